What follows belongs to an exercise in optimizing a design on an open flow for small area and a short achievable clock period; a production flow would make more cautious choices. RTL that was checked went through simulation tests only; none was proved equivalent to the original. Runs are listed by start time; runs that overlapped did not see each other's results, and the first one shown may already differ from the original design. Some runs may be left out. An edit can pass the tests and still lose a function that they never use. For runs 7 and 9, only the layout was checked, not whether the RTL still works. Power and IR drop assume default switching activity.

## flow/config.mk

```make
export PLATFORM = sky130hd
export DESIGN_NAME = cam
export DESIGN_NICKNAME = cam
export VERILOG_FILES = /design/flow/design.v
export SDC_FILE = /design/flow/constraint.sdc
export NUM_CORES = 4
export LEC_CHECK = 0
export CAP_MARGIN = 20
export CORE_MARGIN = 2
export CORE_UTILIZATION = 45
export SLEW_MARGIN = 20
```

## flow/design.v

```verilog
module cam(clk, enable, 
	       data_in, 
	       MatchEn, WriteEn,
	       WriteAddr,
	       MatchAddr, Match
	       );
input clk, enable;
input [15:0] data_in;
input MatchEn, WriteEn;
input [7:0] WriteAddr;
output [7:0] MatchAddr;
output Match;
reg [15:0] mem[255:0];
reg Equal, Hit, Match;
reg [7:0] HitAddr, MatchAddr;
integer i;
always @(posedge clk) begin
	if ((enable==1'b1) && (WriteEn==1'b1))
		mem[WriteAddr] <= data_in;
end
always @* begin
	Hit = 1'b0;
	HitAddr = 8'd0;
	if (MatchEn==1'b1) begin
		for(i=0;i<256;i=i+1) begin
			Equal = (mem[i]==data_in) ? 1'b1: 1'b0;
			if ((Equal==1'b1) && (Hit==1'b0)) begin
				Hit = 1'b1;
				HitAddr = i;
			end
			else begin
				Hit = Hit;
				HitAddr = HitAddr;
			end
		end
	end
	else begin
		Hit = Hit;
		HitAddr = HitAddr;
	end
end
always @(posedge clk) begin
	if(enable==1'b0) begin
		Match <= 1'b0;
		MatchAddr <= 8'd0;
	end
	else begin
		Match <= Hit;
		MatchAddr <= HitAddr;
	end
end
endmodule
```

## flow/constraint.sdc

```tcl
create_clock -name core_clock -period 10.0 [get_ports {clk}]
set_input_delay 2.0000 -clock core_clock [delete_from_list [all_inputs] [get_ports {clk}]]
set_output_delay 2.0000 -clock core_clock [all_outputs]
set_load 0.01 [all_outputs]
```

## flow/run.sh

```bash
#!/bin/bash
# synth_recipe.tcl (not shown) runs the flow's synth.tcl, then flattens the netlist and writes it again
# the make line also repeats each setting of config.mk as NAME=value (left out here)
make -C /OpenROAD-flow-scripts/flow DESIGN_CONFIG=/design/flow/config.mk WORK_HOME=/design/flow/orfs CLKGATE_MAP_FILE= SYNTH_SCRIPT=/design/flow/synth_recipe.tcl finish
```

==> flow_summary.yaml, run 1 <==
floorplan:
  rows: 232
  die_w_um: 637
  fp.coreArea_um2: 399000
  initial_core_util_pct: 45.2
  io_pins: 37
  chipHeight_um: 637
  die-area_um2: 406000
clock_tree:
  clockBufferDepth: 4
  insertion_delay_ns: 1.00
  h-tree-depth: 5
  holdBufCountCts: 0
  cts_buffers: 430
  clkSlewWorstSetupHoldPaths_ns: 0.07
  cts_root_buf: "clkbuf_16"
  ctsResizeCount: 0
  cts_tree: "built"
  clkSinkCount: 4105
  post_cts_buffers: 0
timing:
  hold_violations: 0
  worst_slew_pin_slew_ns: 1.18
  max_freq_mhz: 127
  setup_viol: 0
  fin_setup_tns_ns: 0
  rsz0062_at_grt: "false"
  slew_headroom_pct: 20.9
  holdWs_ns: 1.20
  finalCritPeriodShare_pct: 78.5
  layout_min_cycle_time_ns: 7.85
  drv_slew: 0
  finClkSkew_ns: 0.0650
critical_path:
  crit_fanout: 40
  critPathKind: "input port to flop"
  cp-endpoint: "MatchAddr[6]"
  critical_path.max_stage_delay_ns: 0.98
  reg2reg_depth: 13
  cp_top_family: "simple AND/OR/NAND/NOR gates"
  worstPathArrival_ns: 8.74
  crit_path_start: "data_in[12]"
  crit_required_ns: 10.89
  rrSetupSlack_ns: 3.91
  setup.worst_path.end_class: "flop"
  crit_buf_inv: 3
  crit_path_cell_trace: "buf_8 > buf_4 > xor2_1 > nor4_1 > and4_1 > nor4_2 > nand2_2 > nor2_1 > nand4_4 > buf_4 > nor4_2 > a31oi_1 > nand3_1 > nor3_1 > a41oi_1"
  cp-start-kind: "input port"
  cpMaxStageDelayCell: "nor4_2"
  cp.depth: 15
  r2r_start: "mem[94][12]"
  timing.rr.end: "MatchAddr[6]"
logic_synthesis:
  synth_cells: 11362
  synth_area_um2: 181000
  ys_ff_latch: 4105
  seq_area_frac_synth_pct: 68.2
  syn_avg_cell_area_um2: 15.9
  yosys_warnings: 1
  synthArstFlopShare_pct: 0
  synth_fp_nets: 11390
  synth_edf_count: 4096
  synth_cell_types: 94
  ys.flop_type: "edfxtp_1"
power:
  p_leak_nw: 63.8
  vdd_drop_max_uv: 188
  power_per_cell_area_nw_per_um2: 178
global_route:
  overflow: 0
  grt_pass1_wl_um: 730000
  antenna_found_initial: 26
  grt_pass1_vias: 97399
  grt_start_max_net_pins: 67
  grt_use_total_pct: 24.7
routing:
  routed_wl_um: 508000
  via_per_inst: 5.55
  ant_nets: 0
  drt_iter0_drc: 9448
  wl_per_cell_um: 28.8
  drc: 0
  dr_total_vias: 97948
  firstDrtPassIters: 6
layout:
  drive_gt1_share_pct: 12.8
  nets: 12057
  areaGrowthSynthToFinish_pct: 12.4
placed_design:
  gp_congestion: 0.960
  io_buffers: 36
  dp_hpwl_um: 324000
run_status:
  status: "no timing/DRC/antenna violations"
flow_run:
  max-cap-violations: 0
hold_path:
  hold_class: "flop to flop"
-- state kept, by name, summed over array words and instances, names as in the netlist --
register,count
Match,1
mem,4096
MatchAddr,8
-- logic make-up (layout without fill, tap and decap cells) --
kind of cell / count (synthesis) / after routing / synth area share (%)
flops: 4105 / 4105 / 68.2
simple gates: 2406 / 2406 / 7.97
compound gates: 184 / 184 / 0.746
xor+xnor: 4096 / 4096 / 19.9
buf+inv: 571 / 1592 / 3.20
other cells: 0 / 10 / 0
-- worst register-to-register path, delay by kind of cell (launching register included) --
kind	cells	cell delay [ns]
simple gates	9	4.36
compound gates	2	0.45
flops	1	0.43
xor+xnor	1	0.27
buf+inv	1	0.47
-- worst min path at each step --
stage,cells after the start,from,to,slack (ns)
after floorplan,5,mem[254][11],Match,0.74
after global placement,7,mem[114][10],MatchAddr[0],1.20
after detailed placement,7,mem[114][10],MatchAddr[0],1.20
after CTS,7,mem[114][10],MatchAddr[0],1.21
after global routing,7,mem[114][7],MatchAddr[0],1.31
final,7,mem[114][10],MatchAddr[0],1.20
-- Yosys cell counts (41+ instances only) --
cell / n / area share, %
edfxtp_1: 4096 / 68
xnor2_1: 2544 / 12
xor2_1: 1552 / 7.5
nand4_1: 800 / 2.8
nor4_1: 604 / 2.1
nor2_1: 401 / 0.83
buf_6: 285 / 1.8
nand2_1: 129 / 0.27
buf_4: 94 / 0.39
nor3_1: 83 / 0.23
nand3_1: 80 / 0.22
buf_8: 62 / 0.52
clkbuf_1: 44 / 0.091
inv_1: 41 / 0.085
-- power breakdown --
group	internal (mW)	switching (mW)
Combinational	0.687	1.31
Clock	8.56	6.71
Sequential	18.9	0.00775
Total	28.2	8.03
-- layer usage --
metal  vias up  GRT usage, %  share of wire [%]
li1      43331             -                  -
met1     51041          35.1                 45
met2      2878          39.4                 47
met3       688          3.80                5.6
met4        10          6.96                3.1
met5         -             0              0.013
-- area by class of cell --
| type | instances | area, um2 |
|---|---|---|
| diodes | 10 | 25.0 |
| clock buffers | 542 | 11200 |
| clock inverters | 244 | 2100 |
| fillers | 32972 | 196000 |
| inverters | 41 | 154 |
| multi-input cells | 6686 | 52400 |
| flip-flops and latches | 4105 | 123000 |
| well taps | 5265 | 6590 |
| repair buffers | 765 | 7350 |
-- stage by stage --
| step | util (%) | power, mW | cells | area [um2] | setup WS [ns] |
|---|---|---|---|---|---|
| after global routing | 50.8 | 37.3 | 17650 | 203000 | 2.37 |
| after CTS | 50.8 | 36.5 | 17648 | 203000 | 2.48 |
| after global placement | 47.4 | 21.3 | 16851 | 189000 | 0.807 |
| after detailed placement | 47.5 | 21.3 | 16862 | 190000 | 1.43 |
| final | 50.8 | 36.2 | 17658 | 203000 | 2.15 |
| after floorplan | - | 20.6 | 11362 | 181000 | 4.56 |
-- cell usage in the layout (no fill, tap or decap), types with 17 or more instances in the layout --
master / n
edfxtp_1: 4096
nor2_1: 312
xnor2_1: 2544
inv_1: 41
nor3b_1: 18
a31oi_1: 19
nand3_1: 76
a21oi_1: 20
nor4_1: 537
clkinv_1: 110
buf_4: 609
nor2_2: 94
buf_12: 112
and4_1: 31
nand4_1: 800
o21ai_0: 23
clkdlybuf4s50_1: 20
nor4_2: 79
clkbuf_1: 109
bufinv_16: 23
nor4_4: 21
clkinv_2: 72
nor3_1: 83
xor2_1: 1552
buf_8: 17
clkbuf_16: 433
nor2b_1: 30
nand2_1: 123
nand2b_1: 28
==> run 2, diff against run 1 <==
==> flow/design.v (replaced) <==
module cam(clk, enable,
	       data_in,
	       MatchEn, WriteEn,
	       WriteAddr,
	       MatchAddr, Match
	       );
input clk, enable;
input [15:0] data_in;
input MatchEn, WriteEn;
input [7:0] WriteAddr;
output [7:0] MatchAddr;
output Match;
reg Match;
reg [7:0] MatchAddr;
reg  [15:0] mem [0:255];
wire [255:0] m;    
genvar g;
generate
	for (g = 0; g < 256; g = g + 1) begin : row
		always @(posedge clk)
			if (enable && WriteEn && (WriteAddr == g))
				mem[g] <= data_in;
		assign m[g] = (mem[g] == data_in);
	end
endgenerate
wire [255:0] v0 = m;
wire [127:0] v1; wire [127:0]     a1;
wire [63:0]  v2; wire [64*2-1:0]  a2;
wire [31:0]  v3; wire [32*3-1:0]  a3;
wire [15:0]  v4; wire [16*4-1:0]  a4;
wire [7:0]   v5; wire [8*5-1:0]   a5;
wire [3:0]   v6; wire [4*6-1:0]   a6;
wire [1:0]   v7; wire [2*7-1:0]   a7;
wire         v8; wire [7:0]       a8;
generate
	for (g = 0; g < 128; g = g + 1) begin : l1
		assign v1[g] = v0[2*g] | v0[2*g+1];
		assign a1[g] = ~v0[2*g] & v0[2*g+1];
	end
	for (g = 0; g < 64; g = g + 1) begin : l2
		assign v2[g] = v1[2*g] | v1[2*g+1];
		assign a2[g*2 +: 2] = {~v1[2*g] & v1[2*g+1],
		                       a1[2*g] | (~v1[2*g] & a1[2*g+1])};
	end
	for (g = 0; g < 32; g = g + 1) begin : l3
		assign v3[g] = v2[2*g] | v2[2*g+1];
		assign a3[g*3 +: 3] = {~v2[2*g] & v2[2*g+1],
		                       a2[2*g*2 +: 2] | ({2{~v2[2*g]}} & a2[(2*g+1)*2 +: 2])};
	end
	for (g = 0; g < 16; g = g + 1) begin : l4
		assign v4[g] = v3[2*g] | v3[2*g+1];
		assign a4[g*4 +: 4] = {~v3[2*g] & v3[2*g+1],
		                       a3[2*g*3 +: 3] | ({3{~v3[2*g]}} & a3[(2*g+1)*3 +: 3])};
	end
	for (g = 0; g < 8; g = g + 1) begin : l5
		assign v5[g] = v4[2*g] | v4[2*g+1];
		assign a5[g*5 +: 5] = {~v4[2*g] & v4[2*g+1],
		                       a4[2*g*4 +: 4] | ({4{~v4[2*g]}} & a4[(2*g+1)*4 +: 4])};
	end
	for (g = 0; g < 4; g = g + 1) begin : l6
		assign v6[g] = v5[2*g] | v5[2*g+1];
		assign a6[g*6 +: 6] = {~v5[2*g] & v5[2*g+1],
		                       a5[2*g*5 +: 5] | ({5{~v5[2*g]}} & a5[(2*g+1)*5 +: 5])};
	end
	for (g = 0; g < 2; g = g + 1) begin : l7
		assign v7[g] = v6[2*g] | v6[2*g+1];
		assign a7[g*7 +: 7] = {~v6[2*g] & v6[2*g+1],
		                       a6[2*g*6 +: 6] | ({6{~v6[2*g]}} & a6[(2*g+1)*6 +: 6])};
	end
endgenerate
assign v8 = v7[0] | v7[1];
assign a8 = {~v7[0] & v7[1], a7[6:0] | ({7{~v7[0]}} & a7[13:7])};
wire search = enable & MatchEn;
always @(posedge clk) begin
	Match     <= search & v8;
	MatchAddr <= {8{search}} & a8;
end
endmodule
==> run 2 against run 1 <==
  * Final cell count fell by 4.6%
  * Worst hold slack lost 0.13 ns
  * Highest routed layer unchanged
  * Still clean on timing, DRC and antenna
  * Combinational power shrank 8%
==> flow_summary.yaml, run 2 <==
layout:
  final_common_cell: "edfxtp_1"
  nets: 11292
  drive_gt1_share_pct: 10.4
  mostFrequentLayoutCells: "4096 x edfxtp_1, 2576 x xor2_1, 1520 x xnor2_1, 737 x nor4_1, 549 x nand4_1"
  top_regs: "mem x4096, MatchAddr x8, Match x1"
  regMostFlops: "mem"
  largest_register_ff_count: 4096
  design_area_um2: 197000
  multi_input_area_um2: 48800
  regArea_um2: 123000
  fillCellCount: 32339
  areaGrowthSynthToFinish_pct: 11.6
placed_design:
  dp_hpwl_um: 244000
  dpl_cell_area_um2: 183000
  gp_congestion: 0.823
  io_buffers: 36
clock_tree:
  cts_buffers: 430
  ctsResizeCount: 0
  cts_tree: "built"
  clockBufferDepth: 4
  h-tree-depth: 5
  clkSlewWorstSetupHoldPaths_ns: 0.06
  insertion_delay_ns: 0.96
  holdBufCountCts: 0
  post_cts_buffers: 0
  cts_root_buf: "clkbuf_16"
  clkSinkCount: 4105
global_route:
  grt_use_total_pct: 21.0
  grt_pass1_vias: 93177
  overflow: 0
  grt_pass1_wl_um: 626000
  grt_start_max_net_pins: 104
  antenna_found_initial: 14
critical_path:
  crit_fanout: 42
  cpMaxStageDelayCell: "o31ai_1"
  rrSetupSlack_ns: 5.68
  critPathKind: "input port to flop"
  crit_path_cell_trace: "buf_8 > buf_4 > buf_4 > xnor2_1 > nand4_1 > nor4_1 > or2_2 > or4bb_1 > or2_2 > and2_1 > o31ai_1 > nand2_1 > a211oi_2 > o32ai_1"
  r2r_start: "mem[230][6]"
  critical_path.max_stage_delay_ns: 0.92
  cp-endpoint: "MatchAddr[4]"
  crit_buf_inv: 3
  setup.worst_path.end_class: "flop"
  cp_top_family: "simple AND/OR/NAND/NOR gates"
  worstPathArrival_ns: 7.29
  crit_path_start: "data_in[0]"
  reg2reg_depth: 11
  cp-start-kind: "input port"
  crit_required_ns: 10.80
  timing.rr.end: "MatchAddr[4]"
  cp.depth: 14
timing:
  max_freq_mhz: 154
  setup_viol: 0
  finalCritPeriodShare_pct: 64.9
  slew_headroom_pct: 22.2
  rsz0062_at_grt: "false"
  drv_slew: 0
  fin_setup_tns_ns: 0
  finClkSkew_ns: 0.0811
  worst_slew_pin_slew_ns: 1.16
  layout_min_cycle_time_ns: 6.49
  hold_violations: 0
hold_path:
  hold_class: "flop to flop"
  whs_path_depth: 6
floorplan:
  rows: 230
  io_pins: 37
  initial_core_util_pct: 45.1
  chipHeight_um: 630
  die-area_um2: 397000
  die_w_um: 630
  fp.coreArea_um2: 391000
logic_synthesis:
  synth_edf_count: 4096
  ys_top_cells_by_area: "edfxtp_1 70%, xor2_1 13%, xnor2_1 7.5%"
  synthArstFlopShare_pct: 0
  ys.flop_type: "edfxtp_1"
  yosysTopAreaCellShare_pct: 69.7
  synth.most_common_cell: "edfxtp_1"
  yosys_warnings: 2
  synth_fp_nets: 10890
  ys_ff_latch: 4105
  synth_area_um2: 177000
  synth_cell_types: 77
  yosys-top-cells-count: "4096 x edfxtp_1, 2576 x xor2_1, 1520 x xnor2_1, 737 x nor4_1, 549 x nand4_1"
  syn_avg_cell_area_um2: 16.3
  seq_area_frac_synth_pct: 69.8
  synth_cells: 10862
  synth_area_leader_cell: "edfxtp_1"
routing:
  firstDrtPassIters: 5
  routed_wl_um: 423000
  drt_iter0_drc: 7090
  ant_nets: 0
  via_per_inst: 5.36
  wl_per_cell_um: 25.1
  drc: 0
  dr_total_vias: 90250
power:
  power_per_cell_area_nw_per_um2: 185
  p_leak_nw: 63.2
  vdd_drop_max_uv: 158
run_status:
  status: "no timing/DRC/antenna violations"
flow_run:
  max-cap-violations: 0
run 2: cell types whose count changed after synthesis, sizes merged, moves of 66 or more:
cell,previous run,this run
nand3,88,22
nand4,812,549
nor2,408,330
nor3,94,18
nor4,637,742
xnor2,2544,1520
xor2,1552,2576
run 2: worst min-delay path by stage:
stage,endpoint,slack [ns],from
6_report,MatchAddr[0],1.07,mem[64][15]
5_1_grt,MatchAddr[0],1.16,mem[64][15]
4_1_cts,MatchAddr[0],1.10,mem[64][15]
3_5_place_dp,MatchAddr[0],1.08,mem[64][15]
3_3_place_gp,MatchAddr[0],1.11,mem[64][10]
2_1_floorplan,MatchAddr[0],0.78,mem[0][2]
run 2: metrics by stage:
stage	instances	total power [mW]	utilization, %	hold WS [ns]	setup slack [ns]
3_3_place_gp	16046	21.1	46.7	1.11	2.17
3_5_place_dp	16052	21.2	46.8	1.08	2.50
4_1_cts	16838	36.7	50.3	1.10	3.56
6_report	16841	36.4	50.3	1.07	3.51
2_1_floorplan	10862	20.5	-	0.782	5.14
5_1_grt	16839	37.5	50.3	1.16	3.39
run 2: cell families after synthesis:
kind of cell / Yosys count / synth area share (%)
AOI/OAI and AO/OA: 231 / 0.862
xor gates and xnor gates: 4096 / 20.3
buffers and inverters: 524 / 2.88
DFF: 4105 / 69.8
and+or+nand+nor: 1906 / 6.16
run 2: worst min-delay path, cell delays in order, from the launching register on:
cell	delay, ns
edfxtp_1	0.34
xnor2_1	0.06
nand4_1	0.07
nor4_1	0.09
o32a_1	0.20
o21ai_0	0.13
a221o_1	0.15
run 2: power by group:
part / total, mW / internal, mW / switching (mW)
Sequential: 18.9 / 18.9 / 0.00768
Clock: 15.6 / 9.00 / 6.62
Combinational: 1.84 / 0.582 / 1.26
Total: 36.4 / 28.5 / 7.89
run 2: area by class of cell:
type | count | share of cell area (%)
Sequential cell | 4105 | 62.5
Clock buffer | 533 | 5.71
Timing Repair Buffer | 468 | 2.38
Clock inverter | 253 | 1.27
Antenna cell | 3 | 0.00381
Inverter | 26 | 0.0495
Tap cell | 5220 | 3.32
Multi-Input combinational cell | 6233 | 24.7
run 2: layer usage:
layer / up-vias / routed length (um) / GRT usage [%] / share of wire, %
li1: 40624 / - / - / -
met1: 46882 / 189000 / 29.3 / 45
met2: 2172 / 202000 / 34.6 / 48
met3: 570 / 20900 / 2.81 / 4.9
met4: 2 / 11500 / 5.55 / 2.7
met5: - / 17 / 0 / 0.0040
==> run 3, diff against run 2 <==
--- a/flow/config.mk
+++ b/flow/config.mk
@@ -8,4 +8,5 @@
 export CAP_MARGIN = 20
 export CORE_MARGIN = 2
 export CORE_UTILIZATION = 45
+export SETUP_SLACK_MARGIN = 5
 export SLEW_MARGIN = 20
==> run 3 against run 2 <==
  * Still clean
  * Combinational power increased by about 20%
  * Via count increased by 5.0%
  * Register-to-register slack improved by 0.61 ns
  * Sequential share of layout area decreased by 1.5 points
  * Worst hold slack got worse by 0.017 ns
  * Worst setup slack improved by 1.4 ns
  * Area after synthesis unchanged
  * Clock power about the same
  * Design area increased by 2.5%
  * Critical path depth unchanged
  * Synthesized cell count unchanged
  * Flip-flop and latch count unchanged
==> flow_summary.yaml, run 3 <==
logic_synthesis:
  synth_cell_types: 77
  synth.most_common_cell: "edfxtp_1"
  yosys-top-cells-count: "4096 x edfxtp_1, 2576 x xor2_1, 1520 x xnor2_1, 737 x nor4_1, 549 x nand4_1"
  synth_fp_nets: 10890
  synth_cells: 10862
  ys.flop_type: "edfxtp_1"
  ys_top_cells_by_area: "edfxtp_1 70%, xor2_1 13%, xnor2_1 7.5%"
  seq_area_frac_synth_pct: 69.8
  yosys_warnings: 2
  yosysTopAreaCellShare_pct: 69.7
  synth_edf_count: 4096
  synth_area_leader_cell: "edfxtp_1"
  synth_area_um2: 177000
  ys_ff_latch: 4105
  synthArstFlopShare_pct: 0
  syn_avg_cell_area_um2: 16.3
power:
  power_per_cell_area_nw_per_um2: 183
  clkPwrFrac_pct: 42.6
  vdd_drop_max_uv: 158
  pwr-share-comb_pct: 6.0
  switching_share_pct: 22.2
  intPower_mw: 28.7
  p_leak_nw: 65.6
  power_switching_mw: 8.17
  finalPower_mw: 36.9
  p_seq_share_pct: 51.4
critical_path:
  cp_top_family: "simple AND/OR/NAND/NOR gates"
  rrSetupSlack_ns: 6.29
  setup.worst_path.end_class: "flop"
  timing.rr.end: "MatchAddr[1]"
  reg2reg_depth: 11
  crit_buf_inv: 3
  r2r_start: "mem[78][7]"
  cp-start-kind: "input port"
  crit_fanout: 20
  critPathKind: "input port to flop"
  worstPathArrival_ns: 5.88
  crit_required_ns: 10.81
  critical_path.max_stage_delay_ns: 0.55
  cpMaxStageDelayCell: "or4bb_1"
  crit_path_cell_trace: "buf_16 > buf_16 > buf_12 > xnor2_1 > nand4_1 > nor4_4 > or2_2 > or4bb_1 > or2_2 > and2_1 > o31ai_4 > nand2_2 > a211oi_4 > o32ai_1"
timing:
  finalCritPeriodShare_pct: 50.8
  setup_viol: 0
  rsz0062_at_grt: "true"
  max_freq_mhz: 197
  hold_violations: 0
  layout_min_cycle_time_ns: 5.08
  holdWs_ns: 1.06
  worst_slew_pin_slew_ns: 1.08
  drv_slew: 0
  slew_headroom_pct: 27.8
  fin_setup_tns_ns: 0
  finClkSkew_ns: 0.0915
clock_tree:
  clkSlewWorstSetupHoldPaths_ns: 0.06
  h-tree-depth: 5
  cts_root_buf: "clkbuf_16"
  clkSinkCount: 4105
  cts_buffers: 430
  clockBufferDepth: 4
  insertion_delay_ns: 0.98
  cts_tree: "built"
global_route:
  overflow: 0
  grt_pass1_wl_um: 646000
  grt_pass1_vias: 93758
  grt_use_total_pct: 21.9
  antenna_found_initial: 26
  grt_start_max_net_pins: 104
floorplan:
  die-area_um2: 397000
  die_w_um: 630
  io_pins: 37
  chipHeight_um: 630
  fp.coreArea_um2: 391000
  initial_core_util_pct: 45.1
  rows: 230
hold_path:
  whs_path_depth: 6
  min_from: "mem[64][10]"
  hold_class: "flop to flop"
  min_to: "MatchAddr[0]"
placed_design:
  io_buffers: 36
  gp_congestion: 0.823
  dp_hpwl_um: 244000
layout:
  final_common_cell: "edfxtp_1"
  areaGrowthSynthToFinish_pct: 14.4
  regMostFlops: "mem"
  largest_register_ff_count: 4096
  nets: 11497
  fillCellCount: 31895
  mostFrequentLayoutCells: "4096 x edfxtp_1, 2576 x xor2_1, 1520 x xnor2_1, 700 x nor4_1, 549 x nand4_1"
  drive_gt1_share_pct: 12.6
  top_regs: "mem x4096, MatchAddr x8, Match x1"
routing:
  dr_total_vias: 94771
  ant_nets: 0
  firstDrtPassIters: 5
  via_per_inst: 5.56
  wl_per_cell_um: 28.8
  drc: 0
  routed_wl_um: 491000
  drt_iter0_drc: 9821
flow_run:
  max-cap-violations: 0
run_status:
  status: "no timing/DRC/antenna violations"
[run 3: worst max path at each step]
| stage | from | to | cells after the start |
|---|---|---|---|
| 6_report | data_in[0] | MatchAddr[4] | 14 |
| 3_5_place_dp | data_in[11] | MatchAddr[4] | 14 |
| 2_1_floorplan | data_in[8] | MatchAddr[0] | 16 |
| 5_1_grt | data_in[0] | MatchAddr[4] | 14 |
| 4_1_cts | data_in[2] | MatchAddr[4] | 14 |
| 3_3_place_gp | data_in[9] | MatchAddr[4] | 14 |
[run 3: cell type report]
type | instances | area, um2 | share of cell area, %
inverters | 26 | 97.6 | 0.0483
clock buffers | 533 | 11300 | 5.57
diodes | 7 | 17.5 | 0.00868
well taps | 5220 | 6530 | 3.24
clock inverters | 253 | 2490 | 1.23
flip-flops and latches | 4105 | 123000 | 61.0
repair buffers | 673 | 8950 | 4.43
multi-input cells | 6233 | 49400 | 24.5
[run 3: kinds of logic after synthesis]
family                 Yosys count  share of synthesized area (%)
AO/OA/AOI/OAI                  231                          0.862
AND/OR/NAND/NOR               1906                           6.16
XOR/XNOR                      4096                           20.3
buffers and inverters          524                           2.88
flip-flops                    4105                           69.8
[run 3: metrics by stage]
stage | setup slack (ns) | utilization (%) | instance area, um2 | instances
floorplan | 5.14 | - | 177000 | 10862
global placement | 2.17 | 46.7 | 183000 | 16046
detailed placement | 2.50 | 46.8 | 183000 | 16052
CTS | 4.72 | 50.8 | 199000 | 16877
global route | 4.92 | 51.6 | 202000 | 17044
finish | 4.92 | 51.6 | 202000 | 17050
[run 3: per-layer routing]
| metal | GRT usage [%] | share of wire, % | up-vias |
|---|---|---|---|
| li1 | - | - | 41112 |
| met1 | 30.7 | 43 | 49579 |
| met2 | 36.0 | 47 | 3435 |
| met3 | 2.85 | 7.0 | 643 |
| met4 | 5.74 | 2.8 | 2 |
| met5 | 0 | 0.0026 | - |
[run 3: power groups by stage]
stage,Clock [mW],Sequential (mW),Combinational [mW]
CTS,15.9,18.9,1.99
detailed placement,0,19.3,1.87
global placement,0,19.3,1.82
global route,16.6,18.9,2.33
floorplan,0,19.3,1.18
finish,15.7,18.9,2.21
[run 3: worst min-delay path, cell delays in order (launching register included)]
cell and delay [ns]:
edfxtp_1 0.34, xnor2_1 0.06, nand4_1 0.09, nor4_2 0.07
o32a_1 0.19, o21ai_0 0.12, a221o_1 0.15
[run 3: repair_timing]
action / CTS / global route
resized for setup: 191 / 129
setup buffers: 17 / 107
cloned: 22 / 59
hold buffers: 0 / 0
pin swaps: 13 / 7
endpoints found under the setup margin: 525 / 197
==> run 4, diff against run 3 <==
==> flow/design.v (replaced) <==
module cam(clk, enable,
	       data_in,
	       MatchEn, WriteEn,
	       WriteAddr,
	       MatchAddr, Match
	       );
input clk, enable;
input [15:0] data_in;
input MatchEn, WriteEn;
input [7:0] WriteAddr;
output [7:0] MatchAddr;
output Match;
reg Match;
reg [7:0] MatchAddr;
wire        wr = enable & WriteEn;
wire [15:0] grp_any;
wire [63:0] grp_idx;
genvar g;
generate
	for (g = 0; g < 16; g = g + 1) begin : grp
		wire gsel = wr & (WriteAddr[7:4] == g);
		cam_group u (
			.clk(clk), .wsel(gsel), .waddr(WriteAddr[3:0]), .d(data_in),
			.any(grp_any[g]), .idx(grp_idx[4*g +: 4])
		);
	end
endgenerate
wire [7:0] addr;
cam_sel16 top_sel (.any(grp_any), .idx(grp_idx), .hit(), .addr(addr));
wire search = enable & MatchEn;
always @(posedge clk) begin
	Match     <= search & (|grp_any);
	MatchAddr <= {8{search}} & addr;
end
endmodule
module cam_sel16(any, idx, hit, addr);
input  [15:0] any;
input  [63:0] idx;
output        hit;
output [7:0]  addr;
reg [3:0] grp;
reg [3:0] low;
integer i;
always @* begin
	grp = 4'd0;
	low = 4'd0;
	for (i = 15; i >= 0; i = i - 1)
		if (any[i]) grp = i;
	for (i = 0; i < 16; i = i + 1)
		if ((any & ((16'd1 << i) - 16'd1)) == 16'd0)
			low = low | idx[4*i +: 4];
end
assign hit  = |any;
assign addr = {grp, low};
endmodule
module cam_group(clk, wsel, waddr, d, any, idx);
input        clk, wsel;
input  [3:0] waddr;
input  [15:0] d;
output       any;
output [3:0] idx;
wire [15:0] m;
genvar e;
generate
	for (e = 0; e < 16; e = e + 1) begin : ent
		wire we = wsel & (waddr == e);
		cam_row u (.clk(clk), .we(we), .we_n(~we), .d(d), .match(m[e]));
	end
endgenerate
reg [3:0] i4;
integer i;
always @* begin
	i4 = 4'd0;
	for (i = 15; i >= 0; i = i - 1)
		if (m[i]) i4 = i;
end
assign any = |m;
assign idx = i4;
endmodule
module cam_row(clk, we, we_n, d, match);
input clk, we, we_n;
input [15:0] d;
output match;
reg [15:0] q;
always @(posedge clk)
	q <= (q & {16{we_n}}) | (d & {16{we}});
assign match = (q == d);
endmodule
--- a/flow/config.mk
+++ b/flow/config.mk
@@ -10,3 +10,4 @@
 export CORE_UTILIZATION = 45
 export SETUP_SLACK_MARGIN = 5
 export SLEW_MARGIN = 20
+export SYNTH_HIERARCHICAL = 1
==> run 4 against run 3 <==
  * First-iteration DRC count down 17%
  * Worst setup slack lost 0.064 ns
  * Highest routed layer is now met4
  * Largest power group unchanged
  * Critical path type unchanged
  * Still clean
  * Worst hold slack got worse by 0.57 ns
  * Flip-flop and latch count did not move
  * Design area down 2.1%
==> flow_summary.yaml, run 4 <==
floorplan:
  rows: 229
  fp.coreArea_um2: 389000
  chipHeight_um: 629
  die-area_um2: 396000
  io_pins: 37
  initial_core_util_pct: 45.2
  die_w_um: 629
timing:
  fin_setup_tns_ns: 0
  drv_slew: 0
  hold_violations: 0
  setup_viol: 0
  slew_headroom_pct: 30.4
  worst_slew_pin_slew_ns: 1.04
  fin_ws_ns: 4.86
  rsz0062_at_grt: "true"
  layout_min_cycle_time_ns: 5.14
  finalCritPeriodShare_pct: 51.4
  max_freq_mhz: 195
  finClkSkew_ns: 0.0661
  holdWs_ns: 0.489
routing:
  dr_total_vias: 121355
  ant_nets: 0
  drc: 0
  via_per_inst: 5.72
  drt_iter0_drc: 8110
  routed_wl_um: 481000
  wl_per_cell_um: 22.7
  firstDrtPassIters: 5
critical_path:
  r2r_start: "grp[14].u.ent[11].u.q[0]"
  timing.rr.end: "MatchAddr[3]"
  cp-start-kind: "input port"
  crit_required_ns: 10.86
  crit_fanout: 17
  critPathKind: "input port to flop"
  rrSetupSlack_ns: 6.64
  cp-endpoint: "grp[14].u.ent[9].u.q[8]"
  worstPathArrival_ns: 6.00
  setup.worst_path.end_class: "flop"
  crit_path_start: "WriteAddr[7]"
  reg2reg_depth: 12
run_status:
  status: "no timing/DRC/antenna violations"
flow_run:
  max-cap-violations: 0
logic_synthesis:
  synth_cells: 15906
  yosys_warnings: 10
  synth_fp_nets: 15934
  synth_area_um2: 176000
  syn_avg_cell_area_um2: 11.0
global_route:
  grt_use_total_pct: 22.7
  grt_pass1_vias: 115929
  grt_start_max_net_pins: 91
  grt_pass1_wl_um: 721000
  antenna_found_initial: 5
  overflow: 0
layout:
  top_regs: "grp.u.ent.u.q x4096, MatchAddr x8, Match x1"
  largest_register_ff_count: 4096
  drive_gt1_share_pct: 10.3
  areaGrowthSynthToFinish_pct: 12.5
  stdcell_count: 21220
  nets: 15693
  mostFrequentLayoutCells: "4105 x dfxtp_1, 4096 x xnor2_1, 3840 x a22o_1, 1040 x nand4_1, 462 x clkbuf_16"
  design_area_um2: 198000
  final_common_cell: "dfxtp_1"
  regMostFlops: "grp.u.ent.u.q"
power:
  power_per_cell_area_nw_per_um2: 187
  vdd_drop_max_uv: 157
  p_leak_nw: 69.1
  p_seq_share_pct: 46.4
  power_switching_mw: 8.78
  pwr-share-comb_pct: 8.0
  clkPwrFrac_pct: 45.6
  intPower_mw: 28.2
  switching_share_pct: 23.8
clock_tree:
  clkSlewWorstSetupHoldPaths_ns: 0.06
  cts_tree: "built"
  cts_root_buf: "clkbuf_16"
  cts_buffers: 436
  clockBufferDepth: 4
  clkSinkCount: 4105
  insertion_delay_ns: 0.98
  h-tree-depth: 5
  holdBufCountCts: 0
placed_design:
  pre_cts_slack_ns: 3.27
  place_inst: 20374
  gp_congestion: 0.811
  dpl_cell_area_um2: 180000
  io_buffers: 36
  dp_hpwl_um: 271000
hold_path:
  hold_class: "flop to flop"
run 4: changes by cell type in the layout (fill, tap and decap cells not counted), moves of 279 or more:
| cell | previous run | this run |
|---|---|---|
| a22o_1 | 0 | 3840 |
| dfxtp_1 | 9 | 4105 |
| edfxtp_1 | 4096 | 0 |
| inv_1 | 26 | 305 |
| nand4_1 | 549 | 1040 |
| nor4_1 | 700 | 4 |
| xnor2_1 | 1520 | 4096 |
| xor2_1 | 2576 | 0 |
run 4: worst min path at each step:
stage	from	end	cells after the start
global placement	grp[1].u.ent[13].u.q[15]	grp[1].u.ent[13].u.q[15]	1
global route	grp[9].u.ent[8].u.q[14]	grp[9].u.ent[8].u.q[14]	1
detailed placement	grp[11].u.ent[3].u.q[14]	grp[11].u.ent[3].u.q[14]	1
floorplan	grp[0].u.ent[0].u.q[14]	grp[0].u.ent[0].u.q[14]	1
CTS	grp[2].u.ent[1].u.q[14]	grp[2].u.ent[1].u.q[14]	1
finish	grp[13].u.ent[7].u.q[14]	grp[13].u.ent[7].u.q[14]	1
run 4: area by class of cell:
type	count	area, um2
inverter	319	1250
tap	5197	6500
antenna	8	20.0
clock inverter	146	2030
sequential	4105	82200
clock buffer	642	13000
multi-input combinational	10454	87800
fill	34899	191000
timing repair buffer	349	4880
run 4: metrics by stage:
step	utilization [%]	power, mW
final	50.8	36.9
after global routing	50.8	38.2
after CTS	50.6	37.2
after detailed placement	46.4	20.3
after global placement	46.4	20.3
after floorplan	-	19.1
run 4: worst max-delay path: stages:
cell             delay [ns]
clkdlybuf4s50_1        0.88
nand2_1                0.66
nor2_2                 0.61
nand2_1                0.10
nor2_1                 0.41
nand2_1                0.50
inv_1                  0.58
a22o_1                 0.21
run 4: layer usage:
metal	share of wire, %	GRT usage (%)	wire length [um]	up-vias
li1	-	-	-	58062
met1	49	32.7	235000	60675
met2	45	36.1	215000	2014
met3	3.8	2.16	18300	604
met4	2.5	5.86	12200	0
met5	0	0	0	-
run 4: power groups by stage:
stage | registers, mW | clock network (mW) | logic [mW]
after floorplan | 17.4 | 0 | 1.64
after global placement | 17.5 | 0 | 2.81
after detailed placement | 17.5 | 0 | 2.82
after CTS | 17.1 | 17.2 | 2.89
after global routing | 17.2 | 17.8 | 3.17
final | 17.1 | 16.8 | 2.94
run 4: what timing repair did:
item	in CTS	in global routing
gates cloned	8	16
pin swaps	2	4
endpoints found under the setup margin	880	368
setup buffers	19	7
resized for setup	105	103
==> run 5, diff against run 4 <==
==> flow/flow/run.sh (new file) <==
#!/bin/bash
set -euo pipefail
bash standard.sh SETUP_SLACK_MARGIN=6.5 finish > standard_flow.log 2>&1
==> flow/standard.sh (new file) <==
#!/bin/bash
# synth_recipe.tcl (not shown) runs the flow's synth.tcl, then flattens the netlist and writes it again
# the make line also repeats each setting of config.mk as NAME=value (left out here)
make -C /OpenROAD-flow-scripts/flow DESIGN_CONFIG=/design/flow/config.mk WORK_HOME=/design/flow/orfs CLKGATE_MAP_FILE= SYNTH_SCRIPT=/design/flow/synth_recipe.tcl "${@:-finish}"
--- a/flow/config.mk
+++ b/flow/config.mk
@@ -7,7 +7,8 @@
 export LEC_CHECK = 0
 export CAP_MARGIN = 20
 export CORE_MARGIN = 2
-export CORE_UTILIZATION = 45
+export CORE_UTILIZATION = 55
 export SETUP_SLACK_MARGIN = 5
 export SLEW_MARGIN = 20
 export SYNTH_HIERARCHICAL = 1
+export TNS_END_PERCENT = 5
removed: flow/run.sh
==> run 5 against run 4 <==
  * Still clean on timing, DRC and antenna
  * Clock skew is 0.034 ns lower
  * Via count grew 12%
  * Worst hold slack about the same
  * Power grew 2.8%
  * Sequential share of layout area decreased by 2.8 points
  * First-iteration DRC count rose by 64%
  * Count of clock-buffer cells in the layout increased by 18
  * Global-route usage rose by 15 points
  * Critical path depth increased by 8
  * Final cell count fell by 1.4%
  * Non-clock buffer count is 681 higher
  * Combinational power is 35% higher
==> flow_summary.yaml, run 5 <==
timing:
  finalCritPeriodShare_pct: 44.6
  setup_viol: 0
  worst_slew_pin_slew_ns: 1.01
  fin_ws_ns: 5.54
  finClkSkew_ns: 0.0325
  fin_setup_tns_ns: 0
  drv_slew: 0
  layout_min_cycle_time_ns: 4.46
  max_freq_mhz: 224
  rsz0062_at_grt: "true"
  holdWs_ns: 0.490
  slew_headroom_pct: 32.7
  hold_violations: 0
global_route:
  antenna_found_initial: 24
  overflow: 0
  grt_use_total_pct: 37.2
  grt_start_max_net_pins: 65
  grt_pass1_wl_um: 909000
  grt_pass1_vias: 131428
routing:
  dr_total_vias: 136385
  via_per_inst: 6.52
  wl_per_cell_um: 30.4
  drc: 0
  ant_nets: 0
  drt_iter0_drc: 13276
  routed_wl_um: 636000
  firstDrtPassIters: 13
placed_design:
  pre_cts_slack_ns: 2.83
  dpl_cell_area_um2: 180000
  io_buffers: 36
  dp_hpwl_um: 290000
  place_inst: 19372
  gp_congestion: 0.851
power:
  clkPwrFrac_pct: 44.4
  vdd_drop_max_uv: 219
  pwr-share-comb_pct: 10.4
  intPower_mw: 28.7
  finalPower_mw: 38.0
  switching_share_pct: 24.5
  power_per_cell_area_nw_per_um2: 179
  p_leak_nw: 77.0
  p_seq_share_pct: 45.2
  power_switching_mw: 9.30
clock_tree:
  h-tree-depth: 5
  insertion_delay_ns: 1.00
  clkSlewWorstSetupHoldPaths_ns: 0.06
  cts_tree: "built"
  cts_root_buf: "clkbuf_16"
  clockBufferDepth: 4
  clkSinkCount: 4105
  holdBufCountCts: 0
  cts_buffers: 431
layout:
  design_area_um2: 212000
  top_regs: "grp.u.ent.u.q x4096, MatchAddr x8, Match x1"
  mostFrequentLayoutCells: "4103 x dfxtp_1, 4089 x xnor2_1, 3840 x a22o_1, 1040 x nand4_1, 464 x clkbuf_16"
  areaGrowthSynthToFinish_pct: 20.5
  regMostFlops: "grp.u.ent.u.q"
  drive_gt1_share_pct: 15.8
  stdcell_count: 20914
  fin_util_pct: 66.6
  nets: 16380
  largest_register_ff_count: 4096
  final_common_cell: "dfxtp_1"
floorplan:
  die_w_um: 569
  chipHeight_um: 569
  rows: 207
  io_pins: 37
  fp.coreArea_um2: 318000
  die-area_um2: 324000
  initial_core_util_pct: 55.3
logic_synthesis:
  synth_cells: 15906
  synth_area_um2: 176000
  synth_fp_nets: 15934
  syn_avg_cell_area_um2: 11.0
  yosys_warnings: 10
critical_path:
  critPathKind: "input port to flop"
  crit_required_ns: 10.86
  critical_path.max_stage_delay_ns: 0.43
  cpMaxStageDelayCell: "nor4_4"
  reg2reg_depth: 13
  setup.worst_path.end_class: "flop"
  crit_path_cell_trace: "buf_16 > buf_16 > buf_6 > xnor2_1 > nand4_1 > nor4_4 > nor4_2 > and3_1 > nand4_1 > buf_4 > inv_1 > a21oi_1 > o21ai_1 > a21o_1 > a221o_1 > and3_1"
  cp-start-kind: "input port"
  crit_fanout: 17
  worstPathArrival_ns: 5.32
flow_run:
  max-cap-violations: 0
hold_path:
  whs_path_depth: 1
  hold_class: "flop to flop"
run_status:
  status: "no timing/DRC/antenna violations"
run 5: cell types whose count changed in the layout (fill, tap and decap cells not counted), sizes merged, moves of 3 or more:
cell           delta
diode            +10
dlymetal6s2s      +3
inv             -110
clkbuf           +24
clkdlybuf4s50     -4
bufbuf          +146
clkinvlp        +114
buf             +529
run 5: cell type report:
type | count | area [um2]
clock inverter | 137 | 1710
fill | 23857 | 106000
antenna | 18 | 45.0
timing repair buffer | 1030 | 17600
clock buffer | 660 | 13200
timing repair inverter | 11 | 62.6
multi-input combinational | 10454 | 90100
tap | 4180 | 5230
sequential | 4105 | 82200
inverter | 319 | 1680
run 5: critical path: cells and delay by family:
kind                      cells  cell delay [ns]
and+or+nand+nor               6             1.20
buffers and inverters         5             0.97
AOI/OAI and AO/OA             4             0.87
xor gates and xnor gates      1             0.14
run 5: worst paths after layout:
check | end | from | slack [ns]
min | grp[3].u.ent[3].u.q[14] | grp[3].u.ent[3].u.q[14] | 0.49
max reg2reg | MatchAddr[2] | grp[2].u.ent[8].u.q[9] | 6.91
min reg2reg | grp[3].u.ent[3].u.q[14] | grp[3].u.ent[3].u.q[14] | 0.49
max | MatchAddr[2] | data_in[15] | 5.54
run 5: power by group through the flow:
stage          Sequential [mW]  Clock, mW  Combinational [mW]
2_1_floorplan             17.4          0                1.64
3_3_place_gp              17.5          0                2.81
3_5_place_dp              17.5          0                2.87
4_1_cts                   17.1       17.0                3.80
5_1_grt                   17.2       17.6                4.09
6_report                  17.2       16.9                3.96
run 5: per-layer routing:
layer | GRT usage (%) | part of all wire (%) | up-vias
met2 | 58.5 | 45 | 5809
met5 | 0 | 0.0077 | -
met3 | 5.28 | 8.2 | 1248
li1 | - | - | 59704
met4 | 15.9 | 4.6 | 6
met1 | 51.1 | 43 | 69618
run 5: timing repair:
| item | 4_1_cts | 5_1_grt |
|---|---|---|
| gates cloned | 193 | 32 |
| pin swaps | 149 | 72 |
| buffers inserted | 364 | 138 |
| setup endpoints to repair | 4114 | 4093 |
| resized for setup | 842 | 193 |
==> run 6, diff against run 5 <==
--- a/flow/config.mk
+++ b/flow/config.mk
@@ -7,7 +7,8 @@
 export LEC_CHECK = 0
 export CAP_MARGIN = 20
 export CORE_MARGIN = 2
-export CORE_UTILIZATION = 55
+export CORE_UTILIZATION = 60
+export CTS_BUF_LIST = sky130_fd_sc_hd__clkbuf_8
 export SETUP_SLACK_MARGIN = 5
 export SLEW_MARGIN = 20
 export SYNTH_HIERARCHICAL = 1
==> run 6 against run 5 <==
  * Still clean on timing, DRC and antenna
  * Flip-flop and latch count stayed put
  * Fmax grew 5.0%
  * Critical path type unchanged
  * Synthesized cell count unchanged
  * Clock skew rose by 0.013 ns
  * Utilization increased by 4.4 points
  * Clock power down 13%
==> flow_summary.yaml, run 6 <==
run_status:
  status: "no timing/DRC/antenna violations"
critical_path:
  cpMaxStageDelayCell: "nor4_4"
  rrSetupSlack_ns: 6.86
  crit_required_ns: 11.17
  setup.worst_path.end_class: "flop"
  critical_path.max_stage_delay_ns: 0.47
  crit_path_cell_trace: "bufbuf_16 > buf_16 > xnor2_1 > nand4_1 > nor4_4 > nor4_2 > and3_1 > nand4_1 > buf_12 > buf_4 > nor4_4 > nand3_2 > nor2_4 > a211oi_1 > nand3_1 > and3_1"
  cp-start-kind: "input port"
  r2r_start: "grp[3].u.ent[11].u.q[10]"
  timing.rr.end: "MatchAddr[1]"
  crit_fanout: 20
  critPathKind: "input port to flop"
  reg2reg_depth: 14
  worstPathArrival_ns: 5.41
global_route:
  grt_util_met3_pct: 8.43
  grt_pass1_wl_um: 899000
  top_usage_layer: "met2"
  grtUsageMet2_pct: 60.9
  overflow: 0
  antenna_found_initial: 24
  grt_start_max_net_pins: 87
  met1_usage_pct: 51.8
  grt_use_total_pct: 39.6
  grt_pass1_vias: 135071
hold_path:
  min_from: "grp[3].u.ent[1].u.q[14]"
  hold_class: "flop to flop"
  min_to: "grp[3].u.ent[1].u.q[14]"
  whs_path_depth: 1
routing:
  dr_total_vias: 137630
  drc: 0
  firstDrtPassIters: 7
  via_per_inst: 6.63
  wl_per_cell_um: 29.8
  drt_iter0_drc: 13879
  routed_wl_um: 618000
  ant_nets: 0
clock_tree:
  clkSlewWorstSetupHoldPaths_ns: 0.06
  cts_buffers: 667
  cts_root_buf: "clkbuf_8"
  insertion_delay_ns: 1.24
  h-tree-depth: 6
  clkSinkCount: 4105
  clockBufferDepth: 4
  cts_tree: "built"
power:
  power_per_cell_area_nw_per_um2: 173
  p_leak_nw: 74.7
  vdd_drop_max_uv: 144
layout:
  final_common_cell: "dfxtp_1"
  regMostFlops: "grp.u.ent.u.q"
  fillCellCount: 20819
  largest_register_ff_count: 4096
  drive_gt1_share_pct: 15.9
  nets: 16359
  top_regs: "grp.u.ent.u.q x4096, MatchAddr x8, Match x1"
  mostFrequentLayoutCells: "4098 x dfxtp_1, 4095 x xnor2_1, 3840 x a22o_1, 1040 x nand4_1, 844 x clkbuf_8"
  areaGrowthSynthToFinish_pct: 17.5
  fin_util_pct: 71.0
timing:
  drv_slew: 0
  hold_violations: 0
  fin_setup_tns_ns: 0
  setup_viol: 0
  slew_headroom_pct: 28.3
  max_freq_mhz: 235
  layout_min_cycle_time_ns: 4.25
  finalCritPeriodShare_pct: 42.5
  worst_slew_pin_slew_ns: 1.08
  finClkSkew_ns: 0.0456
  rsz0062_at_grt: "true"
logic_synthesis:
  synth_cells: 15906
  synth_fp_nets: 15934
  synth_area_um2: 176000
  syn_avg_cell_area_um2: 11.0
  yosys_warnings: 10
floorplan:
  die-area_um2: 297000
  rows: 198
  initial_core_util_pct: 60.4
  fp.coreArea_um2: 291000
  die_w_um: 545
  io_pins: 37
  chipHeight_um: 545
placed_design:
  dp_hpwl_um: 278000
  gp_congestion: 0.879
  io_buffers: 36
flow_run:
  max-cap-violations: 0
## run 6: worst max path at each step
| stage | from | end | slack (ns) |
|---|---|---|---|
| after global placement | data_in[1] | MatchAddr[1] | 3.12 |
| after floorplan | data_in[4] | MatchAddr[2] | 5.77 |
| after detailed placement | data_in[1] | MatchAddr[1] | 3.13 |
| after CTS | data_in[11] | MatchAddr[2] | 6.07 |
| after global routing | data_in[3] | MatchAddr[1] | 5.78 |
| final | data_in[5] | MatchAddr[1] | 5.75 |
## run 6: metrics by stage
| stage | power, mW | cells | worst slack (ns) | cell area [um2] | hold slack [ns] |
|---|---|---|---|---|---|
| finish | 35.7 | 20751 | 5.75 | 207000 | 0.489 |
| global route | 36.6 | 20744 | 5.78 | 207000 | 0.502 |
| CTS | 35.6 | 20696 | 6.07 | 206000 | 0.493 |
| detailed placement | 20.3 | 19039 | 3.13 | 179000 | 0.474 |
| global placement | 20.2 | 19038 | 3.12 | 179000 | 0.473 |
| floorplan | 19.1 | 15906 | 5.77 | 176000 | 0.461 |
## run 6: final cells by class
| cell class | instances | area [um2] | area share [%] |
|---|---|---|---|
| Antenna cell | 16 | 40.0 | 0.0194 |
| Timing Repair inverter | 9 | 50.0 | 0.0242 |
| Clock buffer | 844 | 11600 | 5.62 |
| Tap cell | 3900 | 4880 | 2.36 |
| Sequential cell | 4105 | 82200 | 39.8 |
| Timing Repair Buffer | 775 | 14300 | 6.91 |
| Clock inverter | 329 | 1750 | 0.846 |
| Inverter | 319 | 1860 | 0.901 |
| Multi-Input combinational cell | 10454 | 89900 | 43.5 |
## run 6: worst max-delay path, delay by kind of cell
kind	cells	cell delay [ns]
AND/OR/NAND/NOR	10	2.12
buffers and inverters	4	1.01
XOR/XNOR	1	0.11
AO/OA/AOI/OAI	1	0.09
## run 6: per-layer routing
layer	share of wire (%)	wire length, um
met5	0.015	92
met3	9.7	60100
met4	6.3	39200
met2	44	270000
met1	40	249000
## run 6: timing repair
action                      CTS  global route
hold buffers                  0             0
pin swaps                   115            19
buffers inserted            303            25
cloned                      181            14
setup endpoints to repair  4114          4062
gates resized for setup     966            79
## run 6: power by group
group	switching [mW]	leakage (nW)	total [mW]	internal (mW)
clock	6.93	7.73	14.7	7.76
combinational	2.05	33.8	3.80	1.76
sequential	0.335	33.2	17.2	16.8
==> run 7, diff against run 6 <==
==> flow/design.v (replaced) <==
module cam(clk, enable,
	       data_in,
	       MatchEn, WriteEn,
	       WriteAddr,
	       MatchAddr, Match
	       );
input clk, enable;
input [15:0] data_in;
input MatchEn, WriteEn;
input [7:0] WriteAddr;
output [7:0] MatchAddr;
output Match;
reg Match;
reg [7:0] MatchAddr;
wire        wr = enable & WriteEn;
wire [15:0] grp_none;    
wire [63:0] grp_idx;     
genvar g;
generate
	for (g = 0; g < 16; g = g + 1) begin : grp
		wire gsel = wr & (WriteAddr[7:4] == g);
		cam_group u (
			.clk(clk), .wsel(gsel), .waddr(WriteAddr[3:0]), .d(data_in),
			.none(grp_none[g]), .idx(grp_idx[4*g +: 4])
		);
	end
endgenerate
wire search = enable & MatchEn;
reg [3:0] hi;
reg [3:0] low;
integer i;
always @* begin
	hi = 4'd0;
	low = 4'd0;
	for (i = 15; i >= 0; i = i - 1)
		if (!grp_none[i]) hi = i;
	for (i = 0; i < 16; i = i + 1)
		if ((~grp_none & ((16'd1 << i) - 16'd1)) == 16'd0)
			low = low | grp_idx[4*i +: 4];
end
always @(posedge clk) begin
	Match     <= search & ~(&grp_none);
	MatchAddr <= {8{search}} & {hi, low};
end
endmodule
module cam_group(clk, wsel, waddr, d, none, idx);
input        clk, wsel;
input  [3:0] waddr;
input  [15:0] d;
output       none;
output [3:0] idx;
wire [15:0] mm;    
genvar e;
generate
	for (e = 0; e < 16; e = e + 1) begin : ent
		wire we = wsel & (waddr == e);
		cam_row u (.clk(clk), .we(we), .we_n(~we), .d(d), .mismatch(mm[e]));
	end
endgenerate
reg [3:0] i4;
integer i;
always @* begin
	i4 = 4'd0;
	for (i = 15; i >= 0; i = i - 1)
		if (!mm[i]) i4 = i;
end
assign none = &mm;
assign idx  = i4;
endmodule
module cam_row(clk, we, we_n, d, mismatch);
input clk, we, we_n;
input [15:0] d;
output mismatch;
reg [15:0] q;
always @(posedge clk)
	q <= (q & {16{we_n}}) | (d & {16{we}});
assign mismatch = |(q ^ d);
endmodule
==> run 7 against run 6 <==
  * Critical path type unchanged
  * Critical path depth fell by 2
  * Register-to-register slack hardly changed
  * Critical endpoint unchanged
  * Worst hold slack better by 0.0014 ns
  * Area after synthesis is 1.1% lower
  * Fmax rose by 1.0%
  * First-iteration DRC count decreased by 4.5%
  * Highest routed layer unchanged
  * Via count down 1.4%
  * Still clean on timing, DRC and antenna
  * Final cell count is 0.50% lower
  * Wire length is 2.6% lower
==> flow_summary.yaml, run 7 <==
run_status:
  status: "no timing/DRC/antenna violations"
routing:
  ant_nets: 0
  drt_iter0_drc: 13253
  dr_total_vias: 135723
  wl_per_cell_um: 29.2
  firstDrtPassIters: 6
  via_per_inst: 6.57
  drc: 0
  routed_wl_um: 602000
logic_synthesis:
  seq_area_frac_synth_pct: 47.3
  synthArstFlopShare_pct: 0
  synthSimpleGateAreaFrac_pct: 6.71
  synth.most_common_cell: "dfxtp_1"
  synth_compound_area_share_pct: 21.7
  synth_cells: 15891
  yosys-top-cells-count: "4105 x dfxtp_1, 4096 x xor2_1, 3840 x a22o_1, 1024 x nor4_1"
  ys_ff_latch: 4105
  synth_fp_nets: 15919
  synth_cell_types: 44
  ys_top_cells_by_area: "dfxtp_1 47%, xor2_1 21%, a22o_1 19%"
  synth_mux_area_share_pct: 0
  synth_xor_xnor_area_share_pct: 20.6
  ys.flop_type: "dfxtp_1"
  syn_avg_cell_area_um2: 10.9
  synth_area_leader_cell: "dfxtp_1"
  synth_top_family_by_area: "compound AO/OA/AOI/OAI gates"
  synth_area_um2: 174000
  synth_fa_ha_area_share_pct: 0
  yosysTopAreaCellShare_pct: 47.3
  yosys_warnings: 9
  synth_edf_count: 0
timing:
  slew_headroom_pct: 37.7
  max_freq_mhz: 238
  drv_slew: 0
  hold_violations: 0
  rsz0062_at_grt: "true"
  worst_slew_pin_slew_ns: 0.934
  fin_setup_tns_ns: 0
  setup_viol: 0
  finClkSkew_ns: 0.0565
  finalCritPeriodShare_pct: 42.0
  layout_min_cycle_time_ns: 4.20
critical_path:
  cp-start-kind: "input port"
  crit_fanout: 27
  critPathKind: "input port to flop"
  crit_required_ns: 11.13
  worstPathArrival_ns: 5.33
  setup.worst_path.end_class: "flop"
clock_tree:
  cts_tree: "built"
  cts_buffers: 666
  cts_root_buf: "clkbuf_8"
  holdBufCountCts: 0
  h-tree-depth: 6
  insertion_delay_ns: 1.25
  clkSlewWorstSetupHoldPaths_ns: 0.06
  clkSinkCount: 4105
  clockBufferDepth: 4
layout:
  final_common_cell: "dfxtp_1"
  design_area_um2: 203000
  largest_register_ff_count: 4096
  drive_gt1_share_pct: 15.3
  regMostFlops: "grp.u.ent.u.q"
  mostFrequentLayoutCells: "4099 x dfxtp_1, 4094 x xor2_1, 3840 x a22o_1, 963 x nor4_1, 835 x clkbuf_8"
  areaGrowthSynthToFinish_pct: 16.9
  fin_util_pct: 70.5
  top_regs: "grp.u.ent.u.q x4096, MatchAddr x8, Match x1"
  nets: 16352
placed_design:
  io_buffers: 36
  dp_hpwl_um: 275000
  gp_congestion: 0.838
  dpl_cell_area_um2: 177000
global_route:
  grt_use_total_pct: 39.0
  antenna_found_initial: 26
  grt_pass1_wl_um: 873000
  grt_pass1_vias: 131965
  grt_start_max_net_pins: 64
  overflow: 0
floorplan:
  chipHeight_um: 542
  initial_core_util_pct: 60.3
  io_pins: 37
  fp.coreArea_um2: 288000
  die-area_um2: 294000
  die_w_um: 542
  rows: 197
flow_run:
  max-cap-violations: 0
hold_path:
  hold_class: "flop to flop"
power:
  finalPower_mw: 35.3
  p_leak_nw: 93.2
  power_per_cell_area_nw_per_um2: 174
  vdd_drop_max_uv: 129
-- run 7: kinds of logic after synthesis --
| logic type | after synthesis |
|---|---|
| flops | 4105 |
| xor+xnor | 4096 |
| buf+inv | 1370 |
| compound gates | 4326 |
| simple gates | 1994 |
-- run 7: where the power goes --
group          switching, mW  internal, mW
Clock                   6.94          7.82
Sequential             0.327          16.8
Combinational           1.98          1.43
Total                   9.24          26.1
-- run 7: area by class of cell --
type	instances	area, um2
multi-input cells	10416	86900
fillers	20948	84900
flip-flops and latches	4105	82200
repair buffers	783	13700
clock buffers	834	11500
well taps	3781	4730
inverters	340	2030
clock inverters	360	1970
repair inverters	12	67.6
diodes	17	42.5
-- run 7: metrics by stage --
step	setup slack (ns)	std cells	hold WS (ns)
after CTS	6.06	20560	0.491
after detailed placement	3.40	18923	0.473
after global routing	5.79	20637	0.502
final	5.80	20648	0.490
after floorplan	5.99	15891	0.459
after global placement	3.38	18922	0.471
-- run 7: path summary, 6_finish.rpt --
check | cells past startpoint | start | end | slack, ns
min | 1 | grp[8].u.ent[10].u.q[14] | grp[8].u.ent[10].u.q[14] | 0.49
max | 14 | data_in[3] | MatchAddr[1] | 5.80
max reg2reg | 11 | grp[2].u.ent[13].u.q[1] | MatchAddr[1] | 6.86
min reg2reg | 1 | grp[8].u.ent[10].u.q[14] | grp[8].u.ent[10].u.q[14] | 0.49
-- run 7: critical path, stage by stage --
cell	delay, ns
buf_16	0.13
buf_12	0.16
buf_16	0.23
xor2_1	0.18
nor4_1	0.35
nand4_1	0.25
a31o_1	0.26
a311oi_2	0.28
nor3_1	0.10
buf_4	0.19
a21o_1	0.23
a211oi_4	0.32
o22ai_2	0.12
or3_1	0.38
-- run 7: per-module statistics from Yosys, one instance, submodules excluded --
module,copies in the design,area (um2),flip-flops and latches
cam,1,957,9
cam_row,256,653,16
cam_group,16,354,0
-- run 7: repair_timing --
action / CTS / global route
pin swaps: 138 / 76
setup buffers: 275 / 48
setup endpoints to repair: 4114 / 3976
resized for setup: 845 / 140
gates cloned: 168 / 23
-- run 7: metal layers --
metal / routed length [um] / GRT usage, % / vias up / share of wire [%]
met4: 28200 / 17.4 / 20 / 4.7
li1: - / - / 59692 / -
met5: 142 / 0 / - / 0.024
met1: 255000 / 53.3 / 68748 / 42
met3: 54000 / 7.41 / 1314 / 9.0
met2: 265000 / 60.0 / 5949 / 44
==> run 8, diff against run 7 <==
==> flow/design.v (replaced) <==
module cam(clk, enable,
	       data_in,
	       MatchEn, WriteEn,
	       WriteAddr,
	       MatchAddr, Match
	       );
input clk, enable;
input [15:0] data_in;
input MatchEn, WriteEn;
input [7:0] WriteAddr;
output [7:0] MatchAddr;
output Match;
reg Match;
reg [7:0] MatchAddr;
wire        wr = enable & WriteEn;
wire [15:0] grp_any;
wire [63:0] grp_idx;
genvar g;
generate
	for (g = 0; g < 16; g = g + 1) begin : grp
		wire gsel = wr & (WriteAddr[7:4] == g);
		cam_group u (
			.clk(clk), .wsel(gsel), .waddr(WriteAddr[3:0]), .d(data_in),
			.any(grp_any[g]), .idx(grp_idx[4*g +: 4])
		);
	end
endgenerate
wire [7:0] addr;
cam_sel16 top_sel (.any(grp_any), .idx(grp_idx), .hit(), .addr(addr));
wire search = enable & MatchEn;
always @(posedge clk) begin
	Match     <= search & (|grp_any);
	MatchAddr <= {8{search}} & addr;
end
endmodule
module cam_sel16(any, idx, hit, addr);
input  [15:0] any;
input  [63:0] idx;
output        hit;
output [7:0]  addr;
reg [3:0] grp;
reg [3:0] low;
integer i;
always @* begin
	grp = 4'd0;
	low = 4'd0;
	for (i = 15; i >= 0; i = i - 1)
		if (any[i]) grp = i;
	for (i = 0; i < 16; i = i + 1)
		if ((any & ((16'd1 << i) - 16'd1)) == 16'd0)
			low = low | idx[4*i +: 4];
end
assign hit  = |any;
assign addr = {grp, low};
endmodule
module cam_group(clk, wsel, waddr, d, any, idx);
input        clk, wsel;
input  [3:0] waddr;
input  [15:0] d;
output       any;
output [3:0] idx;
wire [15:0] m;
genvar e;
generate
	for (e = 0; e < 16; e = e + 1) begin : ent
		wire we = wsel & (waddr == e);
		cam_row u (.clk(clk), .we(we), .we_n(~we), .d(d), .match(m[e]));
	end
endgenerate
reg [3:0] i4;
integer i;
always @* begin
	i4 = 4'd0;
	for (i = 15; i >= 0; i = i - 1)
		if (m[i]) i4 = i;
end
assign any = |m;
assign idx = i4;
endmodule
module cam_row(clk, we, we_n, d, match);
input clk, we, we_n;
input [15:0] d;
output match;
reg [15:0] q;
always @(posedge clk)
	q <= (q & {16{we_n}}) | (d & {16{we}});
assign match = (q == d);
endmodule
--- a/flow/config.mk
+++ b/flow/config.mk
@@ -8,7 +8,8 @@
 export CAP_MARGIN = 20
 export CORE_MARGIN = 2
 export CORE_UTILIZATION = 60
-export CTS_BUF_LIST = sky130_fd_sc_hd__clkbuf_8
+export CTS_CLUSTER_DIAMETER = 80
+export CTS_CLUSTER_SIZE = 30
 export SETUP_SLACK_MARGIN = 5
 export SLEW_MARGIN = 20
 export SYNTH_HIERARCHICAL = 1
==> run 8 against run 7 <==
  * Still clean on timing, DRC and antenna
  * Critical path depth rose by 2
  * Sequential share of layout area grew 0.93 points
  * Worst setup slack worse by 0.21 ns
  * Flip-flop and latch count unchanged
  * Synthesized cell count hardly changed
  * Clock power down 35%
  * Utilization fell by 2.3 points
  * Global-route usage decreased by 1.5 points
  * Critical path type unchanged
  * Critical endpoint is now MatchAddr[0]
  * Largest power group unchanged
==> flow_summary.yaml, run 8 <==
floorplan:
  io_pins: 37
  die-area_um2: 297000
  die_w_um: 545
  rows: 198
  initial_core_util_pct: 60.4
  fp.coreArea_um2: 291000
  chipHeight_um: 545
critical_path:
  cp-start-kind: "input port"
  crit_required_ns: 10.91
  timing.rr.end: "MatchAddr[0]"
  setup.worst_path.end_class: "flop"
  crit_fanout: 13
  reg2reg_depth: 13
  critPathKind: "input port to flop"
  rrSetupSlack_ns: 6.93
  r2r_start: "grp[14].u.ent[14].u.q[10]"
  worstPathArrival_ns: 5.32
routing:
  ant_nets: 0
  wl_per_cell_um: 29.9
  dr_total_vias: 133049
  via_per_inst: 6.69
  firstDrtPassIters: 6
  routed_wl_um: 594000
  drt_iter0_drc: 13398
  drc: 0
clock_tree:
  clkSlewWorstSetupHoldPaths_ns: 0.11
  cts_root_buf: "clkbuf_16"
  holdBufCountCts: 0
  h-tree-depth: 4
  clkSinkCount: 4105
  insertion_delay_ns: 0.99
  cts_tree: "built"
  clockBufferDepth: 4
  cts_buffers: 183
timing:
  holdWs_ns: 0.502
  max_freq_mhz: 227
  slew_headroom_pct: 31.0
  finalCritPeriodShare_pct: 44.1
  hold_violations: 0
  fin_setup_tns_ns: 0
  worst_slew_pin_slew_ns: 1.03
  drv_slew: 0
  fin_ws_ns: 5.59
  rsz0062_at_grt: "true"
  finClkSkew_ns: 0.0507
  setup_viol: 0
  layout_min_cycle_time_ns: 4.41
global_route:
  grt_use_total_pct: 37.6
  grt_pass1_wl_um: 856000
  antenna_found_initial: 21
  grt_start_max_net_pins: 83
  overflow: 0
  grt_pass1_vias: 128077
logic_synthesis:
  synth_area_um2: 176000
  yosys_warnings: 10
  synth_fp_nets: 15934
  syn_avg_cell_area_um2: 11.0
  synth_cells: 15906
run_status:
  status: "no timing/DRC/antenna violations"
layout:
  areaGrowthSynthToFinish_pct: 13.0
  regMostFlops: "grp.u.ent.u.q"
  nets: 15879
  mostFrequentLayoutCells: "4101 x dfxtp_1, 4095 x xnor2_1, 3840 x a22o_1, 1040 x nand4_1, 298 x buf_4"
  drive_gt1_share_pct: 12.6
  final_common_cell: "dfxtp_1"
  top_regs: "grp.u.ent.u.q x4096, MatchAddr x8, Match x1"
  stdcell_count: 19886
  largest_register_ff_count: 4096
placed_design:
  gp_congestion: 0.879
  dp_hpwl_um: 278000
  place_inst: 19039
  io_buffers: 36
  pre_cts_slack_ns: 3.13
power:
  p_leak_nw: 69.8
  finalPower_mw: 30.4
  vdd_drop_max_uv: 173
  power_per_cell_area_nw_per_um2: 153
flow_run:
  max-cap-violations: 0
hold_path:
  hold_class: "flop to flop"
  min_from: "grp[3].u.ent[1].u.q[14]"
  whs_path_depth: 1
  min_to: "grp[3].u.ent[1].u.q[14]"
## run 8: changes by cell type in the layout (fill, tap and decap cells not counted), moves of 61 or more
cell | previous run | this run
xnor2_1 | 0 | 4095
nor4_1 | 963 | 2
xor2_1 | 4094 | 0
nand2_2 | 118 | 57
clkbuf_16 | 11 | 213
nand4_1 | 309 | 1040
inv_1 | 384 | 158
clkbuf_8 | 835 | 6
nor4_4 | 0 | 195
## run 8: per-stage QoR
step | instance area (um2) | util, %
after floorplan | 176000 | -
after global placement | 179000 | 61.3
after detailed placement | 179000 | 61.4
after CTS | 196000 | 67.3
after global routing | 199000 | 68.2
final | 199000 | 68.2
## run 8: critical path, cell delays in order
cell and delay [ns]:
buf_16 0.21, buf_12 0.14, buf_12 0.16, buf_16 0.18, xnor2_1 0.13, nand4_1 0.18, nor4_4 0.43, buf_4 0.19
or2b_1 0.22, o311a_1 0.14, o22ai_1 0.32, nor2_1 0.14, a221oi_4 0.41, o31ai_2 0.15, nand3_1 0.12, and3_1 0.14
## run 8: repair_timing
action / in CTS / in global routing
gates resized for setup: 811 / 183
gates cloned: 144 / 33
setup endpoints to repair: 4114 / 4029
setup buffers: 243 / 107
endpoints found under the hold margin: 0 / 0
pin swaps: 83 / 79
## run 8: how the worst max path moves through the flow
| stage | startpoint | end | slack, ns | cells past startpoint |
|---|---|---|---|---|
| final | data_in[0] | MatchAddr[0] | 5.59 | 16 |
| after global routing | data_in[15] | MatchAddr[2] | 5.58 | 17 |
| after CTS | data_in[7] | MatchAddr[2] | 5.73 | 15 |
| after detailed placement | data_in[1] | MatchAddr[1] | 3.13 | 15 |
| after global placement | data_in[1] | MatchAddr[1] | 3.12 | 15 |
| after floorplan | data_in[4] | MatchAddr[2] | 5.77 | 13 |
## run 8: layout make-up
cell class	instances	area (um2)
antenna	20	50.0
clock buffer	199	4770
clock inverter	101	1170
fill	21493	92500
inverter	319	1800
multi-input combinational	10454	89900
sequential	4105	82200
tap	3900	4880
timing repair buffer	781	13800
timing repair inverter	7	47.5
## run 8: metal layers
metal / vias to the layer above / routed length [um] / track usage, %
li1: 58434 / - / -
met1: 67629 / 245000 / 50.5
met2: 5727 / 265000 / 59.0
met3: 1247 / 52700 / 6.31
met4: 12 / 31100 / 17.2
met5: - / 86 / 0
## run 8: where the power goes
| group | total (mW) | switching, mW | internal, mW |
|---|---|---|---|
| Combinational | 3.72 | 2.00 | 1.72 |
| Clock | 9.58 | 5.71 | 3.87 |
| Sequential | 17.1 | 0.333 | 16.8 |
==> run 9, diff against run 8 <==
==> flow/design.v (replaced) <==
module cam(clk, enable,
	       data_in,
	       MatchEn, WriteEn,
	       WriteAddr,
	       MatchAddr, Match
	       );
input clk, enable;
input [15:0] data_in;
input MatchEn, WriteEn;
input [7:0] WriteAddr;
output [7:0] MatchAddr;
output Match;
reg Match;
reg [7:0] MatchAddr;
wire        wr  = enable & WriteEn;
wire [15:0] wlo = 16'd1 << WriteAddr[3:0];
wire [15:0] whi = {15'd0, wr} << WriteAddr[7:4];
wire [255:0] mm;       
wire [63:0]  a_any;    
wire [127:0] a_idx;
wire [15:0]  b_none;   
wire [63:0]  b_idx;
wire [3:0]   c_any;    
wire [23:0]  c_idx;
wire         d_none;   
wire [7:0]   d_idx;
genvar g;
generate
	for (g = 0; g < 256; g = g + 1) begin : ent
		wire we = whi[g / 16] & wlo[g % 16];
		cam_row u (.clk(clk), .we(we), .we_n(~we), .d(data_in), .mismatch(mm[g]));
	end
	for (g = 0; g < 64; g = g + 1) begin : la
		cam_pe4_leaf u (.none(mm[4*g +: 4]), .any(a_any[g]), .idx(a_idx[2*g +: 2]));
	end
	for (g = 0; g < 16; g = g + 1) begin : lb
		cam_pe4_any #(.W(2)) u (.any(a_any[4*g +: 4]), .idx(a_idx[8*g +: 8]),
		                        .none(b_none[g]), .oidx(b_idx[4*g +: 4]));
	end
	for (g = 0; g < 4; g = g + 1) begin : lc
		cam_pe4_none #(.W(4)) u (.none(b_none[4*g +: 4]), .idx(b_idx[16*g +: 16]),
		                         .any(c_any[g]), .oidx(c_idx[6*g +: 6]));
	end
endgenerate
cam_pe4_any #(.W(6)) ld (.any(c_any), .idx(c_idx), .none(d_none), .oidx(d_idx));
wire search = enable & MatchEn;
always @(posedge clk) begin
	Match     <= search & ~d_none;
	MatchAddr <= {8{search}} & d_idx;
end
endmodule
module cam_pe4_leaf(none, any, idx);
input  [3:0] none;
output       any;
output [1:0] idx;
assign any    = ~&none;
assign idx[1] = none[0] & none[1] & ~(none[2] & none[3]);
assign idx[0] = none[0] & (~none[1] | (none[2] & ~none[3]));
endmodule
module cam_pe4_any(any, idx, none, oidx);
parameter W = 2;
input  [3:0]     any;
input  [4*W-1:0] idx;
output           none;
output [W+1:0]   oidx;
assign none = ~|any;
assign oidx[W+1] = ~any[0] & ~any[1] & (any[2] | any[3]);
assign oidx[W]   = ~any[0] & (any[1] | (~any[2] & any[3]));
assign oidx[W-1:0] = idx[0 +: W]
                   | ({W{~any[0]}} & idx[W +: W])
                   | ({W{~any[0] & ~any[1]}} & idx[2*W +: W])
                   | ({W{~any[0] & ~any[1] & ~any[2]}} & idx[3*W +: W]);
endmodule
module cam_pe4_none(none, idx, any, oidx);
parameter W = 2;
input  [3:0]     none;
input  [4*W-1:0] idx;
output           any;
output [W+1:0]   oidx;
assign any = ~&none;
assign oidx[W+1] = none[0] & none[1] & ~(none[2] & none[3]);
assign oidx[W]   = none[0] & (~none[1] | (none[2] & ~none[3]));
assign oidx[W-1:0] = idx[0 +: W]
                   | ({W{none[0]}} & idx[W +: W])
                   | ({W{none[0] & none[1]}} & idx[2*W +: W])
                   | ({W{none[0] & none[1] & none[2]}} & idx[3*W +: W]);
endmodule
module cam_row(clk, we, we_n, d, mismatch);
input clk, we, we_n;
input [15:0] d;
output mismatch;
reg [15:0] q;
always @(posedge clk)
	q <= (q & {16{we_n}}) | (d & {16{we}});
assign mismatch = |(q ^ d);
endmodule
--- a/flow/config.mk
+++ b/flow/config.mk
@@ -8,8 +8,7 @@
 export CAP_MARGIN = 20
 export CORE_MARGIN = 2
 export CORE_UTILIZATION = 60
-export CTS_CLUSTER_DIAMETER = 80
-export CTS_CLUSTER_SIZE = 30
+export CTS_BUF_LIST = sky130_fd_sc_hd__clkbuf_8
 export SETUP_SLACK_MARGIN = 5
 export SLEW_MARGIN = 20
 export SYNTH_HIERARCHICAL = 1
==> run 9 against run 8 <==
  * Still clean on timing, DRC and antenna
  * Sequential power about the same
  * Utilization increased by 3.4 points
  * Clock skew increased by 0.0057 ns
  * Fmax increased by 8.5%
  * Flip-flop and latch count unchanged
==> flow_summary.yaml, run 9 <==
logic_synthesis:
  syn_avg_cell_area_um2: 11.0
  yosys-top-cells-count: "4105 x dfxtp_1, 4096 x xor2_1, 3840 x a22o_1, 1040 x nor4_1, 542 x buf_2"
  synth_fp_nets: 16000
  yosysTopAreaCellShare_pct: 46.9
  synth_edf_count: 0
  ys.flop_type: "dfxtp_1"
  synthArstFlopShare_pct: 0
  ys_top_cells_by_area: "dfxtp_1 47%, xor2_1 20%, a22o_1 19%"
  synth.most_common_cell: "dfxtp_1"
  synth_cell_types: 45
  ys_ff_latch: 4105
  seq_area_frac_synth_pct: 46.9
  synth_area_leader_cell: "dfxtp_1"
  synth_cells: 15972
  synth_area_um2: 175000
  yosys_warnings: 8
layout:
  fillCellCount: 20871
  fin_util_pct: 71.6
  regMostFlops: "ent.u.q"
  multi_input_area_um2: 90500
  design_area_um2: 208000
  mostFrequentLayoutCells: "4098 x dfxtp_1, 4092 x xor2_1, 3840 x a22o_1, 918 x nor4_1, 881 x clkbuf_8"
  drive_gt1_share_pct: 17.2
  largest_register_ff_count: 4096
  areaGrowthSynthToFinish_pct: 18.8
  stdcell_count: 20969
  nets: 16533
  top_regs: "ent.u.q x4096, MatchAddr x8, Match x1"
  final_common_cell: "dfxtp_1"
  regArea_um2: 82200
critical_path:
  setup.worst_path.end_class: "flop"
  crit_fanout: 15
  rrSetupSlack_ns: 7.09
  critPathKind: "input port to flop"
  crit_required_ns: 11.18
  timing.rr.end: "MatchAddr[1]"
  worstPathArrival_ns: 5.25
  cp-endpoint: "MatchAddr[1]"
  crit_path_start: "data_in[7]"
  reg2reg_depth: 13
  r2r_start: "ent[91].u.q[4]"
  cp-start-kind: "input port"
run_status:
  status: "no timing/DRC/antenna violations"
clock_tree:
  cts_buffers: 668
  clockBufferDepth: 4
  insertion_delay_ns: 1.24
  clkSlewWorstSetupHoldPaths_ns: 0.06
  holdBufCountCts: 0
  cts_tree: "built"
  cts_root_buf: "clkbuf_8"
  clkSinkCount: 4105
  h-tree-depth: 6
routing:
  drt_iter0_drc: 16432
  routed_wl_um: 689000
  firstDrtPassIters: 8
  wl_per_cell_um: 32.8
  ant_nets: 0
  drc: 0
  dr_total_vias: 143178
  via_per_inst: 6.83
global_route:
  grt_use_total_pct: 44.1
  grt_start_max_net_pins: 69
  grt_pass1_wl_um: 965000
  antenna_found_initial: 36
  grt_pass1_vias: 137301
  overflow: 0
timing:
  drv_slew: 0
  finalCritPeriodShare_pct: 40.7
  fin_setup_tns_ns: 0
  worst_slew_pin_slew_ns: 1.13
  layout_min_cycle_time_ns: 4.07
  rsz0062_at_grt: "true"
  max_freq_mhz: 246
  finClkSkew_ns: 0.0564
  hold_violations: 0
  setup_viol: 0
  slew_headroom_pct: 24.4
floorplan:
  rows: 198
  io_pins: 37
  die_w_um: 544
  die-area_um2: 296000
  chipHeight_um: 544
  fp.coreArea_um2: 291000
  initial_core_util_pct: 60.2
power:
  intPower_mw: 26.3
  p_leak_nw: 94.1
  clkPwrFrac_pct: 41.9
  vdd_drop_max_uv: 137
  switching_share_pct: 26.7
  power_switching_mw: 9.59
  power_per_cell_area_nw_per_um2: 173
  p_seq_share_pct: 47.8
  pwr-share-comb_pct: 10.3
placed_design:
  gp_congestion: 0.887
  io_buffers: 36
  dpl_cell_area_um2: 180000
  place_inst: 19112
  dp_hpwl_um: 321000
flow_run:
  max-cap-violations: 0
hold_path:
  hold_class: "flop to flop"
  min_from: "ent[171].u.q[14]"
-- run 9: changes by cell type in the layout (fill, tap and decap cells not counted), moves of 178 or more --
cell,previous run,this run
nor4_4,195,17
nand4_1,1040,326
xnor2_1,4095,0
xor2_1,0,4092
buf_4,298,543
clkbuf_16,213,22
nor4_1,2,918
clkbuf_8,6,881
-- run 9: worst max-delay path, cell delays in order --
cell	delay, ns
buf_16	0.13
buf_12	0.18
buf_12	0.16
bufbuf_16	0.31
xor2_1	0.17
nor4_1	0.31
nand4_1	0.33
a21oi_1	0.31
a21oi_2	0.12
o31ai_2	0.48
a21oi_1	0.14
o21ai_1	0.18
a21oi_2	0.09
o21ai_2	0.12
and3_1	0.15
-- run 9: worst min-delay path by stage --
stage / cells after the start / to
floorplan: 1 / ent[0].u.q[14]
global placement: 1 / ent[208].u.q[14]
detailed placement: 1 / ent[144].u.q[14]
CTS: 1 / ent[30].u.q[14]
global route: 1 / ent[87].u.q[14]
finish: 1 / ent[171].u.q[14]
-- run 9: Yosys stat by module, one instance, submodules excluded, a selection --
module / flip-flops and latches / cells inside / times used / area [um2]
cam_row: 16 / 57 / 256 / 653
cam_pe4_leaf: 0 / 5 / 64 / 28.8
cam: 9 / 757 / 1 / 4440
-- run 9: final cells by class --
type	count	area share [%]
Timing Repair Buffer	1061	7.93
Tap cell	3900	2.35
Clock inverter	323	0.788
Sequential cell	4105	39.5
Inverter	34	0.0656
Clock buffer	880	5.82
Antenna cell	31	0.0373
Multi-Input combinational cell	10635	43.5
-- run 9: layer usage --
| layer | wire length, um | track usage, % | up-vias |
|---|---|---|---|
| met5 | 158 | 0 | - |
| li1 | - | - | 60792 |
| met2 | 292000 | 65.2 | 8380 |
| met4 | 53900 | 30.8 | 18 |
| met1 | 264000 | 56.6 | 71922 |
| met3 | 77900 | 10.5 | 2066 |
-- run 9: cells by family after synthesis --
| group | after synthesis | synth area share, % |
|---|---|---|
| simple gates | 2123 | 7.35 |
| xor+xnor | 4096 | 20.5 |
| flops | 4105 | 46.9 |
| buf+inv | 1237 | 3.49 |
| compound gates | 4411 | 21.7 |
-- run 9: power by group through the flow --
stage / logic [mW] / clock network (mW) / registers (mW)
after floorplan: 1.37 / 0 / 17.4
after CTS: 3.49 / 15.0 / 17.1
final: 3.71 / 15.0 / 17.2
after detailed placement: 2.70 / 0 / 17.5
after global routing: 3.79 / 15.8 / 17.2
after global placement: 2.64 / 0 / 17.5
-- run 9: through the flow --
step	setup WS [ns]	power (mW)	hold WS, ns
after floorplan	6.18	18.8	0.459
after global placement	2.93	20.1	0.472
after detailed placement	2.91	20.2	0.473
after CTS	6.14	35.7	0.492
after global routing	5.89	36.8	0.505
final	5.93	35.9	0.491
-- run 9: timing repair --
| item | CTS | global route |
|---|---|---|
| buffers inserted | 306 | 124 |
| resized for setup | 773 | 229 |
| gates cloned | 170 | 22 |
| pin swaps | 163 | 135 |
| endpoints found under the setup margin | 4114 | 3471 |
==> run 10, diff against run 9 <==
--- a/flow/design.v
+++ b/flow/design.v
@@ -15,6 +15,7 @@
 wire        wr  = enable & WriteEn;
 wire [15:0] wlo = 16'd1 << WriteAddr[3:0];
 wire [15:0] whi = {15'd0, wr} << WriteAddr[7:4];
+wire [15:0] wdata_n = ~data_in;
 wire [255:0] mm;       
 wire [63:0]  a_any;    
 wire [127:0] a_idx;
@@ -28,7 +29,8 @@
 generate
 	for (g = 0; g < 256; g = g + 1) begin : ent
 		wire we = whi[g / 16] & wlo[g % 16];
-		cam_row u (.clk(clk), .we(we), .we_n(~we), .d(data_in), .mismatch(mm[g]));
+		cam_row u (.clk(clk), .we(we), .we_n(~we), .key(data_in), .wdata_n(wdata_n),
+		           .mismatch(mm[g]));
 	end
 	for (g = 0; g < 64; g = g + 1) begin : la
 		cam_pe4_leaf u (.none(mm[4*g +: 4]), .any(a_any[g]), .idx(a_idx[2*g +: 2]));
@@ -85,12 +87,13 @@
                    | ({W{none[0] & none[1]}} & idx[2*W +: W])
                    | ({W{none[0] & none[1] & none[2]}} & idx[3*W +: W]);
 endmodule
-module cam_row(clk, we, we_n, d, mismatch);
+module cam_row(clk, we, we_n, key, wdata_n, mismatch);
 input clk, we, we_n;
-input [15:0] d;
+input [15:0] key;
+input [15:0] wdata_n;
 output mismatch;
-reg [15:0] q;
+reg [15:0] q_n;
 always @(posedge clk)
-	q <= (q & {16{we_n}}) | (d & {16{we}});
-assign mismatch = |(q ^ d);
+	q_n <= (q_n & {16{we_n}}) | (wdata_n & {16{we}});
+assign mismatch = |(q_n ~^ key);
 endmodule
--- a/flow/config.mk
+++ b/flow/config.mk
@@ -8,7 +8,8 @@
 export CAP_MARGIN = 20
 export CORE_MARGIN = 2
 export CORE_UTILIZATION = 60
-export CTS_BUF_LIST = sky130_fd_sc_hd__clkbuf_8
+export CTS_CLUSTER_DIAMETER = 60
+export CTS_CLUSTER_SIZE = 24
 export SETUP_SLACK_MARGIN = 5
 export SLEW_MARGIN = 20
 export SYNTH_HIERARCHICAL = 1
==> run 10 against run 9 <==
  * Synthesized cell count is 0.10% higher
  * Now fails the layout checks on max-slew violations
  * Register-to-register slack hardly changed
  * Sequential share of layout area is 0.62 points higher
  * Fmax is 4.0% lower
  * Design area is 1.6% lower
  * Via count is 1.7% higher
  * Global-route usage is 3.0 points higher
  * First-iteration DRC count is 23% higher
  * Count of clock-buffer cells in the layout is 555 lower
  * Worst setup slack worse by 0.17 ns
  * Power is 4.6% lower
  * Combinational power is 15% higher
==> flow_summary.yaml, run 10 <==
critical_path:
  crit_required_ns: 10.85
  crit_buf_inv: 5
  critPathKind: "input port to flop"
  setup.worst_path.end_class: "flop"
  cp_top_family: "compound AO/OA/AOI/OAI gates"
  critical_path.max_stage_delay_ns: 0.42
  rrSetupSlack_ns: 7.09
  crit_fanout: 10
  cp-start-kind: "input port"
  timing.rr.end: "MatchAddr[0]"
  crit_path_frequent_cell: "buf_16"
  r2r_start: "ent[163].u.q_n[10]"
  cpMaxStageDelayCell: "a21oi_4"
  reg2reg_depth: 13
  crit_path_cell_trace: "buf_16 > buf_16 > buf_16 > xnor2_1 > nor4_1 > nand4_1 > nand4_1 > buf_4 > inv_2 > a21oi_4 > o31ai_4 > a21oi_2 > o21ai_2 > a21oi_2 > o21ai_1 > and3_1"
  worstPathArrival_ns: 5.09
layout:
  drive_gt1_share_pct: 15.6
  largest_register_ff_count: 4096
  regMostFlops: "ent.u.q_n"
  mostFrequentLayoutCells: "4096 x dfxtp_1, 4091 x xnor2_1, 3840 x a22o_1, 880 x nor4_1, 591 x buf_4"
  areaGrowthSynthToFinish_pct: 16.9
  top_regs: "ent.u.q_n x4096, MatchAddr x8, Match x1"
  final_common_cell: "dfxtp_1"
  nets: 16240
  stdcell_count: 20360
  fillCellCount: 20951
global_route:
  grt_use_total_pct: 47.1
  grt_pass1_vias: 136067
  antenna_found_initial: 21
  grt_start_max_net_pins: 120
  overflow: 0
  grt_pass1_wl_um: 1010000
hold_path:
  min_from: "ent[230].u.q_n[13]"
  whs_path_depth: 1
  min_to: "ent[230].u.q_n[13]"
  hold_class: "flop to flop"
placed_design:
  io_buffers: 36
  gp_congestion: 0.907
  place_inst: 19056
  dp_hpwl_um: 331000
logic_synthesis:
  yosys_warnings: 8
  synth_top_family_by_area: "compound AO/OA/AOI/OAI gates"
  synth.most_common_cell: "dfxtp_1"
  synthSimpleGateAreaFrac_pct: 7.34
  synth_area_um2: 175000
  synth_fp_nets: 16016
  synth_edf_count: 0
  ys.flop_type: "dfxtp_1"
  synth_fa_ha_area_share_pct: 0
  ys_top_cells_by_area: "dfxtp_1 47%, xnor2_1 20%, a22o_1 19%"
  syn_avg_cell_area_um2: 11.0
  synth_cells: 15988
  synth_compound_area_share_pct: 21.7
  seq_area_frac_synth_pct: 46.9
  synth_area_leader_cell: "dfxtp_1"
  synth_mux_area_share_pct: 0
  yosys-top-cells-count: "4105 x dfxtp_1, 4096 x xnor2_1, 3840 x a22o_1, 1040 x nor4_1, 542 x buf_2"
  synthArstFlopShare_pct: 0
  synth_xor_xnor_area_share_pct: 20.5
  ys_ff_latch: 4105
  synth_cell_types: 45
  yosysTopAreaCellShare_pct: 46.9
timing:
  finalCritPeriodShare_pct: 42.4
  finClkSkew_ns: 0.0307
  drv_slew: 57
  fin_setup_tns_ns: 0
  worst_slew_pin_slew_ns: 1.62
  hold_violations: 0
  slew_headroom_pct: -7.97
  max_freq_mhz: 236
  setup_viol: 0
  rsz0062_at_grt: "true"
  holdWs_ns: 0.508
  layout_min_cycle_time_ns: 4.24
clock_tree:
  clockBufferDepth: 4
  insertion_delay_ns: 0.95
  clkSlewWorstSetupHoldPaths_ns: 0.09
  clkSinkCount: 4105
  cts_buffers: 283
  cts_tree: "built"
  cts_root_buf: "clkbuf_16"
  h-tree-depth: 5
floorplan:
  io_pins: 37
  rows: 198
  initial_core_util_pct: 60.3
  fp.coreArea_um2: 291000
  die_w_um: 544
  chipHeight_um: 544
  die-area_um2: 296000
run_status:
  status: "finished with violations"
  violations: "max-slew violations"
power:
  p_leak_nw: 71.3
  vdd_drop_max_uv: 189
  power_per_cell_area_nw_per_um2: 167
  finalPower_mw: 34.3
routing:
  drt_iter0_drc: 20173
  routed_wl_um: 745000
  drc: 0
  wl_per_cell_um: 36.6
  ant_nets: 0
  firstDrtPassIters: 8
  dr_total_vias: 145584
  via_per_inst: 7.15
flow_run:
  max-cap-violations: 0
## run 10: cell types whose count changed after synthesis, sizes merged
cell / before / now
xnor2: 0 / 4096
xor2: 4096 / 0
inv: 34 / 50
buf: 598 / 593
clkbuf: 605 / 610
## run 10: cells by family after synthesis
kind of cell,count (synthesis)
flip-flops,4105
buffers and inverters,1253
XOR/XNOR,4096
AO/OA/AOI/OAI,4411
AND/OR/NAND/NOR,2123
## run 10: stage by stage
stage | worst slack, ns | cell area [um2] | util [%]
floorplan | 5.06 | 175000 | -
global placement | 2.66 | 179000 | 61.5
detailed placement | 3.13 | 179000 | 61.5
CTS | 5.84 | 199000 | 68.6
global route | 5.80 | 205000 | 70.4
finish | 5.76 | 205000 | 70.5
## run 10: per-layer routing
layer  track usage [%]  share of wire [%]  up-vias  wire (um)
li1                  -                  -    59985          -
met1              60.1                 36    73011     271000
met2              68.6                 41     9919     307000
met3              11.1                 13     2661      97900
met4              36.6                9.2        8      68700
met5                 0             0.0077        -         57
## run 10: area by class of cell
class | count | area [um2] | share of cell area [%]
inverter | 50 | 255 | 0.125
clock buffer | 325 | 7660 | 3.74
timing repair inverter | 9 | 50.0 | 0.0244
tap | 3900 | 4880 | 2.38
sequential | 4105 | 82200 | 40.1
timing repair buffer | 1130 | 16600 | 8.10
clock inverter | 187 | 2160 | 1.05
multi-input combinational | 10633 | 90900 | 44.4
antenna | 21 | 52.6 | 0.0257
## run 10: Yosys stat by module, one instance, submodules excluded, a selection
module        cells  copies in the design  cell area [um2]  flip-flops and latches
cam             773                     1             4500                       9
cam_pe4_leaf      5                    64             28.8                       0
cam_row          57                   256              653                      16
## run 10: what timing repair did
action / in CTS / in global routing
pin swaps: 142 / 237
gates cloned: 150 / 47
setup buffers: 306 / 266
resized for setup: 672 / 379
setup endpoints to repair: 4114 / 3994
hold buffers: 0 / 0
## run 10: power breakdown
part           internal, mW  switching, mW  total [mW]
sequential             16.8          0.337        17.1
combinational          1.77           2.48        4.25
clock                  6.20           6.68        12.9
## run 10: worst reg2reg max path: stages (launching register included)
cell and delay [ns]:
dfxtp_1 0.33, xnor2_1 0.14, nor4_2 0.37, nand4_1 0.24
nand4_1 0.21, buf_4 0.13, inv_2 0.05, a21oi_4 0.42
o31ai_4 0.19, a21oi_2 0.20, o21ai_2 0.09, a21oi_2 0.22
o21ai_1 0.08, and3_1 0.14
## run 10: how the worst max path moves through the flow
stage                 start                end  cells past startpoint
2_1_floorplan    data_in[3]    ent[0].u.q_n[3]                      2
3_3_place_gp     data_in[6]       MatchAddr[1]                     13
3_5_place_dp     data_in[1]       MatchAddr[0]                     14
4_1_cts        WriteAddr[6]  ent[250].u.q_n[3]                      5
5_1_grt          data_in[3]       MatchAddr[0]                     16
6_report         data_in[1]       MatchAddr[0]                     16
==> run 11, diff against run 10 <==
--- a/flow/config.mk
+++ b/flow/config.mk
@@ -8,8 +8,7 @@
 export CAP_MARGIN = 20
 export CORE_MARGIN = 2
 export CORE_UTILIZATION = 60
-export CTS_CLUSTER_DIAMETER = 60
-export CTS_CLUSTER_SIZE = 24
+export CTS_BUF_LIST = sky130_fd_sc_hd__clkbuf_8
 export SETUP_SLACK_MARGIN = 5
 export SLEW_MARGIN = 20
 export SYNTH_HIERARCHICAL = 1
==> run 11 against run 10 <==
  * Now clean on timing, DRC and antenna
  * Design area is 0.68% higher
  * Worst setup slack improved by 0.24 ns
  * Non-clock buffer count shrank 178
  * Critical endpoint is now ent[30].u.q_n[10]
  * Largest cell class unchanged
  * Largest power group unchanged
==> flow_summary.yaml, run 11 <==
logic_synthesis:
  synth_area_um2: 175000
  ys_top_cells_by_area: "dfxtp_1 47%, xnor2_1 20%, a22o_1 19%"
  yosys_warnings: 8
  synthArstFlopShare_pct: 0
  yosysTopAreaCellShare_pct: 46.9
  ys_ff_latch: 4105
  syn_avg_cell_area_um2: 11.0
  seq_area_frac_synth_pct: 46.9
  synth_cells: 15988
  synth_area_leader_cell: "dfxtp_1"
  synth.most_common_cell: "dfxtp_1"
  synth_edf_count: 0
  synth_fp_nets: 16016
  ys.flop_type: "dfxtp_1"
  yosys-top-cells-count: "4105 x dfxtp_1, 4096 x xnor2_1, 3840 x a22o_1, 1040 x nor4_1, 542 x buf_2"
  synth_cell_types: 45
layout:
  stdcell_count: 20811
  largest_register_ff_count: 4096
  top_regs: "ent.u.q_n x4096, MatchAddr x8, Match x1"
  fillCellCount: 21033
  areaGrowthSynthToFinish_pct: 17.7
  nets: 16446
  final_common_cell: "dfxtp_1"
  mostFrequentLayoutCells: "4096 x dfxtp_1, 4090 x xnor2_1, 3840 x a22o_1, 916 x nor4_1, 849 x clkbuf_8"
  regArea_um2: 82200
  design_area_um2: 206000
  drive_gt1_share_pct: 16.8
  fin_util_pct: 70.9
  multi_input_area_um2: 90800
  regMostFlops: "ent.u.q_n"
placed_design:
  pre_cts_slack_ns: 3.13
  place_inst: 19056
  dp_hpwl_um: 331000
  gp_congestion: 0.907
  dpl_cell_area_um2: 179000
  io_buffers: 36
timing:
  fin_setup_tns_ns: 0
  layout_min_cycle_time_ns: 4.00
  worst_slew_pin_slew_ns: 1.31
  max_freq_mhz: 250
  hold_violations: 0
  setup_viol: 0
  finalCritPeriodShare_pct: 40.0
  rsz0062_at_grt: "true"
  drv_slew: 0
  fin_ws_ns: 6.00
  finClkSkew_ns: 0.0696
  holdWs_ns: 0.503
  slew_headroom_pct: 12.9
global_route:
  grt_pass1_wl_um: 1030000
  grt_use_total_pct: 48.0
  antenna_found_initial: 14
  overflow: 0
  grt_pass1_vias: 140592
  grt_start_max_net_pins: 128
power:
  finalPower_mw: 36.1
  vdd_drop_max_uv: 127
  power_per_cell_area_nw_per_um2: 175
  p_leak_nw: 73.1
critical_path:
  timing.rr.end: "MatchAddr[0]"
  cp_top_family: "buffers and inverters"
  cpMaxStageDelayCell: "buf_12"
  r2r_start: "ent[114].u.q_n[3]"
  reg2reg_depth: 12
  worstPathArrival_ns: 5.16
  crit_buf_inv: 7
  crit_path_cell_trace: "buf_16 > buf_16 > buf_4 > buf_16 > clkinvlp_4 > buf_12 > buf_6 > a22o_1"
  critical_path.max_stage_delay_ns: 0.76
  cp.depth: 8
  crit_fanout: 117
  crit_required_ns: 11.16
  crit_path_frequent_cell: "buf_16"
  setup.worst_path.end_class: "flop"
  cp-start-kind: "input port"
  critPathKind: "input port to flop"
  crit_path_start: "data_in[10]"
  cp-endpoint: "ent[30].u.q_n[10]"
  rrSetupSlack_ns: 7.03
clock_tree:
  cts_root_buf: "clkbuf_8"
  insertion_delay_ns: 1.27
  clkSlewWorstSetupHoldPaths_ns: 0.06
  cts_buffers: 671
  h-tree-depth: 6
  clkSinkCount: 4105
  clockBufferDepth: 4
  cts_tree: "built"
routing:
  firstDrtPassIters: 6
  ant_nets: 0
  drc: 0
  wl_per_cell_um: 35.5
  dr_total_vias: 146523
  via_per_inst: 7.04
  drt_iter0_drc: 19257
  routed_wl_um: 740000
floorplan:
  chipHeight_um: 544
  io_pins: 37
  rows: 198
  die-area_um2: 296000
  fp.coreArea_um2: 291000
  initial_core_util_pct: 60.3
  die_w_um: 544
hold_path:
  hold_class: "flop to flop"
flow_run:
  max-cap-violations: 0
run_status:
  status: "no timing/DRC/antenna violations"
## run 11: cell counts after synthesis
No cell type changed its count.
## run 11: worst min-delay path by stage
stage | from | endpoint | slack (ns) | cells after the start
after detailed placement | ent[240].u.q_n[14] | ent[240].u.q_n[14] | 0.49 | 1
after floorplan | ent[0].u.q_n[14] | ent[0].u.q_n[14] | 0.48 | 1
after global placement | ent[53].u.q_n[14] | ent[53].u.q_n[14] | 0.49 | 1
after CTS | ent[251].u.q_n[6] | ent[251].u.q_n[6] | 0.51 | 1
final | ent[218].u.q_n[5] | ent[218].u.q_n[5] | 0.50 | 1
after global routing | ent[153].u.q_n[4] | ent[153].u.q_n[4] | 0.51 | 1
## run 11: per-layer routing
layer	track usage [%]	part of all wire (%)	vias to the layer above
met4	38.7	9.4	14
li1	-	-	60489
met2	69.4	41	10071
met5	0	0.013	-
met3	12.4	13	2815
met1	60.3	37	73134
## run 11: where the power goes
| group | leakage [nW] | internal (mW) | switching [mW] | total [mW] |
|---|---|---|---|---|
| Clock | 7.62 | 7.77 | 7.00 | 14.8 |
| Sequential | 33.2 | 16.8 | 0.337 | 17.2 |
| Combinational | 32.2 | 1.73 | 2.43 | 4.16 |
## run 11: kinds of logic after synthesis
family          after synthesis  share of synthesized area [%]
compound gates             4411                           21.7
buf+inv                    1253                           3.52
flops                      4105                           46.9
simple gates               2123                           7.34
xor+xnor                   4096                           20.5
## run 11: area by class of cell
type	count	share of cell area [%]
multi-input combinational	10633	44.0
sequential	4105	39.9
tap	3900	2.37
clock inverter	305	0.770
antenna	12	0.0146
clock buffer	849	5.67
timing repair inverter	5	0.0134
inverter	50	0.123
timing repair buffer	952	7.13
## run 11: timing repair
item                                    4_1_cts  5_1_grt
gates resized for setup                     855      204
hold buffers                                  0        0
setup buffers                               326       82
endpoints found under the setup margin     4114     3955
pin swaps                                   215      101
cloned                                      168       10
## run 11: per-module statistics from Yosys, one instance, submodules excluded, a selection
module / cell area, um2 / flip-flops and latches / cells inside / times used
cam: 4500 / 9 / 773 / 1
cam_row: 653 / 16 / 57 / 256
cam_pe4_leaf: 28.8 / 0 / 5 / 64
==> run 12, diff against run 11 <==
--- a/flow/design.v
+++ b/flow/design.v
@@ -16,6 +16,7 @@
 wire [15:0] wlo = 16'd1 << WriteAddr[3:0];
 wire [15:0] whi = {15'd0, wr} << WriteAddr[7:4];
 wire [15:0] wdata_n = ~data_in;
+wire search = enable & MatchEn;
 wire [255:0] mm;       
 wire [63:0]  a_any;    
 wire [127:0] a_idx;
@@ -33,7 +34,7 @@
 		           .mismatch(mm[g]));
 	end
 	for (g = 0; g < 64; g = g + 1) begin : la
-		cam_pe4_leaf u (.none(mm[4*g +: 4]), .any(a_any[g]), .idx(a_idx[2*g +: 2]));
+		cam_pe4_leaf u (.search(search), .none(mm[4*g +: 4]), .any(a_any[g]), .idx(a_idx[2*g +: 2]));
 	end
 	for (g = 0; g < 16; g = g + 1) begin : lb
 		cam_pe4_any #(.W(2)) u (.any(a_any[4*g +: 4]), .idx(a_idx[8*g +: 8]),
@@ -45,19 +46,19 @@
 	end
 endgenerate
 cam_pe4_any #(.W(6)) ld (.any(c_any), .idx(c_idx), .none(d_none), .oidx(d_idx));
-wire search = enable & MatchEn;
 always @(posedge clk) begin
-	Match     <= search & ~d_none;
-	MatchAddr <= {8{search}} & d_idx;
+	Match     <= ~d_none;
+	MatchAddr <= d_idx;
 end
 endmodule
-module cam_pe4_leaf(none, any, idx);
+module cam_pe4_leaf(search, none, any, idx);
+input        search;
 input  [3:0] none;
 output       any;
 output [1:0] idx;
-assign any    = ~&none;
-assign idx[1] = none[0] & none[1] & ~(none[2] & none[3]);
-assign idx[0] = none[0] & (~none[1] | (none[2] & ~none[3]));
+assign any    = search & ~&none;
+assign idx[1] = search & none[0] & none[1] & ~(none[2] & none[3]);
+assign idx[0] = search & none[0] & (~none[1] | (none[2] & ~none[3]));
 endmodule
 module cam_pe4_any(any, idx, none, oidx);
 parameter W = 2;
--- a/flow/config.mk
+++ b/flow/config.mk
@@ -7,7 +7,7 @@
 export LEC_CHECK = 0
 export CAP_MARGIN = 20
 export CORE_MARGIN = 2
-export CORE_UTILIZATION = 60
+export CORE_UTILIZATION = 65
 export CTS_BUF_LIST = sky130_fd_sc_hd__clkbuf_8
 export SETUP_SLACK_MARGIN = 5
 export SLEW_MARGIN = 20
==> run 12 against run 11 <==
  * Highest routed layer unchanged
  * Synthesized cell count rose by 0.75%
  * Via count rose by 2.3%
  * Utilization rose by 6.6 points
  * Still clean
  * Clock skew fell by 0.017 ns
==> flow_summary.yaml, run 12 <==
timing:
  fin_setup_tns_ns: 0
  worst_slew_pin_slew_ns: 1.35
  finalCritPeriodShare_pct: 39.2
  finClkSkew_ns: 0.0527
  max_freq_mhz: 255
  drv_slew: 0
  hold_violations: 0
  layout_min_cycle_time_ns: 3.92
  slew_headroom_pct: 10.2
  rsz0062_at_grt: "true"
  setup_viol: 0
floorplan:
  die-area_um2: 275000
  io_pins: 37
  die_w_um: 524
  chipHeight_um: 524
  initial_core_util_pct: 65.5
  fp.coreArea_um2: 269000
  rows: 190
layout:
  multi_input_area_um2: 92400
  regArea_um2: 82200
  drive_gt1_share_pct: 18.3
  regMostFlops: "ent.u.q_n"
  top_regs: "ent.u.q_n x4096, MatchAddr x8, Match x1"
  nets: 16739
  final_common_cell: "dfxtp_1"
  areaGrowthSynthToFinish_pct: 18.5
  mostFrequentLayoutCells: "4097 x dfxtp_1, 4088 x xnor2_1, 3840 x a22o_1, 892 x nor4_1, 837 x clkbuf_8"
  largest_register_ff_count: 4096
  fillCellCount: 17282
logic_synthesis:
  synth_compound_area_share_pct: 22.0
  yosysTopAreaCellShare_pct: 46.7
  yosys_warnings: 8
  synth_fa_ha_area_share_pct: 0
  synth.most_common_cell: "dfxtp_1"
  synthArstFlopShare_pct: 0
  ys_top_cells_by_area: "dfxtp_1 47%, xnor2_1 20%, a22o_1 19%"
  synth_top_family_by_area: "compound AO/OA/AOI/OAI gates"
  synth_cell_types: 44
  syn_avg_cell_area_um2: 10.9
  synth_edf_count: 0
  seq_area_frac_synth_pct: 46.7
  synth_area_leader_cell: "dfxtp_1"
  synth_xor_xnor_area_share_pct: 20.4
  synth_cells: 16108
  ys.flop_type: "dfxtp_1"
  synthSimpleGateAreaFrac_pct: 7.24
  synth_fp_nets: 16136
  ys_ff_latch: 4105
  synth_area_um2: 176000
  yosys-top-cells-count: "4105 x dfxtp_1, 4096 x xnor2_1, 3840 x a22o_1, 1040 x nor4_1, 550 x buf_2"
  synth_mux_area_share_pct: 0
power:
  clkPwrFrac_pct: 40.7
  power_per_cell_area_nw_per_um2: 172
  p_seq_share_pct: 47.8
  p_leak_nw: 73.1
  intPower_mw: 26.2
  finalPower_mw: 35.9
  vdd_drop_max_uv: 158
  pwr-share-comb_pct: 11.6
  power_switching_mw: 9.72
  switching_share_pct: 27.0
hold_path:
  hold_class: "flop to flop"
critical_path:
  crit_path_cell_trace: "buf_16 > buf_4 > buf_16 > clkinvlp_4 > buf_4 > buf_4 > a22o_1"
  cp_top_family: "buffers and inverters"
  crit_required_ns: 11.18
  critPathKind: "input port to flop"
  cpMaxStageDelayCell: "buf_4"
  setup.worst_path.end_class: "flop"
  worstPathArrival_ns: 5.11
  crit_path_frequent_cell: "buf_4"
  cp-start-kind: "input port"
  critical_path.max_stage_delay_ns: 0.80
  crit_buf_inv: 6
  crit_fanout: 38
global_route:
  grt_start_max_net_pins: 121
  grt_pass1_wl_um: 983000
  antenna_found_initial: 22
  overflow: 0
  grt_use_total_pct: 48.3
  grt_pass1_vias: 141450
placed_design:
  dp_hpwl_um: 334000
  gp_congestion: 0.942
  io_buffers: 36
routing:
  routed_wl_um: 717000
  via_per_inst: 7.21
  ant_nets: 0
  drt_iter0_drc: 20318
  dr_total_vias: 149864
  drc: 0
  firstDrtPassIters: 8
  wl_per_cell_um: 34.5
clock_tree:
  clkSinkCount: 4105
  insertion_delay_ns: 1.28
  clkSlewWorstSetupHoldPaths_ns: 0.06
  cts_buffers: 655
  holdBufCountCts: 0
  h-tree-depth: 6
  cts_tree: "built"
  cts_root_buf: "clkbuf_8"
  clockBufferDepth: 4
flow_run:
  max-cap-violations: 0
run_status:
  status: "no timing/DRC/antenna violations"
-- run 12: changes by cell type in the layout (fill, tap and decap cells not counted), moves of 25 or more --
cell and delta:
nand3_1 +54, nor3_2 -60, nor3_4 +44, nor4_2 +26, buf_16 -52, nand4_1 -65, a21oi_2 +49, buf_4 +177
a41oi_4 +53, buf_12 +25, inv_2 +32, clkbuf_16 +38, a21boi_1 -45, inv_1 +44
-- run 12: power by group through the flow --
stage | combinational (mW) | clock [mW] | sequential, mW
2_1_floorplan | 1.92 | 0 | 17.4
3_3_place_gp | 3.19 | 0 | 17.5
3_5_place_dp | 3.25 | 0 | 17.5
4_1_cts | 3.71 | 14.5 | 17.2
5_1_grt | 4.19 | 15.3 | 17.2
6_report | 4.16 | 14.6 | 17.2
-- run 12: cell families after synthesis --
logic type	Yosys count
AO/OA/AOI/OAI	4475
XOR/XNOR	4096
buffers and inverters	1318
flip-flops	4105
AND/OR/NAND/NOR	2114
-- run 12: what timing repair did --
| action | in CTS | in global routing |
|---|---|---|
| endpoints found under the setup margin | 4051 | 3937 |
| pin swaps | 122 | 250 |
| gates cloned | 112 | 50 |
| gates resized for setup | 640 | 432 |
| buffers inserted | 224 | 353 |
-- run 12: layout make-up --
| cell class | count | area share (%) |
|---|---|---|
| Antenna cell | 31 | 0.0372 |
| Clock buffer | 837 | 5.53 |
| Clock inverter | 315 | 0.761 |
| Inverter | 115 | 0.240 |
| Multi-Input combinational cell | 10693 | 44.3 |
| Sequential cell | 4105 | 39.4 |
| Tap cell | 3552 | 2.13 |
| Timing Repair Buffer | 1133 | 7.52 |
| Timing Repair inverter | 8 | 0.0216 |
-- run 12: per-module statistics from Yosys (local to each module, per instance), excerpt --
module / flops+latches / copies in the design / cells / cell area, um2
cam: 9 / 1 / 765 / 4440
cam_pe4_leaf: 0 / 64 / 7 / 41.3
cam_row: 16 / 256 / 57 / 653
-- run 12: through the flow --
| stage | hold WS, ns | setup WS (ns) | instance area [um2] | std cells | utilization [%] |
|---|---|---|---|---|---|
| CTS | 0.506 | 6.17 | 201000 | 20351 | 75.0 |
| finish | 0.502 | 6.08 | 208000 | 20789 | 77.6 |
| detailed placement | 0.491 | 3.10 | 180000 | 18863 | 66.9 |
| global placement | 0.486 | 3.23 | 180000 | 18861 | 66.9 |
| floorplan | 0.476 | 5.06 | 177000 | 16108 | - |
| global route | 0.513 | 6.08 | 208000 | 20765 | 77.6 |
-- run 12: final timing paths --
| check | startpoint | to | slack [ns] | cells past startpoint |
|---|---|---|---|---|
| worst max-delay path | data_in[8] | ent[120].u.q_n[8] | 6.08 | 7 |
| worst min-delay path | ent[187].u.q_n[11] | ent[187].u.q_n[11] | 0.50 | 1 |
| worst max register to register | ent[90].u.q_n[13] | MatchAddr[0] | 7.07 | 11 |
| worst min register to register | ent[187].u.q_n[11] | ent[187].u.q_n[11] | 0.50 | 1 |
-- run 12: layer usage --
| layer | routed length, um | track usage [%] | part of all wire [%] | vias up |
|---|---|---|---|---|
| met1 | 252000 | 60.2 | 35 | 73829 |
| met2 | 295000 | 70.9 | 41 | 11568 |
| met3 | 102000 | 13.5 | 14 | 3175 |
| met5 | 171 | 0 | 0.024 | - |
| met4 | 68200 | 37.0 | 9.5 | 12 |
| li1 | - | - | - | 61280 |
==> run 13, diff against run 12 <==
--- a/flow/config.mk
+++ b/flow/config.mk
@@ -7,7 +7,7 @@
 export LEC_CHECK = 0
 export CAP_MARGIN = 20
 export CORE_MARGIN = 2
-export CORE_UTILIZATION = 65
+export CORE_UTILIZATION = 60
 export CTS_BUF_LIST = sky130_fd_sc_hd__clkbuf_8
 export SETUP_SLACK_MARGIN = 5
 export SLEW_MARGIN = 20
==> run 13 against run 12 <==
  * Still clean on timing, DRC and antenna
  * Synthesized cell count unchanged
  * Final cell count up 1.0%
  * Sequential power about the same
  * Worst hold slack got worse by 0.00052 ns
  * Fmax barely moved
  * First-iteration DRC count fell by 4.4%
  * Area after synthesis did not move
  * Combinational power about the same
  * Sequential share of layout area rose by 0.22 points
  * Register-to-register slack about the same
  * Critical endpoint is now Match
  * Highest routed layer unchanged
==> flow_summary.yaml, run 13 <==
run_status:
  status: "no timing/DRC/antenna violations"
logic_synthesis:
  ys_top_cells_by_area: "dfxtp_1 47%, xnor2_1 20%, a22o_1 19%"
  synth_edf_count: 0
  synthArstFlopShare_pct: 0
  synth_area_um2: 176000
  ys_ff_latch: 4105
  seq_area_frac_synth_pct: 46.7
  synth_area_leader_cell: "dfxtp_1"
  synth_cell_types: 44
  synth_cells: 16108
  yosysTopAreaCellShare_pct: 46.7
  syn_avg_cell_area_um2: 10.9
  synth_fp_nets: 16136
  synth.most_common_cell: "dfxtp_1"
  ys.flop_type: "dfxtp_1"
  yosys-top-cells-count: "4105 x dfxtp_1, 4096 x xnor2_1, 3840 x a22o_1, 1040 x nor4_1, 550 x buf_2"
  yosys_warnings: 8
power:
  vdd_drop_max_uv: 138
  p_leak_nw: 72.1
  power_per_cell_area_nw_per_um2: 174
  finalPower_mw: 36.1
timing:
  fin_ws_ns: 6.08
  finClkSkew_ns: 0.0500
  setup_viol: 0
  hold_violations: 0
  drv_slew: 0
  slew_headroom_pct: 12.2
  rsz0062_at_grt: "true"
  worst_slew_pin_slew_ns: 1.31
  layout_min_cycle_time_ns: 3.92
  holdWs_ns: 0.502
  finalCritPeriodShare_pct: 39.2
  max_freq_mhz: 255
  fin_setup_tns_ns: 0
layout:
  nets: 16608
  fin_util_pct: 71.1
  mostFrequentLayoutCells: "4096 x dfxtp_1, 4086 x xnor2_1, 3840 x a22o_1, 948 x nor4_1, 853 x clkbuf_8"
  areaGrowthSynthToFinish_pct: 17.9
  final_common_cell: "dfxtp_1"
  design_area_um2: 207000
  stdcell_count: 20998
  drive_gt1_share_pct: 17.1
  largest_register_ff_count: 4096
  top_regs: "ent.u.q_n x4096, MatchAddr x8, Match x1"
  regMostFlops: "ent.u.q_n"
  fillCellCount: 21153
global_route:
  grt_start_max_net_pins: 124
  met1_usage_pct: 59.4
  grt_pass1_wl_um: 1040000
  top_usage_layer: "met2"
  grt_util_met3_pct: 12.4
  overflow: 0
  grtUsageMet2_pct: 69.2
  grt_pass1_vias: 142376
  grt_use_total_pct: 47.5
  antenna_found_initial: 29
placed_design:
  gp_congestion: 0.886
  dpl_cell_area_um2: 180000
  dp_hpwl_um: 345000
  pre_cts_slack_ns: 3.01
  place_inst: 19215
  io_buffers: 36
critical_path:
  crit_required_ns: 11.15
  cp-start-kind: "input port"
  worstPathArrival_ns: 5.07
  setup.worst_path.end_class: "flop"
  crit_fanout: 12
  critPathKind: "input port to flop"
clock_tree:
  clockBufferDepth: 4
  holdBufCountCts: 0
  cts_buffers: 663
  cts_tree: "built"
  insertion_delay_ns: 1.26
  clkSlewWorstSetupHoldPaths_ns: 0.07
  cts_root_buf: "clkbuf_8"
  h-tree-depth: 6
  clkSinkCount: 4105
routing:
  drc: 0
  ant_nets: 0
  wl_per_cell_um: 35.2
  firstDrtPassIters: 8
  dr_total_vias: 148385
  routed_wl_um: 740000
  via_per_inst: 7.07
  drt_iter0_drc: 19416
floorplan:
  io_pins: 37
  die-area_um2: 297000
  fp.coreArea_um2: 291000
  initial_core_util_pct: 60.4
  rows: 198
  chipHeight_um: 545
  die_w_um: 545
hold_path:
  hold_class: "flop to flop"
flow_run:
  max-cap-violations: 0
==> run 13: cell type report <==
| cell class | instances | area (um2) | share of cell area, % |
|---|---|---|---|
| well taps | 3900 | 4880 | 2.35 |
| diodes | 21 | 52.6 | 0.0254 |
| inverters | 115 | 500 | 0.241 |
| flip-flops and latches | 4105 | 82200 | 39.7 |
| repair inverters | 4 | 20.0 | 0.00966 |
| clock inverters | 310 | 1590 | 0.768 |
| repair buffers | 1000 | 14700 | 7.10 |
| multi-input cells | 10691 | 91600 | 44.2 |
| clock buffers | 852 | 11700 | 5.66 |
==> run 13: critical path, cell delays in order <==
cell and delay, ns:
buf_16 0.17, buf_16 0.20, buf_12 0.16, buf_12 0.16, xnor2_1 0.24, nor4_2 0.08, nand4_1 0.18, a41oi_4 0.19
nor4_4 0.65, nand4_1 0.21, buf_6 0.18, buf_12 0.13, or2_4 0.27, nor3_2 0.11, inv_1 0.05
==> run 13: cells by family after synthesis <==
logic type,after synthesis,share of synthesized area [%]
AOI/OAI and AO/OA,4475,22.0
DFF,4105,46.7
xor gates and xnor gates,4096,20.4
and+or+nand+nor,2114,7.24
buffers and inverters,1318,3.64
==> run 13: per-module statistics from Yosys, one instance, submodules excluded, a selection <==
module	flip-flops and latches	cell area, um2	cells
cam_pe4_leaf	0	41.3	7
cam	9	4440	765
cam_row	16	653	57
==> run 13: power by group <==
part	leakage (nW)	switching [mW]	total [mW]	internal, mW
Sequential	33.2	0.338	17.2	16.8
Clock	7.72	6.98	14.8	7.79
Combinational	31.2	2.44	4.16	1.72
==> run 13: repair_timing <==
item,4_1_cts,5_1_grt
setup endpoints to repair,3944,2571
setup buffers,363,76
resized for setup,859,118
pin swaps,261,65
gates cloned,151,7
==> run 13: final timing paths <==
check                           end               from  slack, ns  depth (start not counted)
setup / recovery              Match         data_in[6]       6.08                         15
hold / removal    ent[225].u.q_n[8]  ent[225].u.q_n[8]       0.50                          1
setup reg to reg              Match   ent[7].u.q_n[11]       7.08                         12
hold reg to reg   ent[225].u.q_n[8]  ent[225].u.q_n[8]       0.50                          1
==> run 13: metal layers <==
layer / vias to the layer above / wire [um]
li1: 61057 / -
met1: 74032 / 270000
met2: 10365 / 307000
met3: 2921 / 93500
met4: 10 / 69500
met5: - / 68
==> run 14, diff against run 13 <==
--- a/flow/config.mk
+++ b/flow/config.mk
@@ -8,8 +8,7 @@
 export CAP_MARGIN = 20
 export CORE_MARGIN = 2
 export CORE_UTILIZATION = 60
-export CTS_BUF_LIST = sky130_fd_sc_hd__clkbuf_8
 export SETUP_SLACK_MARGIN = 5
-export SLEW_MARGIN = 20
+export SLEW_MARGIN = 30
 export SYNTH_HIERARCHICAL = 1
 export TNS_END_PERCENT = 5
==> run 14 against run 13 <==
  * First-iteration DRC count hardly changed
  * Via count down 1.8%
  * Critical endpoint is now MatchAddr[0]
  * Largest cell class unchanged
  * Highest routed layer unchanged
  * Non-clock buffer count shrank 46
  * Synthesized cell count unchanged
  * Still clean
  * Final cell count is 2.2% lower
  * Power increased by 4.5%
  * Sequential power is essentially flat
  * Critical path type unchanged
==> flow_summary.yaml, run 14 <==
timing:
  finClkSkew_ns: 0.0354
  drv_slew: 0
  finalCritPeriodShare_pct: 42.8
  rsz0062_at_grt: "true"
  layout_min_cycle_time_ns: 4.28
  slew_headroom_pct: 19.9
  fin_ws_ns: 5.72
  hold_violations: 0
  fin_setup_tns_ns: 0
  setup_viol: 0
  holdWs_ns: 0.503
  worst_slew_pin_slew_ns: 1.20
  max_freq_mhz: 234
logic_synthesis:
  yosys-top-cells-count: "4105 x dfxtp_1, 4096 x xnor2_1, 3840 x a22o_1, 1040 x nor4_1, 550 x buf_2"
  yosys_warnings: 8
  yosysTopAreaCellShare_pct: 46.7
  synth_area_leader_cell: "dfxtp_1"
  synth_cell_types: 44
  ys.flop_type: "dfxtp_1"
  ys_top_cells_by_area: "dfxtp_1 47%, xnor2_1 20%, a22o_1 19%"
  syn_avg_cell_area_um2: 10.9
  seq_area_frac_synth_pct: 46.7
  synth_cells: 16108
  synthArstFlopShare_pct: 0
  synth_fp_nets: 16136
  synth.most_common_cell: "dfxtp_1"
  synth_edf_count: 0
  ys_ff_latch: 4105
  synth_area_um2: 176000
floorplan:
  fp.coreArea_um2: 291000
  initial_core_util_pct: 60.4
  die_w_um: 545
  chipHeight_um: 545
  rows: 198
  io_pins: 37
  die-area_um2: 297000
placed_design:
  io_buffers: 36
  dp_hpwl_um: 346000
  gp_congestion: 0.886
  pre_cts_slack_ns: 3.01
  dpl_cell_area_um2: 180000
global_route:
  grt_use_total_pct: 46.1
  grtUsageMet2_pct: 68.3
  overflow: 0
  grt_start_max_net_pins: 120
  grt_util_met3_pct: 11.8
  met1_usage_pct: 57.7
  antenna_found_initial: 32
  top_usage_layer: "met2"
  grt_pass1_vias: 139203
  grt_pass1_wl_um: 1010000
run_status:
  status: "no timing/DRC/antenna violations"
layout:
  regMostFlops: "ent.u.q_n"
  drive_gt1_share_pct: 15.8
  fillCellCount: 20874
  nets: 16320
  mostFrequentLayoutCells: "4096 x xnor2_1, 4096 x dfxtp_1, 3840 x a22o_1, 974 x nor4_1, 497 x buf_4"
  largest_register_ff_count: 4096
  design_area_um2: 208000
  top_regs: "ent.u.q_n x4096, MatchAddr x8, Match x1"
  areaGrowthSynthToFinish_pct: 18.3
routing:
  wl_per_cell_um: 35.1
  drt_iter0_drc: 19434
  ant_nets: 0
  routed_wl_um: 722000
  firstDrtPassIters: 8
  dr_total_vias: 145782
  drc: 0
  via_per_inst: 7.10
critical_path:
  timing.rr.end: "MatchAddr[1]"
  critPathKind: "input port to flop"
  worstPathArrival_ns: 5.12
  cp-start-kind: "input port"
  rrSetupSlack_ns: 7.03
  crit_required_ns: 10.85
  r2r_start: "ent[67].u.q_n[1]"
  setup.worst_path.end_class: "flop"
  crit_fanout: 13
  reg2reg_depth: 11
flow_run:
  max-cap-violations: 0
clock_tree:
  clkSinkCount: 4105
  clockBufferDepth: 4
  holdBufCountCts: 0
  cts_root_buf: "clkbuf_16"
  cts_buffers: 419
  clkSlewWorstSetupHoldPaths_ns: 0.06
  h-tree-depth: 5
  insertion_delay_ns: 1.01
  cts_tree: "built"
hold_path:
  whs_path_depth: 1
  min_from: "ent[119].u.q_n[8]"
  hold_class: "flop to flop"
  min_to: "ent[119].u.q_n[8]"
power:
  power_per_cell_area_nw_per_um2: 181
  finalPower_mw: 37.7
  p_leak_nw: 71.5
  vdd_drop_max_uv: 178
run 14: report_power, final:
part / total, mW / switching, mW / leakage [nW] / internal, mW
logic: 4.06 / 2.39 / 31.4 / 1.67
registers: 17.2 / 0.338 / 33.2 / 16.8
clock network: 16.5 / 6.83 / 7.00 / 9.66
run 14: how the worst max path moves through the flow:
stage                      startpoint         endpoint  slack, ns
after detailed placement   data_in[4]     MatchAddr[1]       3.01
after CTS                 data_in[10]     MatchAddr[1]       5.98
after floorplan            data_in[3]  ent[0].u.q_n[3]       5.06
final                     data_in[15]     MatchAddr[0]       5.72
after global routing      data_in[15]     MatchAddr[0]       5.70
after global placement     data_in[4]     MatchAddr[0]       3.09
run 14: final cells by class:
type	count	area, um2	area share, %
inverters	115	495	0.238
diodes	20	50.0	0.0241
repair inverters	5	27.5	0.0132
clock inverters	140	1940	0.932
multi-input cells	10692	92200	44.4
well taps	3900	4880	2.35
repair buffers	954	13800	6.64
clock buffers	614	12300	5.92
flip-flops and latches	4105	82200	39.5
run 14: critical path, stage by stage:
cell	delay [ns]
buf_16	0.15
buf_12	0.21
bufbuf_16	0.40
xnor2_1	0.11
nor4_2	0.38
nand4_1	0.14
buf_4	0.19
a41oi_4	0.25
buf_4	0.19
inv_2	0.04
a21oi_1	0.18
o31ai_1	0.12
a21oi_1	0.19
o21ai_1	0.14
a21oi_4	0.26
o21ai_1	0.11
run 14: cell families (layout without fill, tap and decap cells):
family	Yosys count	count (layout)	share of synthesized area, %
simple gates	2114	2121	7.24
buf+inv	1318	1828	3.64
compound gates	4475	4475	22.0
flops	4105	4105	46.7
xor+xnor	4096	4096	20.4
other cells	0	20	0
run 14: Yosys stat by module (local to each module, per instance), a selection:
module / flip-flops and latches / cells inside
cam_pe4_leaf: 0 / 7
cam_row: 16 / 57
cam: 9 / 765
run 14: layer usage:
metal,wire (um),part of all wire [%]
met1,263000,36
met4,64600,9.0
met5,23,0.0032
met3,91600,13
met2,302000,42
run 14: timing repair:
action | CTS | global route
hold endpoints to repair | 0 | 0
pin swaps | 187 | 77
setup endpoints to repair | 4114 | 3567
gates resized for setup | 805 | 191
cloned | 117 | 12
setup buffers | 317 | 104
run 14: stage by stage:
stage          std cells  utilization, %
6_report           20545            71.4
5_1_grt            20535            71.4
4_1_cts            20408            70.5
3_5_place_dp       19220            61.9
3_3_place_gp       19214            61.9
2_1_floorplan      16108               -

separate check: timing with driven ports:
The flow's constraints put no driver on any port. The routed layouts listed below were extracted and timed again, unchanged, in two steps.
Step 1 (the two cells are an assumption about what drives the block):
set clk [get_ports {clk}]
set_driving_cell -lib_cell sky130_fd_sc_hd__clkbuf_16 $clk
set_driving_cell -lib_cell sky130_fd_sc_hd__buf_2 [delete_from_list [all_inputs] $clk]
Step 2 times the ports against the registers' clock, not the clock port: input delays grow and output delays shrink by t, the midpoint of the rising clock arrivals with the driver on.
a / b / c = no drivers / after step 1 / after step 2; a / b = the first two.
run	t (ns)	setup WS [ns]	worst setup path at the end	worst slew at a driven data input, ns
run 1	1.077	2.145 / 2.202 / 1.126	input to register	0.14
run 2	1.041	3.510 / 3.560 / 2.519	input to register	0.15
run 3	1.058	4.924 / 4.519 / 3.461	input to register	0.64
run 4	1.056	4.860 / 4.830 / 3.774	input to register	0.37
run 5	1.084	5.540 / 5.196 / 4.112	input to register	0.54
run 6	1.333	5.752 / 5.441 / 4.108	input to register	0.52
run 7	1.343	5.796 / 5.503 / 4.160	input to register	0.52
run 8	1.056	5.587 / 5.229 / 4.173	input to register	0.67
run 9	1.321	5.933 / 5.474 / 4.153	input to register	0.73
run 10	1.051	5.763 / 5.402 / 4.350	input to register	0.69
run 11	1.349	6.002 / 5.572 / 4.223	input to register	0.72
run 12	1.367	6.076 / 5.738 / 4.372	input to register	0.57
run 13	1.362	6.080 / 5.772 / 4.410	input to register	0.57
run 14	1.098	5.724 / 5.422 / 4.324	input to register	0.58
For run 9, which loses most, drivers alone change the setup slack by -0.459 ns; drivers and shift together by -1.780 ns.
